This is an optimization exercise on Yosys and OpenROAD, whose aim is small area, not a production implementation.
Function was checked by simulation only, so behaviour that the tests miss may differ from the original.
Runs are listed by start time; runs that overlapped did not see each other's results, and the first one shown may already differ from the original design.
The series may have gaps, and a smaller design here may also do less where the tests do not look.
Power and IR drop assume default switching activity.

==> run.sh <==
#!/bin/bash
# synth_recipe.tcl (not shown) runs the flow's synth.tcl, then flattens the netlist and writes it again
# the make line also repeats each setting of config.mk as NAME=value (left out here)
make -C /OpenROAD-flow-scripts/flow DESIGN_CONFIG=/design/flow/config.mk WORK_HOME=/design/flow/orfs CLKGATE_MAP_FILE= SYNTH_SCRIPT=/design/flow/synth_recipe.tcl finish
==> design.v <==
module linked_fifo(rst, clk, push, push_fifo, pop, pop_fifo, d, q, empty, full, almost_full);
    parameter WIDTH = 8;
    parameter DEPTH = 32;
    parameter FIFOS = 8;
    parameter LOG2_FIFOS = log2(FIFOS-1);
    parameter LOG2_DEPTH = log2(DEPTH-1);
    parameter FIFO_COUNT = FIFOS;
    input rst;
    input clk;
    input push;
    input [LOG2_FIFOS-1:0] push_fifo;
    input pop;
    input [LOG2_FIFOS-1:0] pop_fifo;
    input [WIDTH-1:0] d;
    output [WIDTH-1:0] q;
    output empty;
    output full;
    output reg almost_full;
    reg [WIDTH-1:0] ram [DEPTH - 1:0];
    reg [LOG2_DEPTH:0] linked_ram [DEPTH - 1:0];
    reg ram_we;
    reg [LOG2_DEPTH-1:0] ram_addr_a, ram_addr_b;
    reg [WIDTH-1:0] ram_d, ram_q;
    reg [LOG2_DEPTH:0] linked_ram_d, linked_ram_q;
    reg [WIDTH-1:0] r_q;
    reg [LOG2_DEPTH-1:0] r_beg [FIFOS-1:0];
    reg [LOG2_DEPTH-1:0] r_end [FIFOS-1:0];
    reg [LOG2_DEPTH-1:0] beg_next, beg_curr, end_next, end_curr;
    reg [LOG2_DEPTH-1:0] empty_check;
    reg c_empty;
    reg [LOG2_FIFOS-1:0] beg_ptr, end_ptr;
    reg [LOG2_DEPTH:0] free, next_free;
    reg [LOG2_DEPTH:0] free_count;
    reg beg_we, end_we;
    integer i, j, k;
    reg [LOG2_DEPTH:0] rst_counter, next_rst_counter;
    reg [1:0] state, next_state;
    always @(posedge clk) begin
        if(state != 2) begin
            free_count <= DEPTH-FIFOS;
        end else if(pop & push) begin
        end else if(pop) begin
            free_count <= free_count + 1;
        end else if(push) begin
            free_count <= free_count - 1;
        end
    end
    always @*
        if(free_count < 2)
            almost_full = 1;
        else
            almost_full = 0;
    always @(posedge clk) begin
        if(ram_we) begin
            ram[ram_addr_a] <= ram_d;
        end
        ram_q <= ram[ram_addr_b];
    end
    assign q = ram_q;
    always @*
        ram_d = d;
    always @(posedge clk) begin
        if(ram_we) begin
            linked_ram[ram_addr_a] <= linked_ram_d;
        end
    end
    always @*
        linked_ram_q = linked_ram[ram_addr_b];
    always @(posedge clk) begin
        if(beg_we)
            r_beg[beg_ptr] <= beg_next;
        if(end_we)
            r_end[end_ptr] <= end_next;
    end
    always @* begin
        beg_curr = r_beg[beg_ptr];
        end_curr = r_end[end_ptr];
        empty_check = r_end[beg_ptr];
    end
    always @* begin
        if(empty_check == beg_curr)
            c_empty = 1;
        else
            c_empty = 0;
    end
    assign empty = c_empty;
    always @* begin
        if(rst) begin
            next_rst_counter = 0;
        end else if(rst_counter[LOG2_DEPTH] != 1) begin
            next_rst_counter = rst_counter + 1;
        end else
            next_rst_counter = DEPTH;
    end
    always @(posedge clk)
        rst_counter <= next_rst_counter;
    always @* begin
        if(rst)
            next_state = 0;
        else if((state == 0) && (next_rst_counter == FIFOS))
            next_state = 1;
        else if(rst_counter[LOG2_DEPTH] == 1)
            next_state = 2;
        else
            next_state = state;
    end
    always @(posedge clk) begin
        state <= next_state;
        free <= next_free;
    end
    always @* begin
        ram_we = 0;
        beg_next = 0;
        beg_we = 0;
        end_we = 0;
        end_next = 0;
        beg_ptr = pop_fifo;
        end_ptr = push_fifo;
        next_free = free;
        ram_addr_a = end_curr;
        ram_addr_b = beg_curr;
        linked_ram_d = 0;
        if(state == 0)begin
            ram_we = 0;
            beg_we = 1;
            end_we = 1;
            beg_next = rst_counter;
            end_next = rst_counter;
            beg_ptr = rst_counter;
            end_ptr = rst_counter;
            next_free = FIFOS;
            ram_addr_a = end_curr;
            ram_addr_b = beg_curr;
        end else if(state == 1) begin
            ram_we = 1;
            linked_ram_d = next_rst_counter;
            ram_addr_a = rst_counter;
        end else if(state == 2) begin
            if(push && pop) begin
                ram_we = 1;
                beg_we = 1;
                end_we = 1;
                ram_addr_a = end_curr;
                linked_ram_d = beg_curr;
                end_ptr = push_fifo;
                beg_ptr = pop_fifo;
                end_next = beg_curr;
                beg_next = linked_ram_q;
                ram_addr_b = beg_curr;
            end else if(push) begin
                ram_we = 1;
                end_we = 1;
                ram_addr_a = end_curr;
                linked_ram_d = free; 
                end_ptr = push_fifo;
                end_next = free;
                ram_addr_b = free;
                next_free = linked_ram_q;
            end else if(pop) begin
                beg_we = 1;
                beg_next = linked_ram_q;
                ram_addr_b = beg_curr;
                ram_addr_a = beg_curr;
                next_free = beg_curr;
                ram_we = 1;
                linked_ram_d = free;
            end
        end
    end
    assign full = free[LOG2_DEPTH];
     function integer log2;
    input [31:0] value;
    for (log2=0; value>0; log2=log2+1)
        value = value>>1;
endfunction
endmodule
function integer log2;
    input [31:0] value;
    for (log2=0; value>0; log2=log2+1)
        value = value>>1;
endfunction
==> constraint.sdc <==
create_clock -name core_clock -period 6.0 [get_ports {clk}]
set_input_delay 1.2000 -clock core_clock [delete_from_list [all_inputs] [get_ports {clk}]]
set_output_delay 1.2000 -clock core_clock [all_outputs]
set_load 0.01 [all_outputs]
==> config.mk <==
export PLATFORM = sky130hd
export DESIGN_NAME = linked_fifo
export DESIGN_NICKNAME = linked_fifo
export VERILOG_FILES = /design/flow/design.v
export SDC_FILE = /design/flow/constraint.sdc
export NUM_CORES = 4
export LEC_CHECK = 0
export CAP_MARGIN = 20
export CORE_MARGIN = 2
export CORE_UTILIZATION = 40
export SLEW_MARGIN = 20
==> results.sh, run 1 <==
export IMPL_wire_per_inst_um=22.5
export IMPL_ys_flop_type="edfxtp_1"
export IMPL_core_um2=58900
export IMPL_htreeDepth=2
export IMPL_r2r_end="r_beg[1][2]"
export IMPL_rrSetupSlack_ns=1.24
export IMPL_routed_via_density=5.68
export IMPL_ir_drop_uv=288
export IMPL_cts_setup_buffers=0
export IMPL_detail_route_antenna_nets=0
export IMPL_routed_wl_um=61700
export IMPL_cts_buffers=56
export IMPL_p_leak_nw=9.38
export IMPL_slew_violations=0
export IMPL_antenna_found_initial=0
export IMPL_synth_edf_count=528
export IMPL_grt_pass1_vias=15100
export IMPL_cts_resized=0
export IMPL_yosys_cell_types_count=76
export IMPL_worst_hold_slack_ns=0.506
export IMPL_ys_seq_area_share_pct=68.9
export IMPL_max_slew_margin_pct=34.5
export IMPL_status="no timing/DRC/antenna violations"
export IMPL_min_from="free_count[2]"
export IMPL_path_cells="clkdlybuf4s50_1 > inv_1 > a31oi_1 > buf_4 > o32a_1 > and2_1 > xnor2_1 > nand3_1 > nor3_1 > clkdlybuf4s50_1"
export IMPL_worst_path_max_delay_cell="clkdlybuf4s50_1"
export IMPL_path_class="input pin to primary output"
export IMPL_first_pass_iters=5
export IMPL_min_period_ns=5.48
export IMPL_power_internal_mw=6.84
export IMPL_n_antenna_cell=0
export IMPL_synth_nets=1878
export IMPL_rr_worst_depth=11
export IMPL_most_common_layout_cells="528 x edfxtp_1, 386 x nand2_1, 165 x nor2_1"
export IMPL_cpMostUsedCell="clkdlybuf4s50_1"
export IMPL_synth_seq_cells=556
export IMPL_gp_congestion=0.903
export IMPL_r2r_start="state[1]"
export IMPL_hold_viol=0
export IMPL_drcViolationCount=0
export IMPL_ys_warn_count=9
export IMPL_grt_pass1_wl_um=93800
export IMPL_postSynthCellCount=1851
export IMPL_start_util_pct=40.4
export IMPL_clock_latency_ns=0.65
export IMPL_worstPathMaxFanout=10
export IMPL_hp_class="register to register"
export IMPL_io_buffers=28
export IMPL_worstPathArrival_ns=4.28
export IMPL_final_common_cell="edfxtp_1"
export IMPL_drv_cap=0
export IMPL_numClockSinks=556
export IMPL_p_clk_share_pct=35.3
export IMPL_num_rows=89
export IMPL_grt_total_usage_pct=20.1
export IMPL_dieArea_um2=61500
export IMPL_clock_skew_ns=0.0500
export IMPL_setup_violations=0
export IMPL_clkSlewWorstSetupHoldPaths_ns=0.05
export IMPL_hpwl_um=38000
export IMPL_cts_tree="built"
export IMPL_power_density_nw_per_um2=354
export IMPL_p_comb_share_pct=19.7
export IMPL_avgSynthCellArea_um2=12.9
export IMPL_setup_tns_ns=0
export IMPL_root_buffer="clkbuf_16"
export IMPL_grt_max_degree=84
export IMPL_p_sw_share_pct=28.9
export IMPL_first_iter_violations=1516
export IMPL_route_vias_total=15600
export IMPL_cts_hold_buffers=0
export IMPL_worstSetupStartpointType="input pin"
export IMPL_cp_slowest_stage_delay_ns=0.57
export IMPL_cp_required_ns=4.80
export IMPL_max_freq_mhz=183
export IMPL_fin_nets=1948
export IMPL_rsz0062_at_grt="false"
export IMPL_worstSetupEndpointType="primary output"
export IMPL_synth_area_um2=23800
export IMPL_finalCritPeriodShare_pct=91.3
export IMPL_whs_path_depth=2
export IMPL_ios=29
export IMPL_cp_top_family="buffers and inverters"
export IMPL_worst_pin_slew_ns=0.983
export IMPL_fill_cells=5222
export IMPL_p_switching_mw=2.78
export IMPL_globalRouteOverflowTotal=0
export IMPL_drive_gt1_share_pct=13.0
export IMPL_cp_num_buf_inv=4
export IMPL_min_to="free_count[2]"
export IMPL_synthArstFlopShare_pct=0
export IMPL_layout_area_overhead_vs_synth_pct=14.1
export IMPL_pwr_share_seq_pct=45.0
export IMPL_fp_dieW_um=248
export IMPL_die_y_um=248
export IMPL_clockBufferDepth=3
how the worst max path moves through the flow:
stage | slack (ns) | cells after the start | to | startpoint
global placement | 0.45 | 12 | r_beg[0][2] | push
floorplan | 1.68 | 13 | empty | pop_fifo[0]
CTS | 0.55 | 10 | empty | pop_fifo[2]
finish | 0.52 | 10 | empty | pop_fifo[2]
global route | 0.25 | 9 | empty | pop_fifo[2]
detailed placement | 0.42 | 13 | r_beg[0][2] | pop_fifo[2]
power by group through the flow:
stage | combinational (mW) | sequential [mW] | clock (mW)
after floorplan | 1.21 | 4.40 | 0
after global placement | 1.87 | 4.41 | 0
after detailed placement | 1.88 | 4.41 | 0
after CTS | 1.90 | 4.33 | 3.47
after global routing | 2.05 | 4.33 | 3.63
final | 1.89 | 4.33 | 3.40
layout make-up:
cell class                      count  area, um2  area share, %
Sequential cell                   556      16400           60.4
Multi-Input combinational cell   1168       6850           25.2
Clock buffer                       70       1460           5.39
Timing Repair Buffer              129       1110           4.08
Tap cell                          773        967           3.56
Clock inverter                     36        337           1.24
Inverter                           10       37.5          0.138
sequential cells by signal, indices dropped and copies added (netlist names):
register	cells
free_count	6
ram	256
r_beg	40
state	2
r_end	40
ram_q	8
free	6
linked_ram	192
rst_counter	6
worst min-delay path, cell delays in order, from the launching register on:
cell	delay, ns
dfxtp_1	0.32
nor2_1	0.09
a211oi_1	0.05
cells in the mapped netlist, drive strengths merged (6+ instances only):
cell type / count / area share [%]
edfxtp: 528 / 67
nand2: 387 / 6.1
nor2: 168 / 2.7
nand3: 91 / 1.9
buf: 80 / 2.0
mux2i: 71 / 3.0
o21ai: 51 / 1.1
clkbuf: 37 / 0.58
a311oi: 35 / 1.3
a21oi: 34 / 0.71
a31oi: 33 / 0.93
and3: 33 / 0.87
dfxtp: 28 / 2.4
a22oi: 22 / 0.75
nor3: 19 / 0.40
o22ai: 17 / 0.45
a211oi: 14 / 0.44
mux2: 13 / 0.61
a22o: 10 / 0.37
a31o: 10 / 0.37
inv: 10 / 0.16
a221oi: 9 / 0.33
a32oi: 9 / 0.33
nand2b: 9 / 0.24
a311o: 8 / 0.34
ha: 8 / 0.42
nor2b: 8 / 0.21
o31a: 8 / 0.29
xnor2: 8 / 0.29
a21boi: 6 / 0.24
o31ai: 6 / 0.33
o32ai: 6 / 0.35
xor2: 6 / 0.22
layer usage:
layer / GRT usage [%] / wire length [um] / vias up
li1: - / - / 7087
met1: 28.0 / 27200 / 7848
met2: 33.3 / 29400 / 555
met3: 2.76 / 3920 / 84
met4: 5.20 / 1200 / 0
met5: 0 / 0 / -
cell families (layout without fill, tap and decap cells):
kind of cell	Yosys count	in the layout	synth area share, %
muxes	89	89	4.07
DFF	556	556	68.9
xor gates and xnor gates	14	14	0.515
buffers and inverters	127	245	2.72
and+or+nand+nor	747	747	13.5
AOI/OAI and AO/OA	309	309	9.72
adders and majority gates	9	9	0.505
stage by stage:
step           power (mW)  instances  instance area (um2)  utilization, %  worst slack (ns)
4_1_cts              9.69       2741                27200            46.1             0.552
6_report             9.62       2742                27200            46.1             0.521
5_1_grt              10.0       2742                27200            46.1             0.248
3_3_place_gp         6.28       2634                25300            43.0             0.454
2_1_floorplan        5.61       1851                23800               -              1.68
3_5_place_dp         6.29       2635                25400            43.1             0.423
==> inputs of run 2 (changes only) <==
==> design.v (replaced) <==
module lf_therm(input [4:0] v, input force_, output [25:0] t);
    reg [7:0] gl;
    reg [3:0] gh, eh;
    reg [25:0] r;
    integer j;
    always @* begin
        for (j = 0; j < 8; j = j + 1) gl[j] = j > v[2:0];
        for (j = 0; j < 4; j = j + 1) begin
            gh[j] = force_ | (j > v[4:3]);
            eh[j] = j == v[4:3];
        end
        for (j = 0; j <= 25; j = j + 1)
            r[j] = gh[j / 8] | (eh[j / 8] & gl[j % 8]);
    end
    assign t = r;
endmodule
module lf_therm_en(input [4:0] v, input en, output [25:0] t);
    reg [7:0] gl;
    reg [3:0] gh, eh;
    reg [25:0] r;
    integer j;
    always @* begin
        for (j = 0; j < 8; j = j + 1) gl[j] = j > v[2:0];
        for (j = 0; j < 4; j = j + 1) begin
            gh[j] = en & (j > v[4:3]);
            eh[j] = en & (j == v[4:3]);
        end
        for (j = 0; j <= 25; j = j + 1)
            r[j] = gh[j / 8] | (eh[j / 8] & gl[j % 8]);
    end
    assign t = r;
endmodule
module lf_ptrs(input clk, input rst, input push, input pop, input c, input [2:0] push_fifo, input [2:0] pop_fifo,
               output [44:0] sflat);
    reg [4:0] s [0:8];
    integer k;
    reg a, b;
    always @(posedge clk) begin
        for (k = 0; k <= 8; k = k + 1) begin
            a = push & (k > push_fifo);
            b = pop & (k <= pop_fifo);
            if (rst)
                s[k] <= 5'd0;
            else if ((a & b) | (~c & (a | b)))
                s[k] <= (s[k] == 5'd24) ? 5'd0 : s[k] + 5'd1;
        end
    end
    genvar i;
    generate for (i = 0; i <= 8; i = i + 1) begin : g
        assign sflat[i*5 +: 5] = s[i];
    end endgenerate
endmodule
module lf_sel(input [44:0] sflat, input [2:0] push_fifo, input [2:0] pop_fifo,
              output [4:0] P, output [4:0] Q, output [4:0] E);
    wire [4:0] s [0:8];
    genvar i;
    generate for (i = 0; i <= 8; i = i + 1) begin : g
        assign s[i] = sflat[i*5 +: 5];
    end endgenerate
    assign P = s[push_fifo + 4'd1];
    assign Q = s[pop_fifo];
    assign E = s[pop_fifo + 4'd1];
endmodule
module lf_flags(input [4:0] s0, input [4:0] s8, input [4:0] P, input [4:0] Q, input [4:0] E,
                input push, input pop,
                output empty, output full, output almost_full, output wx, output wy);
    function [4:0] inc25;
        input [4:0] v;
        inc25 = (v == 24) ? 5'd0 : v + 5'd1;
    endfunction
    assign empty = (Q == E);
    wire [4:0] s8p1 = inc25(s8);
    assign full = (s8p1 == s0);
    assign almost_full = full | (inc25(s8p1) == s0);
    assign wx = pop & (s0 > Q);
    assign wy = push & ~(P < s0);
endmodule
module lf_ctl(input c, input wx, input wy, input [25:0] t0, input [25:0] tp, input [25:0] tq,
              output [24:0] ld, output [24:0] sh, output [24:0] hold, output [24:0] qs);
    genvar i;
    generate
        for (i = 0; i < 25; i = i + 1) begin : g_slot
            wire x = (t0[i] & ~tq[i]) | (wx & (t0[i] | ~tq[i]));
            wire y = (tp[i] & ~t0[i+1]) | (wy & (tp[i] | ~t0[i+1]));
            assign sh[i] = (x & y) | (~c & (x | y));
            assign ld[i] = tp[i+1] & ~tp[i];
            assign hold[i] = ~(sh[i] | ld[i]);
            assign qs[i] = tq[i+1] & ~tq[i];
        end
    endgenerate
endmodule
module lf_data(input clk, input [7:0] d, input [24:0] ld, input [24:0] sh, input [24:0] hold, input [24:0] qs,
               output [7:0] q);
    reg [7:0] mem [0:24];
    reg [7:0] r_q;
    wire [7:0] qsel [0:25];
    assign qsel[0] = 8'd0;
    genvar i;
    generate
        for (i = 0; i < 25; i = i + 1) begin : g_slot
            wire [7:0] prev = mem[(i + 24) % 25];
            always @(posedge clk)
                mem[i] <= ({8{ld[i]}} & d) | ({8{sh[i]}} & prev) | ({8{hold[i]}} & mem[i]);
            assign qsel[i+1] = qsel[i] | ({8{qs[i]}} & mem[i]);
        end
    endgenerate
    always @(posedge clk)
        r_q <= qsel[25];
    assign q = r_q;
endmodule
module linked_fifo(rst, clk, push, push_fifo, pop, pop_fifo, d, q, empty, full, almost_full);
    input rst;
    input clk;
    input push;
    input [2:0] push_fifo;
    input pop;
    input [2:0] pop_fifo;
    input [7:0] d;
    output [7:0] q;
    output empty;
    output full;
    output almost_full;
    wire [44:0] sflat;
    wire [4:0] P, Q, E;
    wire wx, wy;
    wire [25:0] t0, tp, tq;
    wire [24:0] ld, sh, hold, qs;
    wire c = push & pop & (push_fifo < pop_fifo);
    lf_ptrs u_ptrs(clk, rst, push, pop, c, push_fifo, pop_fifo, sflat);
    lf_sel u_sel(sflat, push_fifo, pop_fifo, P, Q, E);
    lf_flags u_flags(sflat[4:0], sflat[44:40], P, Q, E, push, pop, empty, full, almost_full, wx, wy);
    lf_therm u_t0(sflat[4:0], 1'b0, t0);
    lf_therm_en u_tp(P, push, tp);
    lf_therm u_tq(Q, ~pop, tq);
    lf_ctl u_ctl(c, wx, wy, t0, tp, tq, ld, sh, hold, qs);
    lf_data u_data(clk, d, ld, sh, hold, qs, q);
endmodule
function integer log2;
    input [31:0] value;
    for (log2=0; value>0; log2=log2+1)
        value = value>>1;
endfunction
==> results.sh, run 2 <==
export IMPL_avgSynthCellArea_um2=8.85
export IMPL_hpwl_um=47800
export IMPL_numClockSinks=253
export IMPL_largest_reg_flops=200
export IMPL_cp_top_family="buffers and inverters"
export IMPL_path_class="input pin to primary output"
export IMPL_ir_drop_uv=190
export IMPL_clock_latency_ns=0.57
export IMPL_die_y_um=201
export IMPL_cts_buffers=28
export IMPL_synth_nets=1806
export IMPL_clockBufferDepth=3
export IMPL_routed_via_density=6.66
export IMPL_worst_path_max_delay_cell="clkdlybuf4s50_1"
export IMPL_drive_gt1_share_pct=14.9
export IMPL_routed_wl_um=65300
export IMPL_p_sw_share_pct=38.6
export IMPL_worstSetupEndpointType="primary output"
export IMPL_p_clk_share_pct=25.4
export IMPL_finalCritPeriodShare_pct=95.4
export IMPL_grt_pass1_vias=14600
export IMPL_synth_edf_count=0
export IMPL_drcViolationCount=0
export IMPL_drv_cap=0
export IMPL_wire_per_inst_um=28.0
export IMPL_cts_hold_buffers=0
export IMPL_postSynthCellCount=1754
export IMPL_max_slew_margin_pct=20.9
export IMPL_cp_slowest_stage_delay_ns=0.61
export IMPL_final_util_pct=45.7
export IMPL_setup_tns_ns=0
export IMPL_p_leak_nw=7.23
export IMPL_worstPathMaxFanout=17
export IMPL_path_cells="clkdlybuf4s50_1 > and2_1 > ha_1 > buf_4 > mux2_2 > a21oi_1 > o22ai_1 > a21oi_1 > xnor2_1 > nand3_1 > nor3_1 > clkdlybuf4s50_1"
export IMPL_cts_setup_buffers=0
export IMPL_cp_required_ns=4.80
export IMPL_num_rows=72
export IMPL_p_switching_mw=2.69
export IMPL_synth_seq_cells=253
export IMPL_cts_tree="built"
export IMPL_worstPathArrival_ns=4.53
export IMPL_htreeDepth=1
export IMPL_antenna_found_initial=0
export IMPL_power_density_nw_per_um2=397
export IMPL_layout_area_overhead_vs_synth_pct=13.2
export IMPL_synthArstFlopShare_pct=0
export IMPL_first_pass_iters=6
export IMPL_dieArea_um2=40400
export IMPL_regMostFlops="u_data.mem"
export IMPL_design_area_um2=17600
export IMPL_ys_flop_type="dfxtp_1"
export IMPL_placed_area_um2=16600
export IMPL_synth_most_common_cell="dfxtp_1"
export IMPL_worst_pin_slew_ns=1.19
export IMPL_ys_warn_count=8
export IMPL_clock_skew_ns=0.0209
export IMPL_worstSetupStartpointType="input pin"
export IMPL_core_um2=38500
export IMPL_finalPower_mw=6.97
export IMPL_grt_total_usage_pct=31.7
export IMPL_rsz0062_at_grt="false"
export IMPL_synth_area_top_cells="dfxtp_1 33%, a22o_1 5.8%, a221o_1 5.4%, a21o_1 4.8%, a22oi_1 4.2%"
export IMPL_start_util_pct=40.4
export IMPL_ios=29
export IMPL_pwr_share_seq_pct=46.2
export IMPL_cts_resized=0
export IMPL_ys_seq_area_share_pct=32.6
export IMPL_yosysTopAreaCell="dfxtp_1"
export IMPL_io_buffers=28
export IMPL_fin_nets=1844
export IMPL_setup_violations=0
export IMPL_fp_dieW_um=201
export IMPL_slew_violations=0
export IMPL_yosys_cell_types_count=105
export IMPL_hp_class="register to register"
export IMPL_p_comb_share_pct=28.4
export IMPL_globalRouteOverflowTotal=0
export IMPL_power_internal_mw=4.28
export IMPL_min_period_ns=5.73
export IMPL_final_common_cell="dfxtp_1"
export IMPL_cp_num_buf_inv=3
export IMPL_hold_viol=0
export IMPL_rrSetupSlack_ns=1.77
export IMPL_yosys_top_cells_count="253 x dfxtp_1, 142 x nor2_1, 103 x a22o_1, 100 x a21o_1, 94 x nand2_1"
export IMPL_root_buffer="clkbuf_16"
export IMPL_first_iter_violations=2164
export IMPL_worst_hold_slack_ns=0.483
export IMPL_n_antenna_cell=0
export IMPL_most_common_layout_cells="253 x dfxtp_1, 142 x nor2_1, 103 x a22o_1"
export IMPL_max_freq_mhz=175
export IMPL_grt_max_degree=38
export IMPL_route_vias_total=15500
export IMPL_detail_route_antenna_nets=0
export IMPL_clkSlewWorstSetupHoldPaths_ns=0.06
export IMPL_yosysTopAreaCellShare_pct=32.6
export IMPL_gp_congestion=0.998
export IMPL_status="no timing/DRC/antenna violations"
export IMPL_synth_area_um2=15500
export IMPL_largestRegisters="u_data.mem: 200 flops, u_ptrs.s: 45 flops, u_data.r_q: 8 flops"
export IMPL_grt_pass1_wl_um=98000
-- run 2: metrics by stage --
stage / worst slack (ns) / instances
floorplan: 0.167 / 1754
global placement: 0.244 / 2278
detailed placement: 0.139 / 2280
CTS: 0.358 / 2330
global route: 0.192 / 2330
finish: 0.274 / 2330
-- run 2: kinds of logic (layout without fill, tap and decap cells) --
group,Yosys count,count (layout),share of synthesized area (%)
buffers and inverters,182,240,5.20
flip-flops,253,253,32.6
XOR/XNOR,49,49,2.76
multiplexers,33,33,2.48
AO/OA/AOI/OAI,651,651,33.6
AND/OR/NAND/NOR,510,510,17.7
adder cells (fa/ha/maj),76,76,5.63
-- run 2: path summary, 6_finish.rpt --
| check | from | end | depth (start not counted) |
|---|---|---|---|
| min reg2reg | u_data.mem[1][7] | u_data.mem[1][7] | 2 |
| max | pop_fifo[1] | empty | 12 |
| min | u_data.mem[1][7] | u_data.mem[1][7] | 2 |
| max reg2reg | u_ptrs.s[0][4] | u_data.mem[9][2] | 14 |
-- run 2: area by class of cell --
class	count	area, um2
Multi-Input combinational cell	1319	9680
Timing Repair Buffer	116	963
Fill cell	3783	20900
Inverter	74	280
Clock buffer	39	823
Sequential cell	253	5060
Tap cell	518	648
Clock inverter	11	114
-- run 2: power by group through the flow --
stage                     Combinational [mW]  Sequential [mW]  Clock (mW)
after floorplan                         1.42             2.73           0
after CTS                               1.94             3.15        1.78
after global placement                  1.89             3.18           0
after global routing                    2.13             3.23        1.86
after detailed placement                1.93             3.17           0
final                                   1.98             3.22        1.77
-- run 2: worst register-to-register path, cell delays in order (launching register included) --
cell,delay (ns)
dfxtp_1,0.30
buf_4,0.20
inv_1,0.42
and3_1,0.30
a21o_1,0.13
inv_1,0.10
ha_1,0.32
a21oi_1,0.20
o21ai_0,0.19
o21ai_2,0.67
buf_4,0.25
o22ai_1,0.07
a2bb2oi_1,0.15
maj3_2,0.44
a221o_1,0.39
-- run 2: layer usage --
| layer | wire length, um | GRT usage (%) | up-vias |
|---|---|---|---|
| li1 | - | - | 6861 |
| met1 | 28200 | 45.6 | 7568 |
| met2 | 27000 | 45.8 | 937 |
| met3 | 7310 | 6.57 | 159 |
| met4 | 2800 | 12.7 | 0 |
| met5 | 0 | 0 | - |
==> inputs of run 3 (changes only) <==
--- a/config.mk
+++ b/config.mk
@@ -10,2 +10,4 @@
 export CORE_UTILIZATION = 40
+export CTS_BUF_LIST = sky130_fd_sc_hd__clkbuf_4
+export CTS_CLUSTER_SIZE = 20
 export SLEW_MARGIN = 20
==> results.sh, run 3 <==
export IMPL_core_um2=38500
export IMPL_dpl_cell_count=2280
export IMPL_first_iter_violations=2380
export IMPL_max_freq_mhz=175
export IMPL_routed_via_density=6.58
export IMPL_yosys_cell_types_count=105
export IMPL_setup_tns_ns=0
export IMPL_antenna_found_initial=2
export IMPL_most_common_layout_cells="253 x dfxtp_1, 142 x nor2_1, 103 x a22o_1"
export IMPL_synth_area_um2=15500
export IMPL_synth_nets=1806
export IMPL_yosysTopAreaCellShare_pct=32.6
export IMPL_min_period_ns=5.71
export IMPL_die_y_um=201
export IMPL_drive_gt1_share_pct=17.8
export IMPL_clock_latency_ns=0.84
export IMPL_synth_most_common_cell="dfxtp_1"
export IMPL_worstPathArrival_ns=4.51
export IMPL_first_pass_iters=6
export IMPL_grt_pass1_wl_um=98600
export IMPL_yosys_top_cells_count="253 x dfxtp_1, 142 x nor2_1, 103 x a22o_1, 100 x a21o_1, 94 x nand2_1"
export IMPL_grt_total_usage_pct=32.3
export IMPL_cp_required_ns=4.80
export IMPL_grt_pass1_vias=14900
export IMPL_design_area_um2=17500
export IMPL_regMostFlops="u_data.mem"
export IMPL_ios=29
export IMPL_rsz0062_at_grt="false"
export IMPL_synth_area_top_cells="dfxtp_1 33%, a22o_1 5.8%, a221o_1 5.4%, a21o_1 4.8%, a22oi_1 4.2%"
export IMPL_cts_buffers=72
export IMPL_ys_seq_area_share_pct=32.6
export IMPL_p_leak_nw=7.29
export IMPL_io_buffers=28
export IMPL_synth_compound_area_share_pct=33.6
export IMPL_gp_congestion=0.998
export IMPL_ys_warn_count=8
export IMPL_worstPathMaxFanout=6
export IMPL_clkSlewWorstSetupHoldPaths_ns=0.07
export IMPL_placed_area_um2=16600
export IMPL_root_buffer="clkbuf_4"
export IMPL_routed_wl_um=66200
export IMPL_final_common_cell="dfxtp_1"
export IMPL_rrSetupSlack_ns=1.76
export IMPL_fp_dieW_um=201
export IMPL_cts_hold_buffers=0
export IMPL_drv_cap=0
export IMPL_largest_reg_flops=200
export IMPL_worstSetupStartpointType="input pin"
export IMPL_detail_route_antenna_nets=0
export IMPL_htreeDepth=3
export IMPL_numClockSinks=253
export IMPL_layout_area_overhead_vs_synth_pct=12.9
export IMPL_path_class="input pin to primary output"
export IMPL_start_util_pct=40.4
export IMPL_finalCritPeriodShare_pct=95.1
export IMPL_cts_resized=0
export IMPL_fin_nets=1888
export IMPL_max_slew_margin_pct=22.8
export IMPL_final_cells=2403
export IMPL_hpwl_um=47800
export IMPL_cts_setup_buffers=0
export IMPL_dieArea_um2=40400
export IMPL_synth_top_family_by_area="compound AO/OA/AOI/OAI gates"
export IMPL_wire_per_inst_um=27.5
export IMPL_worstSetupEndpointType="primary output"
export IMPL_ys_flop_type="dfxtp_1"
export IMPL_cts_tree="built"
export IMPL_clockBufferDepth=3
export IMPL_grt_max_degree=38
export IMPL_hp_class="register to register"
export IMPL_yosysTopAreaCell="dfxtp_1"
export IMPL_clock_skew_ns=0.107
export IMPL_ir_drop_uv=128
export IMPL_synth_mux_area_share_pct=2.48
export IMPL_synth_xor_area_share_pct=2.76
export IMPL_route_vias_total=15800
export IMPL_drcViolationCount=0
export IMPL_yosys_area_share_simple_pct=17.7
export IMPL_status="no timing/DRC/antenna violations"
export IMPL_worst_hold_slack_ns=0.468
export IMPL_synth_seq_cells=253
export IMPL_slew_violations=0
export IMPL_synthArstFlopShare_pct=0
export IMPL_synth_edf_count=0
export IMPL_yosys_area_share_adder_pct=5.63
export IMPL_postSynthCellCount=1754
export IMPL_globalRouteOverflowTotal=0
export IMPL_avgSynthCellArea_um2=8.85
export IMPL_largestRegisters="u_data.mem: 200 flops, u_ptrs.s: 45 flops, u_data.r_q: 8 flops"
export IMPL_num_rows=72
export IMPL_power_density_nw_per_um2=389
export IMPL_setup_violations=0
export IMPL_hold_viol=0
export IMPL_worst_pin_slew_ns=1.16
-- run 3: path summary, 6_finish.rpt --
| kind | startpoint | endpoint | cells after the start |
|---|---|---|---|
| worst max register to register | u_ptrs.s[0][4] | u_data.mem[9][2] | 14 |
| worst max-delay path | pop_fifo[0] | empty | 12 |
| worst min register to register | u_data.mem[21][4] | u_data.mem[22][4] | 2 |
| worst min-delay path | u_data.mem[21][4] | u_data.mem[22][4] | 2 |
-- run 3: kinds of logic (layout without fill, tap and decap cells) --
family	after synthesis	in the layout
and+or+nand+nor	510	510
DFF	253	253
buffers and inverters	182	309
xor gates and xnor gates	49	49
muxes	33	33
AOI/OAI and AO/OA	651	651
other	0	4
adders and majority gates	76	76
-- run 3: worst max-delay path, cell delays in order --
cell,delay (ns)
clkdlybuf4s50_1,0.46
and2_1,0.20
ha_1,0.35
nand2b_1,0.25
nand2_1,0.12
nor2_1,0.05
o21ai_0,0.37
o211ai_1,0.14
o21ai_0,0.25
xnor2_1,0.12
nor3_1,0.36
clkdlybuf4s50_1,0.61
-- run 3: routing by layer --
layer / track usage [%] / vias to the layer above / part of all wire (%)
met3: 8.44 / 171 / 12
li1: - / 6988 / -
met4: 14.4 / 0 / 4.7
met5: 0 / - / 0
met1: 45.5 / 7652 / 43
met2: 45.9 / 991 / 41
-- run 3: metrics by stage --
step	util [%]	power (mW)	setup WS (ns)
global route	45.6	7.10	0.190
detailed placement	43.3	5.10	0.139
finish	45.6	6.82	0.292
global placement	43.2	5.08	0.244
CTS	45.5	6.73	0.358
floorplan	-	4.15	0.167
-- run 3: layout make-up --
type                            count  area, um2
Multi-Input combinational cell   1319       9680
Timing Repair Buffer              116        963
Antenna cell                        4       10.0
Inverter                           74        280
Fill cell                        3821      20900
Sequential cell                   253       5060
Clock inverter                     17        111
Tap cell                          518        648
Clock buffer                      102        766
-- run 3: where the power goes --
part           internal (mW)  switching, mW  leakage (nW)
clock network          0.823          0.799         0.522
registers               2.33          0.888          2.09
logic                  0.907           1.07          4.68
==> inputs of run 4 (changes only) <==
--- a/config.mk
+++ b/config.mk
@@ -9,5 +9,4 @@
 export CORE_MARGIN = 2
-export CORE_UTILIZATION = 40
-export CTS_BUF_LIST = sky130_fd_sc_hd__clkbuf_4
-export CTS_CLUSTER_SIZE = 20
+export CORE_UTILIZATION = 60
+export CTS_BUF_LIST = sky130_fd_sc_hd__clkbuf_8
 export SLEW_MARGIN = 20
==> results.sh, run 4 <==
export IMPL_worst_path_max_delay_cell="clkdlybuf4s50_1"
export IMPL_clockBufferDepth=3
export IMPL_yosysTopAreaCellShare_pct=32.6
export IMPL_io_buffers=28
export IMPL_cts_hold_buffers=0
export IMPL_gp_congestion=1.07
export IMPL_rr_worst_depth=14
export IMPL_postSynthCellCount=1754
export IMPL_synth_most_common_cell="dfxtp_1"
export IMPL_setup_violations=0
export IMPL_crit_start="pop_fifo[0]"
export IMPL_hold_viol=0
export IMPL_hp_class="register to register"
export IMPL_clock_skew_ns=0.0271
export IMPL_slew_violations=0
export IMPL_ys_warn_count=8
export IMPL_setup_tns_ns=0
export IMPL_detail_route_antenna_nets=0
export IMPL_min_from="u_data.mem[19][4]"
export IMPL_synth_seq_cells=253
export IMPL_largestRegisters="u_data.mem: 200 flops, u_ptrs.s: 45 flops, u_data.r_q: 8 flops"
export IMPL_r2r_start="u_ptrs.s[0][4]"
export IMPL_worstPathArrival_ns=4.51
export IMPL_route_vias_total=16100
export IMPL_grt_pass1_vias=14600
export IMPL_htreeDepth=2
export IMPL_largest_reg_flops=200
export IMPL_numClockSinks=253
export IMPL_whs_path_depth=1
export IMPL_avgSynthCellArea_um2=8.85
export IMPL_routed_wl_um=63000
export IMPL_yosys_cell_types_count=105
export IMPL_path_cells="clkdlybuf4s50_1 > and2_1 > ha_1 > buf_4 > a21o_1 > o211ai_2 > and2_1 > buf_4 > xnor2_1 > nor3_1 > clkdlybuf4s50_1"
export IMPL_ir_drop_uv=357
export IMPL_synth_nets=1806
export IMPL_power_internal_mw=4.08
export IMPL_p_comb_share_pct=29.1
export IMPL_final_common_cell="dfxtp_1"
export IMPL_clkSlewWorstSetupHoldPaths_ns=0.06
export IMPL_max_freq_mhz=175
export IMPL_clock_latency_ns=0.57
export IMPL_globalRouteOverflowTotal=0
export IMPL_grt_max_degree=27
export IMPL_cts_setup_buffers=0
export IMPL_yosysTopAreaCell="dfxtp_1"
export IMPL_worstPathMaxFanout=26
export IMPL_start_util_pct=61.3
export IMPL_num_rows=58
export IMPL_worstSetupEndpointType="primary output"
export IMPL_synth_area_top_cells="dfxtp_1 33%, a22o_1 5.8%, a221o_1 5.4%, a21o_1 4.8%, a22oi_1 4.2%"
export IMPL_synth_area_um2=15500
export IMPL_pwr_share_seq_pct=47.9
export IMPL_ys_seq_area_share_pct=32.6
export IMPL_root_buffer="clkbuf_8"
export IMPL_fp_dieW_um=165
export IMPL_status="no timing/DRC/antenna violations"
export IMPL_rsz0062_at_grt="false"
export IMPL_synth_edf_count=0
export IMPL_worstSetupStartpointType="input pin"
export IMPL_first_pass_iters=8
export IMPL_synthArstFlopShare_pct=0
export IMPL_ys_flop_type="dfxtp_1"
export IMPL_die_y_um=165
export IMPL_layout_area_overhead_vs_synth_pct=10.6
export IMPL_fin_nets=1852
export IMPL_p_leak_nw=7.22
export IMPL_cts_buffers=43
export IMPL_max_slew_margin_pct=26.4
export IMPL_routed_via_density=7.45
export IMPL_finalWorstSetupSlack_ns=0.286
export IMPL_n_antenna_cell=0
export IMPL_ios=29
export IMPL_most_common_layout_cells="253 x dfxtp_1, 142 x nor2_1, 103 x a22o_1"
export IMPL_yosys_top_cells_count="253 x dfxtp_1, 142 x nor2_1, 103 x a22o_1, 100 x a21o_1, 94 x nand2_1"
export IMPL_p_sw_share_pct=39.6
export IMPL_drcViolationCount=0
export IMPL_cts_resized=0
export IMPL_grt_pass1_wl_um=92900
export IMPL_cp_slowest_stage_delay_ns=0.62
export IMPL_power_density_nw_per_um2=394
export IMPL_cts_tree="built"
export IMPL_pre_cts_slack_ns=0.220
export IMPL_first_iter_violations=2936
export IMPL_finalCritPeriodShare_pct=95.2
export IMPL_p_clk_share_pct=23.0
export IMPL_regMostFlops="u_data.mem"
export IMPL_drive_gt1_share_pct=15.0
export IMPL_core_um2=25300
export IMPL_drv_cap=0
export IMPL_grt_total_usage_pct=45.8
export IMPL_hpwl_um=45800
export IMPL_path_class="input pin to primary output"
export IMPL_worst_pin_slew_ns=1.10
export IMPL_p_switching_mw=2.68
export IMPL_min_period_ns=5.71
export IMPL_dieArea_um2=27200
export IMPL_antenna_found_initial=0
export IMPL_cp_required_ns=4.80
export IMPL_wire_per_inst_um=29.2
==> run 4: stage by stage <==
stage          hold slack [ns]  area (um2)  std cells  power, mW  utilization (%)
6_report                 0.494       17200       2157       6.77             67.8
5_1_grt                  0.508       17200       2157       6.93             67.8
4_1_cts                  0.487       17200       2157       6.61             67.8
3_5_place_dp             0.474       16300       2085       5.05             64.4
3_3_place_gp             0.458       16300       2085       5.00             64.4
2_1_floorplan            0.441       15500       1754       4.15                -
==> run 4: kinds of logic (layout without fill, tap and decap cells) <==
family | after synthesis | in the layout | synth area share, %
AO/OA/AOI/OAI | 651 | 651 | 33.6
AND/OR/NAND/NOR | 510 | 510 | 17.7
flip-flops | 253 | 253 | 32.6
buffers and inverters | 182 | 255 | 5.20
adder cells (fa/ha/maj) | 76 | 76 | 5.63
XOR/XNOR | 49 | 49 | 2.76
multiplexers | 33 | 33 | 2.48
==> run 4: layout make-up <==
cell class              instances  area (um2)
multi-input cells            1319        9680
clock buffers                  51         702
well taps                     330         413
repair buffers                109         883
clock inverters                21         144
inverters                      74         280
fillers                      2091        8160
flip-flops and latches        253        5060
==> run 4: final timing paths <==
check                                         end  slack [ns]
worst min-delay path            u_data.mem[19][4]        0.49
worst max-delay path                        empty        0.29
worst max register to register  u_data.mem[14][2]        1.64
worst min register to register  u_data.mem[19][4]        0.49
==> run 4: worst max-delay path: cells and delay by family <==
| family | cells | cell delay [ns] |
|---|---|---|
| AND/OR/NAND/NOR | 3 | 0.74 |
| adder cells (fa/ha/maj) | 1 | 0.28 |
| XOR/XNOR | 1 | 0.18 |
| buffers and inverters | 4 | 1.70 |
| AO/OA/AOI/OAI | 2 | 0.40 |
==> run 4: metal layers <==
layer / routed length [um] / share of wire, % / GRT usage [%] / up-vias
met2: 24800 / 39 / 64.3 / 1359
li1: - / - / - / 6894
met1: 24500 / 39 / 65.0 / 7541
met5: 0 / 0 / 0.568 / -
met4: 3550 / 5.6 / 19.9 / 0
met3: 10200 / 16 / 13.2 / 282
==> run 4: power by group through the flow <==
stage,Clock (mW),Combinational (mW),Sequential [mW]
after floorplan,0,1.42,2.73
after global placement,0,1.84,3.16
after detailed placement,0,1.89,3.16
after CTS,1.56,1.91,3.14
after global routing,1.62,2.09,3.21
final,1.56,1.97,3.24
==> inputs of run 5 (changes only) <==
--- a/design.v
+++ b/design.v
@@ -35,16 +35,18 @@
     reg [4:0] s [0:8];
-    integer k;
-    reg a, b;
-    always @(posedge clk) begin
-        for (k = 0; k <= 8; k = k + 1) begin
-            a = push & (k > push_fifo);
-            b = pop & (k <= pop_fifo);
-            if (rst)
-                s[k] <= 5'd0;
-            else if ((a & b) | (~c & (a | b)))
-                s[k] <= (s[k] == 5'd24) ? 5'd0 : s[k] + 5'd1;
-        end
-    end
+    wire [8:0] a, b, en;
     genvar i;
     generate for (i = 0; i <= 8; i = i + 1) begin : g
+        assign a[i] = push & (i > push_fifo);
+        assign b[i] = pop & (i <= pop_fifo);
+        assign en[i] = (a[i] & b[i]) | (~c & (a[i] | b[i]));
+        wire [4:0] v = s[i];
+        wire w = v[4] & v[3];
+        wire [4:0] t;
+        assign t[0] = en[i] & ~w;
+        assign t[1] = en[i] & v[0];
+        assign t[2] = t[1] & v[1];
+        assign t[3] = (t[2] & v[2]) | (en[i] & w);
+        assign t[4] = (t[2] & v[2] & v[3]) | (en[i] & w);
+        always @(posedge clk)
+            s[i] <= rst ? 5'd0 : (v ^ t);
         assign sflat[i*5 +: 5] = s[i];
@@ -54,10 +56,17 @@
               output [4:0] P, output [4:0] Q, output [4:0] E);
-    wire [4:0] s [0:8];
-    genvar i;
-    generate for (i = 0; i <= 8; i = i + 1) begin : g
-        assign s[i] = sflat[i*5 +: 5];
-    end endgenerate
-    assign P = s[push_fifo + 4'd1];
-    assign Q = s[pop_fifo];
-    assign E = s[pop_fifo + 4'd1];
+    wire [7:0] fh = 8'd1 << push_fifo;
+    wire [7:0] gh = 8'd1 << pop_fifo;
+    reg [4:0] p, q, e;
+    integer k;
+    always @* begin
+        p = 5'd0; q = 5'd0; e = 5'd0;
+        for (k = 0; k < 8; k = k + 1) begin
+            p = p | ({5{fh[k]}} & sflat[(k+1)*5 +: 5]);
+            q = q | ({5{gh[k]}} & sflat[k*5 +: 5]);
+            e = e | ({5{gh[k]}} & sflat[(k+1)*5 +: 5]);
+        end
+    end
+    assign P = p;
+    assign Q = q;
+    assign E = e;
 endmodule
@@ -66,10 +75,6 @@
                 output empty, output full, output almost_full, output wx, output wy);
-    function [4:0] inc25;
-        input [4:0] v;
-        inc25 = (v == 24) ? 5'd0 : v + 5'd1;
-    endfunction
     assign empty = (Q == E);
-    wire [4:0] s8p1 = inc25(s8);
-    assign full = (s8p1 == s0);
-    assign almost_full = full | (inc25(s8p1) == s0);
+    wire [5:0] r = {1'b0, s0} - {1'b0, s8};
+    assign full = (r == 6'd1) | (r == 6'd40);
+    assign almost_full = full | (r == 6'd2) | (r == 6'd41);
     assign wx = pop & (s0 > Q);
--- a/config.mk
+++ b/config.mk
@@ -9,4 +9,3 @@
 export CORE_MARGIN = 2
-export CORE_UTILIZATION = 60
-export CTS_BUF_LIST = sky130_fd_sc_hd__clkbuf_8
+export CORE_UTILIZATION = 40
 export SLEW_MARGIN = 20
==> results.sh, run 5 <==
export IMPL_status="no timing/DRC/antenna violations"
export IMPL_routed_wl_um=62600
export IMPL_die_y_um=194
export IMPL_fill_cells=3407
export IMPL_worstPathMaxFanout=12
export IMPL_ir_drop_uv=303
export IMPL_rrSetupSlack_ns=1.60
export IMPL_min_period_ns=5.43
export IMPL_path_class="input pin to primary output"
export IMPL_cts_hold_buffers=0
export IMPL_final_util_pct=46.6
export IMPL_clkSlewWorstSetupHoldPaths_ns=0.06
export IMPL_grt_total_usage_pct=32.4
export IMPL_drv_cap=0
export IMPL_max_freq_mhz=184
export IMPL_cts_setup_buffers=0
export IMPL_p_comb_share_pct=24.1
export IMPL_grt_max_degree=46
export IMPL_avgSynthCellArea_um2=9.03
export IMPL_fp_dieW_um=194
export IMPL_dieArea_um2=37500
export IMPL_most_common_layout_cells="253 x dfxtp_1, 144 x nor2_1, 109 x a22o_1, 109 x a221o_1, 103 x a21o_1"
export IMPL_fin_nets=1705
export IMPL_first_pass_iters=7
export IMPL_setup_tns_ns=0
export IMPL_finalCritPeriodShare_pct=90.5
export IMPL_yosysTopAreaCellShare_pct=35.2
export IMPL_finalWorstSetupSlack_ns=0.572
export IMPL_yosys_cell_types_count=85
export IMPL_ys_warn_count=7
export IMPL_first_iter_violations=2052
export IMPL_num_rows=69
export IMPL_ys_flop_type="dfxtp_1"
export IMPL_clock_skew_ns=0.0454
export IMPL_pwr_share_seq_pct=48.2
export IMPL_hold_viol=0
export IMPL_multiInputGateArea_um2=8790
export IMPL_clock_latency_ns=0.60
export IMPL_htreeDepth=1
export IMPL_p_leak_nw=7.07
export IMPL_worstPathArrival_ns=4.23
export IMPL_cp_num_buf_inv=6
export IMPL_placed_area_um2=15500
export IMPL_routed_via_density=6.84
export IMPL_synth_area_um2=14400
export IMPL_power_density_nw_per_um2=406
export IMPL_worst_hold_slack_ns=0.497
export IMPL_path_cells="clkdlybuf4s50_1 > buf_4 > inv_2 > mux2_2 > inv_1 > buf_4 > a21oi_1 > o21ai_0 > nor4_1 > clkdlybuf4s50_1"
export IMPL_grt_pass1_vias=13600
export IMPL_worst_path_max_delay_cell="clkdlybuf4s50_1"
export IMPL_grt_pass1_wl_um=92300
export IMPL_finalPower_mw=6.70
export IMPL_postSynthCellCount=1595
export IMPL_layout_area_overhead_vs_synth_pct=14.7
export IMPL_core_um2=35500
export IMPL_start_util_pct=40.6
export IMPL_rsz0062_at_grt="false"
export IMPL_dpl_cell_count=2081
export IMPL_p_clk_share_pct=27.6
export IMPL_antenna_found_initial=3
export IMPL_route_vias_total=14600
export IMPL_final_common_cell="dfxtp_1"
export IMPL_ios=29
export IMPL_regMostFlops="u_data.mem"
export IMPL_io_buffers=28
export IMPL_globalRouteOverflowTotal=0
export IMPL_max_slew_margin_pct=21.2
export IMPL_wire_per_inst_um=29.3
export IMPL_synth_seq_cells=253
export IMPL_register_area_um2=5060
export IMPL_synth_edf_count=0
export IMPL_ys_seq_area_share_pct=35.2
export IMPL_synthArstFlopShare_pct=0
export IMPL_worst_pin_slew_ns=1.17
export IMPL_root_buffer="clkbuf_16"
export IMPL_design_area_um2=16500
export IMPL_cts_buffers=28
export IMPL_cp_top_family="buffers and inverters"
export IMPL_hp_class="register to register"
export IMPL_p_sw_share_pct=37.3
export IMPL_synth_most_common_cell="dfxtp_1"
export IMPL_power_internal_mw=4.20
export IMPL_worstSetupEndpointType="primary output"
export IMPL_cp_slowest_stage_delay_ns=0.75
export IMPL_cts_tree="built"
export IMPL_cp_required_ns=4.80
export IMPL_hpwl_um=46500
export IMPL_clockBufferDepth=3
export IMPL_detail_route_antenna_nets=0
export IMPL_largestRegisters="u_data.mem: 200 flops, u_ptrs.s: 45 flops, u_data.r_q: 8 flops"
export IMPL_drcViolationCount=0
export IMPL_pre_cts_slack_ns=0.129
export IMPL_cts_resized=0
export IMPL_gp_congestion=1.04
export IMPL_worstSetupStartpointType="input pin"
export IMPL_setup_violations=0
export IMPL_yosysTopAreaCell="dfxtp_1"
export IMPL_final_cells=2136
export IMPL_synth_nets=1648
export IMPL_largest_reg_flops=200
export IMPL_drive_gt1_share_pct=12.4
export IMPL_numClockSinks=253
export IMPL_p_switching_mw=2.50
export IMPL_synth_area_top_cells="dfxtp_1 35%, a221o_1 7.6%, a22o_1 6.6%, a21o_1 5.4%, nor2_1 3.8%"
export IMPL_slew_violations=0
export IMPL_yosys_top_cells_count="253 x dfxtp_1, 144 x nor2_1, 109 x a221o_1, 109 x a22o_1, 103 x a21o_1"
run 5: cell count changes after synthesis, sizes merged, moves of 19 or more:
cell	delta
a221o	+26
inv	-22
nand2	-20
nor4	-20
xnor2	-19
a22oi	-32
run 5: final timing paths:
kind	endpoint	cells after the start	from
max	empty	10	pop_fifo[1]
min	u_data.mem[16][3]	1	u_data.mem[16][3]
max reg2reg	u_data.mem[23][1]	9	u_ptrs.s[0][2]
min reg2reg	u_data.mem[16][3]	1	u_data.mem[16][3]
run 5: logic make-up after synthesis:
| group | share of synthesized area (%) |
|---|---|
| flops | 35.2 |
| mux | 5.27 |
| fa+ha+maj | 5.73 |
| compound gates | 34.3 |
| simple gates | 14.8 |
| buf+inv | 3.90 |
| xor+xnor | 0.791 |
run 5: power by group through the flow:
| stage | logic, mW | clock network (mW) | registers (mW) |
|---|---|---|---|
| after floorplan | 1.17 | 0 | 2.69 |
| after global placement | 1.54 | 0 | 3.18 |
| after detailed placement | 1.57 | 0 | 3.17 |
| after CTS | 1.58 | 1.87 | 3.15 |
| after global routing | 1.74 | 1.93 | 3.22 |
| final | 1.62 | 1.85 | 3.23 |
run 5: final cells by class:
cell class	count	area share, %
antenna	3	0.0454
clock buffer	37	4.75
clock inverter	13	1.23
inverter	48	1.09
multi-input combinational	1210	53.2
sequential	253	30.7
tap	461	3.49
timing repair buffer	111	5.51
run 5: worst reg2reg max path, delay by kind of cell, from the launching register on:
kind                       cells  cell delay [ns]
AOI/OAI and AO/OA              6             2.19
DFF                            1             0.82
and+or+nand+nor                1             0.59
adders and majority gates      1             0.39
buffers and inverters          1             0.33
run 5: metal layers:
layer	global-route usage, %	share of wire [%]
met1	43.2	41
met2	47.6	42
met3	6.75	10
met4	20.8	7.6
met5	0	0.021
==> inputs of run 6 (changes only) <==
==> flow/run.sh (new file) <==
#!/bin/bash
# Standard ORFS layout; clock tree built without dummy loads.
set -euo pipefail
export CTS_ARGS="-sink_clustering_enable -repair_clock_nets -dont_use_dummy_load"
bash standard.sh > standard_flow.log 2>&1
==> standard.sh (new file) <==
#!/bin/bash
# synth_recipe.tcl (not shown) runs the flow's synth.tcl, then flattens the netlist and writes it again
# the make line also repeats each setting of config.mk as NAME=value (left out here)
make -C /OpenROAD-flow-scripts/flow DESIGN_CONFIG=/design/flow/config.mk WORK_HOME=/design/flow/orfs CLKGATE_MAP_FILE= SYNTH_SCRIPT=/design/flow/synth_recipe.tcl "${@:-finish}"
removed: run.sh
==> results.sh, run 6 <==
export IMPL_status="no timing/DRC/antenna violations"
export IMPL_ir_drop_uv=284
export IMPL_largest_reg_flops=200
export IMPL_fp_dieW_um=194
export IMPL_io_buffers=28
export IMPL_hold_viol=0
export IMPL_synth_area_um2=14400
export IMPL_drv_cap=0
export IMPL_cts_tree="built"
export IMPL_cp_required_ns=4.80
export IMPL_clkSlewWorstSetupHoldPaths_ns=0.05
export IMPL_slew_violations=0
export IMPL_root_buffer="clkbuf_16"
export IMPL_start_util_pct=40.6
export IMPL_hp_class="register to register"
export IMPL_synth_edf_count=0
export IMPL_p_leak_nw=6.93
export IMPL_setup_tns_ns=0
export IMPL_cts_setup_buffers=0
export IMPL_fin_nets=1705
export IMPL_first_iter_violations=2078
export IMPL_antenna_found_initial=0
export IMPL_worstSetupStartpointType="input pin"
export IMPL_cts_hold_buffers=0
export IMPL_worstSetupEndpointType="primary output"
export IMPL_power_density_nw_per_um2=390
export IMPL_n_antenna_cell=0
export IMPL_ys_seq_area_share_pct=35.2
export IMPL_first_pass_iters=7
export IMPL_max_freq_mhz=184
export IMPL_yosys_cell_types_count=85
export IMPL_routed_via_density=6.89
export IMPL_synth_most_common_cell="dfxtp_1"
export IMPL_worst_hold_slack_ns=0.491
export IMPL_finalCritPeriodShare_pct=90.6
export IMPL_numClockSinks=253
export IMPL_gp_congestion=1.04
export IMPL_grt_max_degree=46
export IMPL_dieArea_um2=37500
export IMPL_synth_nets=1648
export IMPL_setup_violations=0
export IMPL_most_common_layout_cells="253 x dfxtp_1, 144 x nor2_1, 109 x a22o_1, 109 x a221o_1, 103 x a21o_1"
export IMPL_yosys_top_cells_count="253 x dfxtp_1, 144 x nor2_1, 109 x a221o_1, 109 x a22o_1, 103 x a21o_1"
export IMPL_globalRouteOverflowTotal=0
export IMPL_grt_pass1_vias=13500
export IMPL_yosysTopAreaCell="dfxtp_1"
export IMPL_yosysTopAreaCellShare_pct=35.2
export IMPL_final_common_cell="dfxtp_1"
export IMPL_worstPathMaxFanout=12
export IMPL_num_rows=69
export IMPL_clock_skew_ns=0.0736
export IMPL_ios=29
export IMPL_drive_gt1_share_pct=11.5
export IMPL_core_um2=35500
export IMPL_grt_pass1_wl_um=91900
export IMPL_ys_flop_type="dfxtp_1"
export IMPL_worst_pin_slew_ns=1.14
export IMPL_grt_total_usage_pct=32.3
export IMPL_rsz0062_at_grt="false"
export IMPL_synthArstFlopShare_pct=0
export IMPL_die_y_um=194
export IMPL_synth_seq_cells=253
export IMPL_layout_area_overhead_vs_synth_pct=12.7
export IMPL_route_vias_total=14600
export IMPL_detail_route_antenna_nets=0
export IMPL_synth_area_top_cells="dfxtp_1 35%, a221o_1 7.6%, a22o_1 6.6%, a21o_1 5.4%, nor2_1 3.8%"
export IMPL_avgSynthCellArea_um2=9.03
export IMPL_clock_latency_ns=0.59
export IMPL_path_class="input pin to primary output"
export IMPL_cts_buffers=28
export IMPL_worstPathArrival_ns=4.24
export IMPL_clockBufferDepth=3
export IMPL_ys_warn_count=7
export IMPL_regMostFlops="u_data.mem"
export IMPL_largestRegisters="u_data.mem: 200 flops, u_ptrs.s: 45 flops, u_data.r_q: 8 flops"
export IMPL_htreeDepth=1
export IMPL_wire_per_inst_um=29.6
export IMPL_cts_resized=0
export IMPL_drcViolationCount=0
export IMPL_routed_wl_um=62500
export IMPL_postSynthCellCount=1595
export IMPL_hpwl_um=46500
export IMPL_max_slew_margin_pct=23.6
export IMPL_min_period_ns=5.44
==> run 6: cell counts after synthesis <==
No cell type changed its count.
==> run 6: worst paths after layout <==
| check | from | endpoint | slack (ns) | cells after the start |
|---|---|---|---|---|
| worst max-delay path | pop_fifo[1] | empty | 0.56 | 10 |
| worst min-delay path | u_data.mem[16][3] | u_data.mem[16][3] | 0.49 | 1 |
| worst max register to register | u_ptrs.s[0][2] | u_data.mem[23][3] | 1.59 | 9 |
| worst min register to register | u_data.mem[16][3] | u_data.mem[16][3] | 0.49 | 1 |
==> run 6: logic make-up (layout without fill, tap and decap cells) <==
logic type	after synthesis	in the layout	synth area share, %
AO/OA/AOI/OAI	627	627	34.3
XOR/XNOR	13	13	0.791
adder cells (fa/ha/maj)	71	71	5.73
buffers and inverters	132	187	3.90
flip-flops	253	253	35.2
multiplexers	55	55	5.27
AND/OR/NAND/NOR	444	444	14.8
==> run 6: per-stage QoR <==
step	setup WS, ns	util (%)	instances	area [um2]	power [mW]
global placement	0.282	43.7	2081	15500	4.72
finish	0.562	45.7	2111	16200	6.32
detailed placement	0.129	43.7	2081	15500	4.74
floorplan	0.886	-	1595	14400	3.87
global route	0.357	45.7	2111	16200	6.50
CTS	0.582	45.7	2109	16200	6.22
==> run 6: routing by layer <==
layer / vias up / track usage (%) / wire (um)
li1: 6360 / - / -
met4: 0 / 19.9 / 4840
met2: 868 / 48.0 / 26000
met1: 7100 / 43.2 / 25300
met5: - / 0 / 0
met3: 223 / 6.31 / 6320
==> run 6: layout make-up <==
| type | count | area [um2] |
|---|---|---|
| Fill cell | 3426 | 19300 |
| Multi-Input combinational cell | 1210 | 8790 |
| Sequential cell | 253 | 5060 |
| Timing Repair Buffer | 111 | 911 |
| Clock buffer | 28 | 701 |
| Tap cell | 461 | 577 |
| Inverter | 48 | 180 |
==> run 6: where the power goes <==
part | leakage [nW] | total (mW) | internal [mW] | switching, mW
clock | 0.345 | 1.48 | 0.811 | 0.665
combinational | 4.51 | 1.61 | 0.794 | 0.821
sequential | 2.07 | 3.23 | 2.31 | 0.917
total | 6.93 | 6.32 | 3.92 | 2.40
==> run 6: critical path, stage by stage <==
cell and delay, ns:
clkdlybuf4s50_1 0.75, buf_4 0.26, inv_2 0.12, mux2_2 0.48, inv_1 0.11, buf_4 0.22, a21oi_1 0.13, o21ai_0 0.09
nor4_1 0.26, clkdlybuf4s50_1 0.60
==> inputs of run 7 (changes only) <==
==> flow/run.sh (replaced) <==
#!/bin/bash
# Standard synthesis, then an area re-map of its combinational logic (registers untouched),
# then the standard layout with a leaner clock tree and small port buffers.
set -euo pipefail
export CTS_ARGS="-sink_clustering_enable -repair_clock_nets -dont_use_dummy_load"
R=$PWD/orfs/results/$FLOW_PLATFORM/linked_fifo/base
bash standard.sh synth > standard_synth.log 2>&1
cp $R/1_2_yosys.v $R/1_2_yosys_standard.v
export REMAP_LIB=$FLOW_HOME/platforms/sky130hd/lib/sky130_fd_sc_hd__tt_025C_1v80.lib
export REMAP_IN=$R/1_2_yosys_standard.v
export REMAP_OUT=$R/1_2_yosys.v
export REMAP_TOP=$FLOW_TOP
export REMAP_SCRIPT=$PWD/flow/remap.abc
export REMAP_DONT_USE="$(sed -n 's/^export DONT_USE_CELLS += //p;/^    sky130/p' $FLOW_HOME/platforms/sky130hd/config.mk | tr -d '\\' | tr -s ' \n' ' ' | sed 's/\(sky130_[a-z0-9_]*\)/-dont_use \1/g')"
YOSYS=$(command -v yosys || echo $FLOW_HOME/../tools/install/yosys/bin/yosys)
$YOSYS -c flow/remap.tcl > remap.log 2>&1
rm -f $R/1_synth.odb $R/1_synth.sdc
bash standard.sh > standard_flow.log 2>&1
==> flow/remap.abc (new file) <==
strash
&get -n
&st
&dch
&nf
&put
==> flow/remap.tcl (new file) <==
# Re-map the combinational logic of the standard synthesis for area; registers stay as they are.
yosys read_liberty -ignore_miss_func $::env(REMAP_LIB)
yosys read_verilog $::env(REMAP_IN)
yosys hierarchy -top $::env(REMAP_TOP)
yosys blackbox sky130_fd_sc_hd__df* sky130_fd_sc_hd__edf* sky130_fd_sc_hd__sdf* sky130_fd_sc_hd__sedf* sky130_fd_sc_hd__dl*
yosys flatten
yosys hierarchy -top $::env(REMAP_TOP)
yosys opt -purge
yosys stat
yosys abc -liberty $::env(REMAP_LIB) {*}$::env(REMAP_DONT_USE) -script $::env(REMAP_SCRIPT)
yosys opt_clean -purge
yosys hilomap -singleton -hicell sky130_fd_sc_hd__conb_1 HI -locell sky130_fd_sc_hd__conb_1 LO
yosys splitnets
yosys opt_clean -purge
yosys insbuf -buf sky130_fd_sc_hd__buf_4 A X
yosys check
yosys stat -liberty $::env(REMAP_LIB)
yosys write_verilog -noattr -nohex -nodec $::env(REMAP_OUT)
==> results.sh, run 7 <==
export IMPL_drv_cap=0
export IMPL_root_buffer="clkbuf_16"
export IMPL_power_density_nw_per_um2=398
export IMPL_finalWorstSetupSlack_ns=0.498
export IMPL_detail_route_antenna_nets=0
export IMPL_ios=29
export IMPL_path_cells="clkdlybuf4s50_1 > buf_4 > nor2_1 > a221oi_1 > a21oi_1 > xnor2_1 > nand3_1 > a211oi_1 > clkdlybuf4s50_1"
export IMPL_ys_warn_count=7
export IMPL_worstPathMaxFanout=13
export IMPL_cp_num_buf_inv=3
export IMPL_finalCritPeriodShare_pct=91.7
export IMPL_drive_gt1_share_pct=7.74
export IMPL_ir_drop_uv=227
export IMPL_routed_via_density=6.54
export IMPL_grt_max_degree=45
export IMPL_finalPower_mw=6.17
export IMPL_design_area_um2=15500
export IMPL_max_slew_margin_pct=24.9
export IMPL_placed_area_um2=14800
export IMPL_io_buffers=28
export IMPL_slew_violations=0
export IMPL_worst_pin_slew_ns=1.12
export IMPL_cts_hold_buffers=0
export IMPL_final_util_pct=47.7
export IMPL_avgSynthCellArea_um2=8.10
export IMPL_final_common_cell="nand2_1"
export IMPL_clock_latency_ns=0.58
export IMPL_path_class="input pin to primary output"
export IMPL_fp_dieW_um=186
export IMPL_hpwl_um=43200
export IMPL_antenna_found_initial=1
export IMPL_die_y_um=186
export IMPL_grt_pass1_vias=13400
export IMPL_most_common_layout_cells="382 x nand2_1, 253 x dfxtp_1, 179 x a22oi_1"
export IMPL_min_period_ns=5.50
export IMPL_clockBufferDepth=3
export IMPL_num_rows=66
export IMPL_cp_top_family="buffers and inverters"
export IMPL_worstSetupStartpointType="input pin"
export IMPL_setup_violations=0
export IMPL_clkSlewWorstSetupHoldPaths_ns=0.05
export IMPL_postSynthCellCount=1630
export IMPL_synth_area_um2=13200
export IMPL_layout_area_overhead_vs_synth_pct=17.5
export IMPL_htreeDepth=1
export IMPL_setup_tns_ns=0
export IMPL_globalRouteOverflowTotal=0
export IMPL_p_leak_nw=6.67
export IMPL_status="no timing/DRC/antenna violations"
export IMPL_worstPathArrival_ns=4.30
export IMPL_drcViolationCount=0
export IMPL_worst_path_max_delay_cell="clkdlybuf4s50_1"
export IMPL_cts_buffers=29
export IMPL_gp_congestion=1.05
export IMPL_routed_wl_um=58800
export IMPL_hold_viol=0
export IMPL_grt_pass1_wl_um=87100
export IMPL_worstSetupEndpointType="primary output"
export IMPL_rsz0062_at_grt="false"
export IMPL_synth_nets=1648
export IMPL_first_iter_violations=2145
export IMPL_cpMostUsedCell="clkdlybuf4s50_1"
export IMPL_first_pass_iters=6
export IMPL_cts_tree="built"
export IMPL_cts_setup_buffers=0
export IMPL_route_vias_total=14600
export IMPL_start_util_pct=40.6
export IMPL_grt_total_usage_pct=33.8
export IMPL_max_freq_mhz=182
export IMPL_cts_resized=0
export IMPL_numClockSinks=253
export IMPL_fin_nets=1804
export IMPL_clock_skew_ns=0.0626
export IMPL_wire_per_inst_um=26.4
export IMPL_core_um2=32500
export IMPL_largestRegisters="u_data.mem: 200 flops, u_ptrs.s: 45 flops, u_data.r_q: 8 flops"
export IMPL_dieArea_um2=34500
export IMPL_cp_required_ns=4.80
export IMPL_pre_cts_slack_ns=0.325
export IMPL_regMostFlops="u_data.mem"
export IMPL_hp_class="register to register"
export IMPL_largest_reg_flops=200
export IMPL_cp_slowest_stage_delay_ns=0.71
[run 7: worst paths after layout]
kind,cells past startpoint,startpoint,slack (ns),end
setup reg to reg,13,u_ptrs.s[0][0],1.82,u_data.mem[17][1]
hold / removal,2,u_data.mem[16][7],0.46,u_data.mem[16][7]
hold reg to reg,2,u_data.mem[16][7],0.46,u_data.mem[16][7]
setup / recovery,9,pop_fifo[2],0.50,empty
[run 7: routing by layer]
layer / vias to the layer above / track usage (%) / routed length [um]
met1: 6959 / 44.9 / 23600
li1: 6495 / - / -
met4: 2 / 16.7 / 3380
met3: 205 / 7.49 / 6510
met2: 912 / 51.6 / 25200
met5: - / 0 / 13
[run 7: worst reg2reg max path: cells and delay by family, from the launching register on]
family,cells,cell delay [ns]
compound gates,7,2.01
fa+ha+maj,1,0.51
buf+inv,2,0.46
flops,1,0.52
simple gates,3,0.58
[run 7: area by class of cell]
type,instances,area [um2]
fillers,3214,17000
multi-input cells,1358,8080
flip-flops and latches,253,5060
repair buffers,125,1010
clock buffers,29,726
well taps,442,553
inverters,19,71.3
diodes,1,2.50
[run 7: through the flow]
step                hold WS, ns  instances
finish                    0.461       2227
floorplan                 0.430       1630
global route              0.480       2226
CTS                       0.458       2226
global placement          0.441       2197
detailed placement        0.454       2197
[run 7: where the power goes]
| part | total, mW | leakage [nW] | switching, mW | internal (mW) |
|---|---|---|---|---|
| clock network | 1.51 | 0.357 | 0.670 | 0.839 |
| logic | 1.37 | 4.24 | 0.732 | 0.636 |
| registers | 3.29 | 2.07 | 0.953 | 2.34 |
==> inputs of run 8 (changes only) <==
--- a/flow/run.sh
+++ b/flow/run.sh
@@ -4,3 +4,4 @@
 set -euo pipefail
-export CTS_ARGS="-sink_clustering_enable -repair_clock_nets -dont_use_dummy_load"
+export CTS_ARGS="-sink_clustering_enable -repair_clock_nets -dont_use_dummy_load -buf_list sky130_fd_sc_hd__clkbuf_8 -sink_clustering_size 16 -sink_clustering_max_diameter 80"
+export BUFFER_PORTS_ARGS="-buffer_cell sky130_fd_sc_hd__buf_2"
 R=$PWD/orfs/results/$FLOW_PLATFORM/linked_fifo/base
--- a/config.mk
+++ b/config.mk
@@ -7,5 +7,6 @@
 export LEC_CHECK = 0
-export CAP_MARGIN = 20
+export CAP_MARGIN = 0
 export CORE_MARGIN = 2
 export CORE_UTILIZATION = 40
-export SLEW_MARGIN = 20
+export GPL_TIMING_DRIVEN = 0
+export SLEW_MARGIN = 0
==> results.sh, run 8 <==
export IMPL_power_internal_mw=3.21
export IMPL_worstPathArrival_ns=6.15
export IMPL_clock_latency_ns=0.59
export IMPL_worstPathMaxFanout=28
export IMPL_grt_total_usage_pct=32.6
export IMPL_fp_dieW_um=186
export IMPL_first_pass_iters=8
export IMPL_globalRouteOverflowTotal=0
export IMPL_cts_buffers=21
export IMPL_wire_per_inst_um=26.9
export IMPL_design_area_um2=14300
export IMPL_slew_violations=9
export IMPL_core_um2=32500
export IMPL_num_rows=66
export IMPL_finalPower_mw=5.42
export IMPL_finalWorstSetupSlack_ns=0.380
export IMPL_worstSetupStartpointType="input pin"
export IMPL_power_density_nw_per_um2=380
export IMPL_htreeDepth=1
export IMPL_synth_area_um2=13200
export IMPL_final_cells=2125
export IMPL_fin_nets=1703
export IMPL_detail_route_antenna_nets=0
export IMPL_largest_reg_flops=200
export IMPL_numClockSinks=253
export IMPL_placed_area_um2=14000
export IMPL_final_common_cell="nand2_1"
export IMPL_most_common_layout_cells="382 x nand2_1, 253 x dfxtp_1, 178 x a22oi_1"
export IMPL_die_y_um=186
export IMPL_gp_congestion=0.942
export IMPL_p_switching_mw=2.21
export IMPL_dpl_cell_count=2104
export IMPL_io_buffers=28
export IMPL_path_class="input pin to register"
export IMPL_violations="max-capacitance violations, max-slew violations"
export IMPL_grt_pass1_vias=12800
export IMPL_clock_skew_ns=0.0895
export IMPL_grt_max_degree=45
export IMPL_pre_cts_slack_ns=-0.236
export IMPL_p_clk_share_pct=16.7
export IMPL_max_freq_mhz=178
export IMPL_grt_pass1_wl_um=83700
export IMPL_rsz0062_at_grt="false"
export IMPL_n_antenna_cell=0
export IMPL_drv_cap=1
export IMPL_fill_cells=3328
export IMPL_status="failed layout checks"
export IMPL_worst_pin_slew_ns=1.50
export IMPL_ys_warn_count=7
export IMPL_dieArea_um2=34500
export IMPL_clockBufferDepth=3
export IMPL_final_util_pct=43.9
export IMPL_multiInputGateArea_um2=8120
export IMPL_route_vias_total=14100
export IMPL_regMostFlops="u_data.mem"
export IMPL_cts_hold_buffers=0
export IMPL_register_area_um2=5060
export IMPL_p_leak_nw=6.02
export IMPL_avgSynthCellArea_um2=8.10
export IMPL_worstSetupEndpointType="register"
export IMPL_root_buffer="clkbuf_8"
export IMPL_finalCritPeriodShare_pct=93.7
export IMPL_min_period_ns=5.62
export IMPL_hp_class="register to register"
export IMPL_hold_viol=0
export IMPL_drive_gt1_share_pct=3.92
export IMPL_ir_drop_uv=198
export IMPL_postSynthCellCount=1630
export IMPL_cp_required_ns=6.53
export IMPL_routed_wl_um=57100
export IMPL_routed_via_density=6.63
export IMPL_synth_nets=1648
export IMPL_max_slew_margin_pct=-0.832
export IMPL_first_iter_violations=2156
export IMPL_pwr_share_seq_pct=59.3
export IMPL_hpwl_um=40900
export IMPL_antenna_found_initial=1
export IMPL_cts_tree="built"
export IMPL_largestRegisters="u_data.mem: 200 flops, u_ptrs.s: 45 flops, u_data.r_q: 8 flops"
export IMPL_start_util_pct=40.6
export IMPL_clkSlewWorstSetupHoldPaths_ns=0.11
export IMPL_p_comb_share_pct=24.0
export IMPL_setup_violations=0
export IMPL_layout_area_overhead_vs_synth_pct=8.11
export IMPL_drcViolationCount=0
export IMPL_p_sw_share_pct=40.8
export IMPL_ios=29
run 8: area by class of cell:
| cell class | instances | share of cell area [%] |
|---|---|---|
| sequential | 253 | 35.5 |
| inverter | 19 | 0.500 |
| timing repair buffer | 32 | 1.27 |
| multi-input combinational | 1358 | 56.8 |
| clock buffer | 21 | 2.02 |
| tap | 442 | 3.87 |
run 8: repair_timing:
action                                  in CTS  in global routing
endpoints found under the setup margin       0                 29
gates resized for setup                      0                  2
setup buffers                                0                  0
run 8: critical path, stage by stage:
cell       delay (ns)
buf_2            0.41
nor2_1           0.23
a2111oi_0        0.50
mux2_1           0.59
o221ai_1         0.22
o211a_1          0.34
o21ai_0          1.00
o22ai_1          0.24
maj3_1           0.64
a21oi_1          0.57
nand2_1          0.12
nand2_1          0.07
run 8: final timing paths:
check	slack, ns	cells after the start	end	start
max	0.38	12	u_data.mem[11][1]	push_fifo[1]
min	0.47	2	u_data.mem[11][4]	u_data.mem[11][4]
max reg2reg	1.16	11	u_data.mem[11][1]	u_ptrs.s[2][3]
min reg2reg	0.47	2	u_data.mem[11][4]	u_data.mem[11][4]
run 8: routing by layer:
layer / vias to the layer above / routed length, um / global-route usage [%]
li1: 6278 / - / -
met1: 6712 / 23200 / 44.0
met2: 921 / 24500 / 49.7
met3: 177 / 6260 / 6.63
met4: 2 / 3100 / 15.4
met5: - / 12 / 0
run 8: power groups by stage:
stage / logic, mW / registers [mW] / clock network [mW]
finish: 1.30 / 3.22 / 0.904
global route: 1.45 / 3.23 / 0.966
CTS: 1.28 / 3.15 / 0.905
detailed placement: 1.27 / 3.19 / 0
global placement: 1.24 / 3.19 / 0
floorplan: 0.933 / 2.74 / 0
run 8: stage by stage:
step / TNS (ns) / hold WS, ns
floorplan: 0 / 0.430
global placement: -406.52 / 0.444
detailed placement: -7.48 / 0.449
CTS: 0 / 0.460
global route: 0 / 0.490
finish: 0 / 0.468
==> inputs of run 9 (changes only) <==
--- a/config.mk
+++ b/config.mk
@@ -7,3 +7,3 @@
 export LEC_CHECK = 0
-export CAP_MARGIN = 0
+export CAP_MARGIN = 10
 export CORE_MARGIN = 2
@@ -11,2 +11,2 @@
 export GPL_TIMING_DRIVEN = 0
-export SLEW_MARGIN = 0
+export SLEW_MARGIN = 10
==> results.sh, run 9 <==
export IMPL_io_buffers=28
export IMPL_cp_required_ns=6.45
export IMPL_antenna_found_initial=1
export IMPL_pwr_share_seq_pct=59.5
export IMPL_drive_gt1_share_pct=4.21
export IMPL_clock_skew_ns=0.0520
export IMPL_multiInputGateArea_um2=8120
export IMPL_worst_pin_slew_ns=1.37
export IMPL_clockBufferDepth=3
export IMPL_most_common_layout_cells="381 x nand2_1, 253 x dfxtp_1, 178 x a22oi_1"
export IMPL_start_util_pct=40.6
export IMPL_path_class="input pin to register"
export IMPL_max_freq_mhz=179
export IMPL_hp_class="register to register"
export IMPL_regMostFlops="u_data.mem"
export IMPL_detail_route_antenna_nets=0
export IMPL_avgSynthCellArea_um2=8.10
export IMPL_wire_per_inst_um=26.7
export IMPL_p_switching_mw=2.21
export IMPL_status="no timing/DRC/antenna violations"
export IMPL_p_comb_share_pct=24.0
export IMPL_layout_area_overhead_vs_synth_pct=8.25
export IMPL_finalWorstSetupSlack_ns=0.401
export IMPL_max_slew_margin_pct=8.79
export IMPL_die_y_um=186
export IMPL_gp_congestion=0.942
export IMPL_fill_cells=3329
export IMPL_ios=29
export IMPL_hold_viol=0
export IMPL_num_rows=66
export IMPL_p_leak_nw=6.04
export IMPL_fin_nets=1707
export IMPL_final_common_cell="nand2_1"
export IMPL_min_period_ns=5.60
export IMPL_routed_wl_um=56900
export IMPL_worstSetupStartpointType="input pin"
export IMPL_power_density_nw_per_um2=379
export IMPL_pre_cts_slack_ns=-0.263
export IMPL_largestRegisters="u_data.mem: 200 flops, u_ptrs.s: 45 flops, u_data.r_q: 8 flops"
export IMPL_clkSlewWorstSetupHoldPaths_ns=0.10
export IMPL_grt_pass1_vias=12900
export IMPL_grt_pass1_wl_um=83900
export IMPL_route_vias_total=14100
export IMPL_register_area_um2=5060
export IMPL_grt_max_degree=45
export IMPL_cts_hold_buffers=0
export IMPL_worstPathMaxFanout=31
export IMPL_core_um2=32500
export IMPL_drv_cap=0
export IMPL_globalRouteOverflowTotal=0
export IMPL_cts_buffers=21
export IMPL_p_clk_share_pct=16.5
export IMPL_finalCritPeriodShare_pct=93.3
export IMPL_synth_nets=1648
export IMPL_power_internal_mw=3.21
export IMPL_numClockSinks=253
export IMPL_setup_tns_ns=0
export IMPL_largest_reg_flops=200
export IMPL_worstPathArrival_ns=6.05
export IMPL_drcViolationCount=0
export IMPL_first_pass_iters=10
export IMPL_routed_via_density=6.64
export IMPL_hpwl_um=41200
export IMPL_ir_drop_uv=172
export IMPL_setup_violations=0
export IMPL_dieArea_um2=34500
export IMPL_rsz0062_at_grt="false"
export IMPL_min_from="u_data.mem[11][0]"
export IMPL_cts_setup_buffers=0
export IMPL_ys_warn_count=7
export IMPL_cts_tree="built"
export IMPL_htreeDepth=1
export IMPL_first_iter_violations=2260
export IMPL_cts_resized=0
export IMPL_r2r_start="u_ptrs.s[0][0]"
export IMPL_root_buffer="clkbuf_8"
export IMPL_crit_start="pop_fifo[0]"
export IMPL_worstSetupEndpointType="register"
export IMPL_grt_total_usage_pct=32.7
export IMPL_slew_violations=0
export IMPL_p_sw_share_pct=40.8
export IMPL_fp_dieW_um=186
export IMPL_clock_latency_ns=0.59
export IMPL_synth_area_um2=13200
export IMPL_n_antenna_cell=0
export IMPL_postSynthCellCount=1630
run 9: per-layer routing:
layer / track usage [%] / wire [um] / up-vias
li1: - / - / 6301
met1: 44.6 / 22900 / 6751
met2: 48.6 / 24200 / 915
met3: 6.34 / 6400 / 175
met4: 17.0 / 3380 / 4
met5: 1.19 / 67 / -
run 9: final timing paths:
kind | endpoint | slack, ns | cells after the start
hold reg to reg | u_data.mem[11][0] | 0.46 | 2
hold / removal | u_data.mem[11][0] | 0.46 | 2
setup reg to reg | u_data.mem[0][6] | 1.12 | 12
setup / recovery | u_data.mem[0][6] | 0.40 | 13
run 9: power groups by stage:
stage | registers [mW] | clock network, mW | logic, mW
after global routing | 3.23 | 0.959 | 1.45
after detailed placement | 3.18 | 0 | 1.27
after global placement | 3.19 | 0 | 1.24
after CTS | 3.15 | 0.905 | 1.28
after floorplan | 2.74 | 0 | 0.933
final | 3.22 | 0.895 | 1.30
run 9: area by class of cell:
type | instances | share of cell area [%]
multi-input combinational | 1358 | 56.8
sequential | 253 | 35.4
clock buffer | 21 | 2.02
tap | 442 | 3.87
inverter | 19 | 0.499
timing repair buffer | 36 | 1.38
run 9: worst max-delay path, cell delays in order:
cell      delay [ns]
buf_2           0.48
nor2b_1         0.25
a221o_1         0.45
o31ai_2         0.53
buf_4           0.27
a22oi_1         0.07
a2111o_1        0.36
a31oi_4         0.73
o21ai_0         0.16
o21ai_0         0.85
nor2_1          0.34
a22oi_1         0.24
nand2_1         0.08
run 9: through the flow:
| step | cells | util (%) | hold WS, ns | area [um2] | power, mW |
|---|---|---|---|---|---|
| detailed placement | 2107 | 43.0 | 0.449 | 14000 | 4.46 |
| global placement | 2100 | 42.7 | 0.444 | 13900 | 4.43 |
| floorplan | 1630 | - | 0.430 | 13200 | 3.67 |
| CTS | 2128 | 43.9 | 0.461 | 14300 | 5.34 |
| finish | 2129 | 43.9 | 0.463 | 14300 | 5.42 |
| global route | 2129 | 43.9 | 0.485 | 14300 | 5.64 |
==> inputs of run 10 (changes only) <==
--- a/config.mk
+++ b/config.mk
@@ -7,6 +7,5 @@
 export LEC_CHECK = 0
-export CAP_MARGIN = 10
+export CAP_MARGIN = 0
 export CORE_MARGIN = 2
 export CORE_UTILIZATION = 40
-export GPL_TIMING_DRIVEN = 0
-export SLEW_MARGIN = 10
+export SLEW_MARGIN = 0
==> results.sh, run 10 <==
export IMPL_root_buffer="clkbuf_8"
export IMPL_hp_class="register to register"
export IMPL_largest_reg_flops=200
export IMPL_layout_area_overhead_vs_synth_pct=9.56
export IMPL_drive_gt1_share_pct=5.31
export IMPL_worstPathMaxFanout=25
export IMPL_clock_latency_ns=0.60
export IMPL_numClockSinks=253
export IMPL_rrSetupSlack_ns=1.67
export IMPL_setup_tns_ns=0
export IMPL_crit_start="pop_fifo[2]"
export IMPL_first_iter_violations=1965
export IMPL_status="no timing/DRC/antenna violations"
export IMPL_globalRouteOverflowTotal=0
export IMPL_avgSynthCellArea_um2=8.10
export IMPL_power_density_nw_per_um2=379
export IMPL_final_cells=2155
export IMPL_r2r_end="u_data.mem[5][2]"
export IMPL_cts_resized=0
export IMPL_cp_required_ns=4.80
export IMPL_slew_violations=0
export IMPL_worstSetupStartpointType="input pin"
export IMPL_cp_slowest_stage_delay_ns=0.44
export IMPL_final_util_pct=44.5
export IMPL_placed_area_um2=14200
export IMPL_dpl_cell_count=2134
export IMPL_fp_dieW_um=186
export IMPL_synth_nets=1648
export IMPL_pwr_share_seq_pct=60.3
export IMPL_drcViolationCount=0
export IMPL_first_pass_iters=9
export IMPL_num_rows=66
export IMPL_cts_tree="built"
export IMPL_p_clk_share_pct=16.1
export IMPL_synth_area_um2=13200
export IMPL_cts_setup_buffers=0
export IMPL_grt_max_degree=45
export IMPL_n_antenna_cell=0
export IMPL_hpwl_um=42700
export IMPL_max_freq_mhz=198
export IMPL_grt_pass1_wl_um=85300
export IMPL_routed_wl_um=57800
export IMPL_cts_hold_buffers=0
export IMPL_hold_viol=0
export IMPL_drv_cap=0
export IMPL_clockBufferDepth=3
export IMPL_wire_per_inst_um=26.8
export IMPL_most_common_layout_cells="382 x nand2_1, 253 x dfxtp_1, 179 x a22oi_1"
export IMPL_postSynthCellCount=1630
export IMPL_htreeDepth=1
export IMPL_crit_cells=9
export IMPL_routed_via_density=6.55
export IMPL_worst_pin_slew_ns=1.12
export IMPL_clkSlewWorstSetupHoldPaths_ns=0.10
export IMPL_ys_warn_count=7
export IMPL_finalCritPeriodShare_pct=84.1
export IMPL_fin_nets=1733
export IMPL_antenna_found_initial=2
export IMPL_grt_total_usage_pct=33.3
export IMPL_dieArea_um2=34500
export IMPL_p_leak_nw=6.17
export IMPL_cpMostUsedCell="buf_2"
export IMPL_gp_congestion=1.01
export IMPL_grt_pass1_vias=13000
export IMPL_min_period_ns=5.04
export IMPL_power_internal_mw=3.22
export IMPL_die_y_um=186
export IMPL_clock_skew_ns=0.101
export IMPL_regMostFlops="u_data.mem"
export IMPL_ir_drop_uv=182
export IMPL_worstPathArrival_ns=3.84
export IMPL_path_cells="buf_2 > nor2_1 > a221o_1 > a22oi_1 > buf_4 > xnor2_1 > o21ai_0 > a211oi_1 > buf_2"
export IMPL_rr_worst_depth=11
export IMPL_p_comb_share_pct=23.7
export IMPL_setup_violations=0
export IMPL_design_area_um2=14500
export IMPL_largestRegisters="u_data.mem: 200 flops, u_ptrs.s: 45 flops, u_data.r_q: 8 flops"
export IMPL_worstSetupEndpointType="primary output"
export IMPL_p_switching_mw=2.26
export IMPL_io_buffers=28
export IMPL_worst_path_max_delay_cell="a221o_1"
export IMPL_p_sw_share_pct=41.3
export IMPL_cp_num_buf_inv=3
export IMPL_core_um2=32500
export IMPL_max_slew_margin_pct=24.5
export IMPL_final_common_cell="nand2_1"
export IMPL_r2r_start="u_ptrs.s[7][3]"
export IMPL_start_util_pct=40.6
export IMPL_route_vias_total=14100
export IMPL_rsz0062_at_grt="false"
export IMPL_ios=29
export IMPL_cts_buffers=21
export IMPL_path_class="input pin to primary output"
export IMPL_detail_route_antenna_nets=0
export IMPL_cp_top_family="compound AO/OA/AOI/OAI gates"
export IMPL_crit_end="empty"
[run 10: worst min path at each step]
| stage | start | end | slack, ns | cells after the start |
|---|---|---|---|---|
| after floorplan | u_data.mem[9][3] | u_data.mem[9][3] | 0.43 | 2 |
| after global routing | u_data.mem[14][1] | u_data.mem[14][1] | 0.49 | 2 |
| after global placement | u_data.mem[14][1] | u_data.mem[14][1] | 0.45 | 2 |
| after CTS | u_data.mem[16][7] | u_data.mem[16][7] | 0.47 | 2 |
| final | u_data.mem[16][7] | u_data.mem[16][7] | 0.47 | 2 |
| after detailed placement | u_data.mem[16][7] | u_data.mem[16][7] | 0.46 | 2 |
[run 10: cell type report]
class	instances	area [um2]
multi-input cells	1358	8080
flip-flops and latches	253	5060
well taps	442	553
inverters	19	71.3
fillers	3402	18100
clock buffers	21	289
repair buffers	62	408
[run 10: metal layers]
layer / up-vias / GRT usage [%] / share of wire (%)
met5: - / 0 / 0.059
met4: 6 / 20.6 / 7.6
met3: 221 / 6.36 / 9.6
met2: 867 / 52.1 / 43
met1: 6676 / 42.4 / 39
li1: 6349 / - / -
[run 10: power groups by stage]
stage / combinational, mW / clock (mW) / sequential [mW]
2_1_floorplan: 0.933 / 0 / 2.74
3_3_place_gp: 1.24 / 0 / 3.29
3_5_place_dp: 1.27 / 0 / 3.27
4_1_cts: 1.28 / 0.897 / 3.24
5_1_grt: 1.44 / 0.953 / 3.31
6_report: 1.30 / 0.882 / 3.31
[run 10: metrics by stage]
step / hold WS [ns] / power (mW) / worst slack [ns]
finish: 0.468 / 5.49 / 0.957
global route: 0.492 / 5.70 / 0.666
CTS: 0.469 / 5.41 / 0.995
detailed placement: 0.456 / 4.54 / 0.535
global placement: 0.447 / 4.53 / 0.738
floorplan: 0.430 / 3.67 / 0.0614
[run 10: worst reg2reg max path, delay by kind of cell, from the launching register on]
family	cells	cell delay [ns]
mux	1	0.47
fa+ha+maj	2	1.07
simple gates	3	0.81
compound gates	5	1.55
flops	1	0.41
==> inputs of run 11 (changes only) <==
==> design.v (replaced) <==
module linked_fifo(rst, clk, push, push_fifo, pop, pop_fifo, d, q, empty, full, almost_full);
    parameter WIDTH = 8;
    parameter FIFOS = 8;
    parameter SLOTS = 24;
    input rst;
    input clk;
    input push;
    input [2:0] push_fifo;
    input pop;
    input [2:0] pop_fifo;
    input [WIDTH-1:0] d;
    output [WIDTH-1:0] q;
    output empty;
    output full;
    output almost_full;
    reg [WIDTH-1:0] mem [0:SLOTS-1];
    reg [4:0] s [1:FIFOS];
    reg [WIDTH-1:0] r_q;
    function [SLOTS+1:0] therm;
        input [4:0] v;
        input en;
        reg [7:0] gl;
        reg [3:0] gh, eh;
        integer j, m;
        begin
            for (j = 0; j < 8; j = j + 1) gl[j] = j >= v[2:0];
            for (j = 0; j < 4; j = j + 1) begin
                gh[j] = en & (j > v[4:3]);
                eh[j] = en & (j == v[4:3]);
            end
            therm[0] = 1'b0;
            for (j = 1; j <= SLOTS + 1; j = j + 1) begin
                m = j - 1;
                therm[j] = gh[m / 8] | (eh[m / 8] & gl[m % 8]);
            end
        end
    endfunction
    wire [4:0] sv [0:FIFOS];
    assign sv[0] = 5'd0;
    genvar k;
    generate for (k = 1; k <= FIFOS; k = k + 1) begin : g_sv
        assign sv[k] = s[k];
    end endgenerate
    wire [4:0] P = sv[push_fifo + 4'd1];
    wire [4:0] Q = sv[pop_fifo];
    wire [4:0] E = sv[pop_fifo + 4'd1];
    assign empty = (Q == E);
    wire [4:0] s8 = s[FIFOS];
    assign full = s8[4] & s8[3];
    assign almost_full = s8[4] & (s8[3] | (s8[2] & s8[1] & s8[0]));
    wire c = push_fifo < pop_fifo;
    wire up_mode = push & (~pop | c);
    wire dn_mode = pop & (~push | ~c);
    wire ld_here = ~pop | c;
    wire [SLOTS+1:0] gp = therm(P, push);
    wire [SLOTS+1:0] gq = therm(Q, pop);
    generate for (k = 1; k <= FIFOS; k = k + 1) begin : g_ptr
        wire inc = up_mode & (k > push_fifo) & ~(pop & (k > pop_fifo));
        wire dec = dn_mode & (k > pop_fifo) & ~(push & (k > push_fifo));
        wire [4:0] v = s[k];
        wire [4:0] tg;
        wire [4:0] ca, cb;
        assign ca[0] = inc;
        assign cb[0] = dec;
        genvar b;
        for (b = 1; b < 5; b = b + 1) begin : g_c
            assign ca[b] = ca[b-1] & v[b-1];
            assign cb[b] = cb[b-1] & ~v[b-1];
        end
        assign tg = ca | cb;
        always @(posedge clk)
            s[k] <= rst ? 5'd0 : s[k] ^ tg;
    end endgenerate
    wire [WIDTH-1:0] qsel [0:SLOTS];
    assign qsel[0] = {WIDTH{1'b0}};
    genvar i;
    generate
        for (i = 0; i < SLOTS; i = i + 1) begin : g_slot
            wire up = gp[i] & ~gq[i];
            wire dn = gq[i+1] & ~gp[i+2];
            wire ld = ld_here ? (gp[i+1] & ~gp[i]) : (gp[i+2] & ~gp[i+1]);
            wire hold = ~(up | dn | ld);
            wire [WIDTH-1:0] below = (i > 0) ? mem[i - 1] : {WIDTH{1'b0}};
            wire [WIDTH-1:0] above = (i < SLOTS - 1) ? mem[i + 1] : {WIDTH{1'b0}};
            always @(posedge clk)
                mem[i] <= ({WIDTH{ld}} & d) | ({WIDTH{up}} & below) | ({WIDTH{dn}} & above)
                        | ({WIDTH{hold}} & mem[i]);
            wire qs = gq[i+1] & ~gq[i];
            assign qsel[i+1] = qsel[i] | ({WIDTH{qs}} & mem[i]);
        end
    endgenerate
    always @(posedge clk)
        r_q <= qsel[SLOTS];
    assign q = r_q;
endmodule
function integer log2;
    input [31:0] value;
    for (log2=0; value>0; log2=log2+1)
        value = value>>1;
endfunction
--- a/flow/run.sh
+++ b/flow/run.sh
@@ -1,4 +1,5 @@
 #!/bin/bash
-# Standard synthesis, then an area re-map of its combinational logic (registers untouched),
-# then the standard layout with a leaner clock tree and small port buffers.
+# Standard synthesis; then the combinational logic is re-mapped for area with a few ABC scripts
+# (registers untouched) and the smallest netlist is kept; then the standard layout with a
+# clock tree without dummy loads and small port buffers.
 set -euo pipefail
@@ -11,9 +12,22 @@
 export REMAP_IN=$R/1_2_yosys_standard.v
-export REMAP_OUT=$R/1_2_yosys.v
 export REMAP_TOP=$FLOW_TOP
-export REMAP_SCRIPT=$PWD/flow/remap.abc
 export REMAP_DONT_USE="$(sed -n 's/^export DONT_USE_CELLS += //p;/^    sky130/p' $FLOW_HOME/platforms/sky130hd/config.mk | tr -d '\\' | tr -s ' \n' ' ' | sed 's/\(sky130_[a-z0-9_]*\)/-dont_use \1/g')"
 YOSYS=$(command -v yosys || echo $FLOW_HOME/../tools/install/yosys/bin/yosys)
-$YOSYS -c flow/remap.tcl > remap.log 2>&1
-rm -f $R/1_synth.odb $R/1_synth.sdc
+best=""; best_area=""
+for s in flow/remap[0-9].abc; do
+  n=$(basename $s .abc)
+  export REMAP_SCRIPT=$PWD/$s REMAP_OUT=$PWD/$n.v
+  if $YOSYS -c flow/remap.tcl > $n.log 2>&1; then
+    a=$(sed -n 's/.*Chip area for module [^:]*: //p' $n.log | tail -1)
+    echo "$n $a" >> remap_choice.log
+    if [[ -n "$a" ]] && { [[ -z "$best_area" ]] || awk -v a=$a -v b=$best_area 'BEGIN{exit !(a<b)}'; }; then
+      best=$n; best_area=$a
+    fi
+  fi
+done
+echo "chosen $best $best_area" >> remap_choice.log
+if [[ -n "$best" ]]; then
+  cp $best.v $R/1_2_yosys.v
+  rm -f $R/1_synth.odb $R/1_synth.sdc
+fi
 bash standard.sh > standard_flow.log 2>&1
--- a/flow/remap.tcl
+++ b/flow/remap.tcl
@@ -8,2 +8,3 @@
 yosys opt -purge
+yosys rename -hide w:_*_.*
 yosys stat
==> flow/remap1.abc (new file) <==
strash
&get -n
&st
&dch
&nf -R 1000 -F 20 -A 20 -C 32
&put
==> flow/remap2.abc (new file) <==
strash
&get -n
&st
&dch
&nf -R 1000 -C 32 -F 4 -A 4
&put
==> flow/remap3.abc (new file) <==
strash
&get -n
&st
&dch -x
&nf -R 1000 -F 10 -A 10
&put
==> flow/remap4.abc (new file) <==
strash
&get -n
&st
&dch
&nf -R 1000 -F 10 -A 10
&put
==> flow/remap5.abc (new file) <==
strash
&get -n
&st
&dch -f
&nf -R 1000 -F 10 -A 10
&put
==> flow/remap6.abc (new file) <==
strash
&get -n
&st
&dch
&nf -R 1000 -C 32
&put
==> flow/remap7.abc (new file) <==
strash
&get -n
&st
&dch -x
&nf -R 1000
&put
--- a/config.mk
+++ b/config.mk
@@ -7,5 +7,6 @@
 export LEC_CHECK = 0
-export CAP_MARGIN = 0
+export CAP_MARGIN = 10
 export CORE_MARGIN = 2
 export CORE_UTILIZATION = 40
-export SLEW_MARGIN = 0
+export GPL_TIMING_DRIVEN = 0
+export SLEW_MARGIN = 10
removed: flow/remap.abc
==> results.sh, run 11 <==
export IMPL_status="no timing/DRC/antenna violations"
export IMPL_dr_wl_met3_um=6820
export IMPL_max_slew_margin_pct=12.7
export IMPL_finalWorstSetupSlack_ns=0.215
export IMPL_regMostFlops="mem"
export IMPL_clockBufferDepth=3
export IMPL_cts_hold_buffers=0
export IMPL_ir_drop_uv=236
export IMPL_rsz0062_at_grt="false"
export IMPL_io_buffers=28
export IMPL_met2_length_um=22300
export IMPL_grt_max_degree=41
export IMPL_fp_dieW_um=179
export IMPL_power_density_nw_per_um2=428
export IMPL_routed_wl_um=54300
export IMPL_layout_area_overhead_vs_synth_pct=8.65
export IMPL_placed_area_um2=13000
export IMPL_worst_path_max_delay_cell="a21oi_4"
export IMPL_most_common_layout_cells="414 x nand2_1, 240 x dfxtp_1, 182 x a222oi_1"
export IMPL_synth_area_um2=12200
export IMPL_design_area_um2=13300
export IMPL_path_class="input pin to primary output"
export IMPL_worst_hold_slack_ns=0.442
export IMPL_worstSetupEndpointType="primary output"
export IMPL_worstPathMaxFanout=22
export IMPL_multiInputGateArea_um2=7400
export IMPL_start_util_pct=40.3
export IMPL_pre_cts_slack_ns=-1.04
export IMPL_numClockSinks=240
export IMPL_max_freq_mhz=173
export IMPL_cts_tree="built"
export IMPL_final_common_cell="nand2_1"
export IMPL_finalCritPeriodShare_pct=96.4
export IMPL_wire_per_inst_um=27.8
export IMPL_dieArea_um2=32000
export IMPL_drv_cap=0
export IMPL_p_leak_nw=5.25
export IMPL_fill_cells=3101
export IMPL_die_y_um=179
export IMPL_finalPower_mw=5.70
export IMPL_cp_slowest_stage_delay_ns=0.72
export IMPL_core_um2=30300
export IMPL_fin_nets=1578
export IMPL_drive_gt1_share_pct=4.75
export IMPL_worstPathArrival_ns=4.58
export IMPL_final_cells=1955
export IMPL_grt_pass1_vias=12400
export IMPL_top_layer="met5"
export IMPL_slew_violations=0
export IMPL_cts_buffers=20
export IMPL_dpl_cell_count=1934
export IMPL_gp_congestion=1.06
export IMPL_worstSetupStartpointType="input pin"
export IMPL_met1Wirelength_um=22900
export IMPL_first_iter_violations=2710
export IMPL_synth_nets=1521
export IMPL_postSynthCellCount=1503
export IMPL_final_util_pct=43.8
export IMPL_cp_num_buf_inv=4
export IMPL_setup_tns_ns=0
export IMPL_hp_class="register to register"
export IMPL_route_vias_total=13500
export IMPL_grt_pass1_wl_um=80600
export IMPL_worst_pin_slew_ns=1.30
export IMPL_largestRegisters="mem: 192 flops, s: 40 flops, r_q: 8 flops"
export IMPL_hold_viol=0
export IMPL_clkSlewWorstSetupHoldPaths_ns=0.09
export IMPL_detail_route_antenna_nets=0
export IMPL_antenna_found_initial=2
export IMPL_register_area_um2=4800
export IMPL_num_rows=64
export IMPL_cp_top_family="buffers and inverters"
export IMPL_setup_violations=0
export IMPL_hpwl_um=39900
export IMPL_largest_reg_flops=192
export IMPL_path_cells="buf_2 > clkinv_1 > a221oi_1 > a31oi_1 > a21oi_4 > clkinvlp_4 > xnor2_1 > nand3_1 > nor3_1 > buf_2"
export IMPL_ios=29
export IMPL_avgSynthCellArea_um2=8.14
export IMPL_cts_setup_buffers=0
export IMPL_clock_skew_ns=0.0737
export IMPL_min_period_ns=5.78
export IMPL_clock_latency_ns=0.59
export IMPL_cp_required_ns=4.80
export IMPL_first_pass_iters=11
export IMPL_cpMostUsedCell="buf_2"
export IMPL_drcViolationCount=0
export IMPL_grt_total_usage_pct=33.4
export IMPL_htreeDepth=1
export IMPL_ys_warn_count=3
export IMPL_root_buffer="clkbuf_8"
export IMPL_globalRouteOverflowTotal=0
export IMPL_routed_via_density=6.92
[run 11: cell type report]
type,count,share of cell area (%)
Multi-Input combinational cell,1229,55.7
Clock buffer,20,2.07
Tap cell,396,3.73
Sequential cell,240,36.1
Antenna cell,1,0.0188
Timing Repair Buffer,35,1.39
Inverter,34,0.988
[run 11: where the power goes]
| group | switching [mW] | internal, mW |
|---|---|---|
| logic | 0.934 | 0.655 |
| registers | 1.05 | 2.21 |
| clock network | 0.550 | 0.299 |
[run 11: final timing paths]
path	depth (start not counted)	from	end	slack, ns
setup / recovery	10	pop_fifo[2]	empty	0.22
hold / removal	2	mem[0][6]	mem[1][6]	0.44
setup reg to reg	13	s[3][0]	mem[20][4]	1.40
hold reg to reg	2	mem[0][6]	mem[1][6]	0.44
[run 11: worst register-to-register path, cell delays in order (launching register included)]
cell and delay (ns):
dfxtp_1 0.41, mux2_1 0.33, a221oi_1 0.24, a31oi_1 0.10, a21oi_4 0.72, clkinvlp_4 0.61
nor2_1 0.35, nor2_1 0.15, nor2_1 0.18, nor2_1 0.07, nor2_1 0.57, nor3_1 0.32
a222oi_1 0.32, nand2_1 0.10
[run 11: what timing repair did]
item	in CTS	in global routing
setup endpoints to repair	51	31
gates cloned	0	0
resized for setup	4	4
[run 11: routing by layer]
metal / GRT usage [%] / up-vias
li1: - / 6021
met1: 47.4 / 6517
met2: 48.4 / 867
met3: 8.84 / 129
met4: 12.2 / 2
met5: 0 / -
==> inputs of run 12 (changes only) <==
--- a/flow/run.sh
+++ b/flow/run.sh
@@ -5,3 +5,3 @@
 set -euo pipefail
-export CTS_ARGS="-sink_clustering_enable -repair_clock_nets -dont_use_dummy_load -buf_list sky130_fd_sc_hd__clkbuf_8 -sink_clustering_size 16 -sink_clustering_max_diameter 80"
+export CTS_ARGS="-sink_clustering_enable -repair_clock_nets -dont_use_dummy_load -buf_list sky130_fd_sc_hd__clkbuf_16 -sink_clustering_size 30 -sink_clustering_max_diameter 120"
 export BUFFER_PORTS_ARGS="-buffer_cell sky130_fd_sc_hd__buf_2"
--- a/config.mk
+++ b/config.mk
@@ -9,4 +9,5 @@
 export CORE_MARGIN = 2
-export CORE_UTILIZATION = 40
+export CORE_UTILIZATION = 50
 export GPL_TIMING_DRIVEN = 0
+export SETUP_SLACK_MARGIN = 0.3
 export SLEW_MARGIN = 10
==> results.sh, run 12 <==
export IMPL_worstSetupStartpointType="input pin"
export IMPL_most_common_layout_cells="414 x nand2_1, 240 x dfxtp_1, 182 x a222oi_1"
export IMPL_wire_per_inst_um=28.3
export IMPL_p_leak_nw=5.28
export IMPL_finalPower_mw=5.73
export IMPL_grt_max_degree=41
export IMPL_design_area_um2=13300
export IMPL_placed_area_um2=12900
export IMPL_met1Wirelength_um=21600
export IMPL_globalRouteOverflowTotal=0
export IMPL_numClockSinks=240
export IMPL_largest_reg_flops=192
export IMPL_cts_hold_buffers=0
export IMPL_setup_violations=0
export IMPL_cts_tree="built"
export IMPL_status="no timing/DRC/antenna violations"
export IMPL_power_density_nw_per_um2=431
export IMPL_fp_dieW_um=160
export IMPL_path_class="input pin to primary output"
export IMPL_ios=29
export IMPL_drcViolationCount=0
export IMPL_grt_pass1_vias=12200
export IMPL_hpwl_um=39400
export IMPL_path_cells="buf_2 > clkinv_1 > and3_1 > a21oi_1 > o21ai_0 > a221oi_2 > clkinv_1 > xnor2_1 > nor3_1 > buf_2"
export IMPL_worst_pin_slew_ns=1.27
export IMPL_cts_resized=5
export IMPL_hold_viol=0
export IMPL_drive_gt1_share_pct=5.10
export IMPL_root_buffer="clkbuf_16"
export IMPL_ir_drop_uv=268
export IMPL_slew_violations=0
export IMPL_drv_cap=0
export IMPL_avgSynthCellArea_um2=8.14
export IMPL_regMostFlops="mem"
export IMPL_postSynthCellCount=1503
export IMPL_detail_route_antenna_nets=0
export IMPL_clkSlewWorstSetupHoldPaths_ns=0.11
export IMPL_die_y_um=160
export IMPL_io_buffers=28
export IMPL_fin_nets=1569
export IMPL_top_layer="met5"
export IMPL_grt_pass1_wl_um=79000
export IMPL_clock_skew_ns=0.0592
export IMPL_synth_nets=1521
export IMPL_n_antenna_cell=0
export IMPL_cp_required_ns=4.80
export IMPL_cp_slowest_stage_delay_ns=0.65
export IMPL_grt_total_usage_pct=39.8
export IMPL_start_util_pct=50.6
export IMPL_core_um2=24200
export IMPL_route_vias_total=13900
export IMPL_first_iter_violations=3083
export IMPL_num_rows=57
export IMPL_met2_length_um=21000
export IMPL_cts_setup_buffers=0
export IMPL_hp_class="register to register"
export IMPL_finalCritPeriodShare_pct=93.6
export IMPL_dr_wl_met3_um=8040
export IMPL_cts_buffers=12
export IMPL_synth_area_um2=12200
export IMPL_worstSetupEndpointType="primary output"
export IMPL_rsz0062_at_grt="true"
export IMPL_clock_latency_ns=0.50
export IMPL_clockBufferDepth=3
export IMPL_worstPathArrival_ns=4.42
export IMPL_ys_warn_count=3
export IMPL_max_freq_mhz=178
export IMPL_dieArea_um2=25700
export IMPL_worst_path_max_delay_cell="a221oi_2"
export IMPL_gp_congestion=1.08
export IMPL_first_pass_iters=13
export IMPL_min_period_ns=5.62
export IMPL_largestRegisters="mem: 192 flops, s: 40 flops, r_q: 8 flops"
export IMPL_final_common_cell="nand2_1"
export IMPL_max_slew_margin_pct=14.9
export IMPL_routed_wl_um=53000
export IMPL_worstPathMaxFanout=25
export IMPL_htreeDepth=1
export IMPL_routed_via_density=7.43
export IMPL_antenna_found_initial=1
export IMPL_layout_area_overhead_vs_synth_pct=8.66
[run 12: metal layers]
layer,track usage [%],up-vias
met5,0,-
met4,12.2,2
met3,9.09,154
met2,55.7,1164
met1,60.3,6606
li1,-,5996
[run 12: worst paths after layout]
path              slack (ns)    endpoint  cells past startpoint        start
setup reg to reg        1.68  mem[17][7]                     13      s[6][2]
hold reg to reg         0.47   mem[0][0]                      2    mem[0][0]
hold / removal          0.47   mem[0][0]                      2    mem[0][0]
setup / recovery        0.38       empty                     10  pop_fifo[0]
[run 12: stage by stage]
stage          utilization (%)  hold slack (ns)  cells  TNS (ns)  setup slack, ns
6_report                  55.0            0.467   1873         0            0.385
5_1_grt                   55.0            0.469   1873         0            0.161
4_1_cts                   54.7            0.469   1873         0            0.344
3_5_place_dp              53.4            0.453   1861    -43.98           -0.878
3_3_place_gp              52.9            0.448   1855   -281.54            -2.85
2_1_floorplan                -            0.430   1503         0            0.593
[run 12: power by group]
group          switching, mW  total (mW)  leakage, nW  internal (mW)
clock network          0.517       0.881        0.148          0.363
logic                  0.942        1.60         3.14          0.661
registers               1.04        3.25         1.99           2.21
[run 12: final cells by class]
type | count | area (um2)
clock buffer | 12 | 300
fill | 2312 | 10900
timing repair buffer | 34 | 198
sequential | 240 | 4800
multi-input combinational | 1229 | 7460
tap | 324 | 405
inverter | 34 | 129
[run 12: critical path: cells and delay by family]
kind | cells | cell delay, ns
buffers and inverters | 4 | 1.52
AO/OA/AOI/OAI | 3 | 0.86
AND/OR/NAND/NOR | 2 | 0.57
XOR/XNOR | 1 | 0.26
==> inputs of run 13 (changes only) <==
--- a/flow/run.sh
+++ b/flow/run.sh
@@ -5,4 +5,4 @@
 set -euo pipefail
-export CTS_ARGS="-sink_clustering_enable -repair_clock_nets -dont_use_dummy_load -buf_list sky130_fd_sc_hd__clkbuf_16 -sink_clustering_size 30 -sink_clustering_max_diameter 120"
-export BUFFER_PORTS_ARGS="-buffer_cell sky130_fd_sc_hd__buf_2"
+export CTS_ARGS="-sink_clustering_enable -repair_clock_nets -dont_use_dummy_load -buf_list sky130_fd_sc_hd__clkbuf_8 -sink_clustering_size 16 -sink_clustering_max_diameter 80"
+export BUFFER_PORTS_ARGS="-buffer_cell sky130_fd_sc_hd__buf_1"
 R=$PWD/orfs/results/$FLOW_PLATFORM/linked_fifo/base
--- a/config.mk
+++ b/config.mk
@@ -7,7 +7,7 @@
 export LEC_CHECK = 0
-export CAP_MARGIN = 10
+export CAP_MARGIN = 5
 export CORE_MARGIN = 2
-export CORE_UTILIZATION = 50
+export CORE_UTILIZATION = 40
 export GPL_TIMING_DRIVEN = 0
-export SETUP_SLACK_MARGIN = 0.3
-export SLEW_MARGIN = 10
+export SETUP_SLACK_MARGIN = 0.2
+export SLEW_MARGIN = 5
==> results.sh, run 13 <==
export IMPL_avgSynthCellArea_um2=8.14
export IMPL_cts_setup_buffers=0
export IMPL_rrSetupSlack_ns=1.56
export IMPL_layout_area_overhead_vs_synth_pct=9.81
export IMPL_hold_viol=0
export IMPL_grt_max_degree=41
export IMPL_pwr_share_seq_pct=57.2
export IMPL_register_area_um2=4800
export IMPL_r2r_start="s[2][0]"
export IMPL_first_iter_violations=3188
export IMPL_htreeDepth=1
export IMPL_num_rows=64
export IMPL_status="no timing/DRC/antenna violations"
export IMPL_worst_path_max_delay_cell="a21oi_4"
export IMPL_crit_start="pop_fifo[2]"
export IMPL_cp_num_buf_inv=4
export IMPL_path_cells="clkdlybuf4s15_2 > clkinv_1 > a221oi_1 > a31oi_2 > a21oi_4 > clkinv_2 > xnor2_1 > nand3_1 > nor3_1 > buf_1"
export IMPL_crit_cells=10
export IMPL_p_leak_nw=5.24
export IMPL_drv_cap=0
export IMPL_routed_via_density=7.02
export IMPL_postSynthCellCount=1503
export IMPL_synth_nets=1521
export IMPL_finalCritPeriodShare_pct=95.8
export IMPL_n_antenna_cell=0
export IMPL_multiInputGateArea_um2=7530
export IMPL_clock_skew_ns=0.0543
export IMPL_finalWorstSetupSlack_ns=0.251
export IMPL_first_pass_iters=9
export IMPL_cp_slowest_stage_delay_ns=0.58
export IMPL_min_period_ns=5.75
export IMPL_p_switching_mw=2.54
export IMPL_regMostFlops="mem"
export IMPL_numClockSinks=240
export IMPL_rsz0062_at_grt="true"
export IMPL_detail_route_antenna_nets=0
export IMPL_grt_pass1_wl_um=81800
export IMPL_clock_latency_ns=0.58
export IMPL_worstPathArrival_ns=4.55
export IMPL_root_buffer="clkbuf_8"
export IMPL_die_y_um=179
export IMPL_wire_per_inst_um=28.4
export IMPL_p_comb_share_pct=28.1
export IMPL_max_freq_mhz=174
export IMPL_drcViolationCount=0
export IMPL_grt_pass1_vias=12200
export IMPL_setup_violations=0
export IMPL_cts_buffers=20
export IMPL_final_common_cell="nand2_1"
export IMPL_p_clk_share_pct=14.7
export IMPL_pre_cts_slack_ns=-1.53
export IMPL_worstSetupEndpointType="primary output"
export IMPL_worstPathMaxFanout=21
export IMPL_dieArea_um2=32000
export IMPL_globalRouteOverflowTotal=0
export IMPL_fp_dieW_um=179
export IMPL_ir_drop_uv=251
export IMPL_power_internal_mw=3.17
export IMPL_largestRegisters="mem: 192 flops, s: 40 flops, r_q: 8 flops"
export IMPL_fin_nets=1580
export IMPL_core_um2=30300
export IMPL_r2r_end="mem[20][7]"
export IMPL_start_util_pct=40.3
export IMPL_routed_wl_um=55500
export IMPL_cts_hold_buffers=0
export IMPL_slew_violations=0
export IMPL_path_class="input pin to primary output"
export IMPL_cts_tree="built"
export IMPL_ys_warn_count=3
export IMPL_grt_total_usage_pct=34.4
export IMPL_p_sw_share_pct=44.5
export IMPL_finalPower_mw=5.71
export IMPL_clkSlewWorstSetupHoldPaths_ns=0.10
export IMPL_fill_cells=3202
export IMPL_route_vias_total=13700
export IMPL_synth_area_um2=12200
export IMPL_io_buffers=28
export IMPL_max_slew_margin_pct=14.7
export IMPL_rr_worst_depth=13
export IMPL_cp_top_family="buffers and inverters"
export IMPL_antenna_found_initial=0
export IMPL_gp_congestion=1.03
export IMPL_hp_class="register to register"
export IMPL_drive_gt1_share_pct=5.32
export IMPL_worstSetupStartpointType="input pin"
export IMPL_power_density_nw_per_um2=425
export IMPL_largest_reg_flops=192
export IMPL_ios=29
export IMPL_worst_pin_slew_ns=1.27
export IMPL_most_common_layout_cells="414 x nand2_1, 240 x dfxtp_1, 182 x a222oi_1"
export IMPL_hpwl_um=40800
export IMPL_cp_required_ns=4.80
export IMPL_setup_tns_ns=0
export IMPL_clockBufferDepth=3
export IMPL_crit_end="empty"
[run 13: repair_timing]
item	in CTS	in global routing
resized for setup	21	23
setup endpoints to repair	172	127
cloned	1	0
[run 13: per-layer routing]
metal	global-route usage (%)	up-vias	part of all wire [%]
li1	-	6022	-
met1	49.3	6685	42
met2	49.9	897	42
met3	8.35	129	12
met4	11.7	0	3.9
met5	0	-	0
[run 13: per-stage QoR]
step                hold WS (ns)  std cells  util [%]  cell area (um2)
floorplan                  0.430       1503         -            12200
CTS                        0.472       1955      43.9            13300
finish                     0.471       1956      44.3            13400
global route               0.484       1956      44.3            13400
detailed placement         0.453       1934      42.7            13000
global placement           0.448       1927      42.3            12800
[run 13: final cells by class]
cell class                      count  area share (%)
Clock buffer                       20            2.05
Inverter                           34           0.987
Multi-Input combinational cell   1230            56.0
Sequential cell                   240            35.7
Tap cell                          396            3.69
Timing Repair Buffer               36            1.52
[run 13: worst reg2reg max path, stage by stage (launching register included)]
cell and delay (ns):
dfxtp_1 0.41, mux2_1 0.32, a221oi_1 0.30, a31oi_2 0.16, a21oi_4 0.58, clkinv_2 0.42, nor2_1 0.35, nor2_1 0.16
nor2_1 0.21, nor2_1 0.06, nor2_1 0.59, nor3_1 0.34, a222oi_1 0.36, nand2_1 0.08
[run 13: power groups by stage]
stage	clock, mW	sequential (mW)	combinational [mW]
floorplan	0	2.70	1.13
global placement	0	3.23	1.50
detailed placement	0	3.23	1.54
CTS	0.855	3.20	1.56
global route	0.903	3.29	1.78
finish	0.838	3.27	1.60
[run 13: how the worst min path moves through the flow]
stage,slack [ns],end,depth (start not counted),startpoint
after floorplan,0.43,mem[22][6],2,mem[23][6]
after global placement,0.45,mem[22][6],2,mem[23][6]
after detailed placement,0.45,mem[22][6],2,mem[23][6]
after CTS,0.47,mem[1][2],2,mem[0][2]
after global routing,0.48,mem[0][2],2,mem[0][2]
final,0.47,mem[1][2],2,mem[0][2]
==> inputs of run 14 (changes only) <==
--- a/flow/run.sh
+++ b/flow/run.sh
@@ -6,3 +6,3 @@
 export CTS_ARGS="-sink_clustering_enable -repair_clock_nets -dont_use_dummy_load -buf_list sky130_fd_sc_hd__clkbuf_8 -sink_clustering_size 16 -sink_clustering_max_diameter 80"
-export BUFFER_PORTS_ARGS="-buffer_cell sky130_fd_sc_hd__buf_1"
+export BUFFER_PORTS_ARGS="-buffer_cell sky130_fd_sc_hd__buf_2"
 R=$PWD/orfs/results/$FLOW_PLATFORM/linked_fifo/base
--- a/config.mk
+++ b/config.mk
@@ -7,3 +7,3 @@
 export LEC_CHECK = 0
-export CAP_MARGIN = 5
+export CAP_MARGIN = 10
 export CORE_MARGIN = 2
@@ -11,3 +11,3 @@
 export GPL_TIMING_DRIVEN = 0
-export SETUP_SLACK_MARGIN = 0.2
-export SLEW_MARGIN = 5
+export SETUP_SLACK_MARGIN = 0.4
+export SLEW_MARGIN = 10
==> results.sh, run 14 <==
export IMPL_layout_area_overhead_vs_synth_pct=9.18
export IMPL_ir_drop_uv=236
export IMPL_largest_reg_flops=192
export IMPL_globalRouteOverflowTotal=0
export IMPL_rrSetupSlack_ns=1.52
export IMPL_worstPathArrival_ns=4.39
export IMPL_p_comb_share_pct=28.0
export IMPL_path_class="input pin to primary output"
export IMPL_worst_hold_slack_ns=0.435
export IMPL_regMostFlops="mem"
export IMPL_p_leak_nw=5.27
export IMPL_max_freq_mhz=179
export IMPL_drcViolationCount=0
export IMPL_gp_congestion=1.06
export IMPL_max_slew_margin_pct=11.2
export IMPL_grt_pass1_vias=12400
export IMPL_route_vias_total=13700
export IMPL_worst_pin_slew_ns=1.32
export IMPL_routed_via_density=7.01
export IMPL_slew_violations=0
export IMPL_cts_tree="built"
export IMPL_grt_pass1_wl_um=80600
export IMPL_final_util_pct=44.0
export IMPL_cp_required_ns=4.80
export IMPL_fp_dieW_um=179
export IMPL_p_sw_share_pct=44.6
export IMPL_clkSlewWorstSetupHoldPaths_ns=0.10
export IMPL_clock_skew_ns=0.0743
export IMPL_synth_area_um2=12200
export IMPL_clock_latency_ns=0.60
export IMPL_numClockSinks=240
export IMPL_largestRegisters="mem: 192 flops, s: 40 flops, r_q: 8 flops"
export IMPL_power_density_nw_per_um2=428
export IMPL_htreeDepth=1
export IMPL_dieArea_um2=32000
export IMPL_setup_violations=0
export IMPL_root_buffer="clkbuf_8"
export IMPL_worstSetupEndpointType="primary output"
export IMPL_p_switching_mw=2.55
export IMPL_first_pass_iters=13
export IMPL_postSynthCellCount=1503
export IMPL_start_util_pct=40.3
export IMPL_hold_viol=0
export IMPL_worstPathMaxFanout=25
export IMPL_wire_per_inst_um=27.9
export IMPL_die_y_um=179
export IMPL_hpwl_um=39900
export IMPL_pwr_share_seq_pct=57.0
export IMPL_cts_buffers=20
export IMPL_core_um2=30300
export IMPL_routed_wl_um=54600
export IMPL_p_clk_share_pct=14.9
export IMPL_n_antenna_cell=0
export IMPL_num_rows=64
export IMPL_worstSetupStartpointType="input pin"
export IMPL_avgSynthCellArea_um2=8.14
export IMPL_min_period_ns=5.59
export IMPL_power_internal_mw=3.17
export IMPL_fill_cells=3092
export IMPL_synth_nets=1521
export IMPL_ys_warn_count=3
export IMPL_drv_cap=0
export IMPL_grt_max_degree=41
export IMPL_hp_class="register to register"
export IMPL_cts_hold_buffers=0
export IMPL_final_common_cell="nand2_1"
export IMPL_first_iter_violations=2892
export IMPL_antenna_found_initial=2
export IMPL_rsz0062_at_grt="true"
export IMPL_io_buffers=28
export IMPL_ios=29
export IMPL_status="no timing/DRC/antenna violations"
export IMPL_finalCritPeriodShare_pct=93.2
export IMPL_detail_route_antenna_nets=0
export IMPL_drive_gt1_share_pct=5.71
export IMPL_fin_nets=1579
export IMPL_grt_total_usage_pct=33.4
export IMPL_most_common_layout_cells="414 x nand2_1, 240 x dfxtp_1, 182 x a222oi_1"
export IMPL_clockBufferDepth=3
==> run 14: per-layer routing <==
| metal | GRT usage [%] | vias to the layer above | routed length [um] |
|---|---|---|---|
| met4 | 12.2 | 4 | 2250 |
| met3 | 8.84 | 135 | 6800 |
| met2 | 48.4 | 937 | 22500 |
| met1 | 47.4 | 6603 | 23000 |
| li1 | - | 6017 | - |
| met5 | 0 | - | 27 |
==> run 14: power groups by stage <==
| stage | clock network (mW) | registers [mW] | logic, mW |
|---|---|---|---|
| after global routing | 0.915 | 3.29 | 1.78 |
| after detailed placement | 0 | 3.22 | 1.54 |
| after global placement | 0 | 3.22 | 1.50 |
| after CTS | 0.855 | 3.19 | 1.55 |
| final | 0.854 | 3.26 | 1.60 |
| after floorplan | 0 | 2.70 | 1.13 |
==> run 14: area by class of cell <==
| type | instances | area (um2) | area share [%] |
|---|---|---|---|
| well taps | 396 | 495 | 3.71 |
| repair buffers | 35 | 185 | 1.39 |
| inverters | 34 | 129 | 0.964 |
| flip-flops and latches | 240 | 4800 | 36.0 |
| clock buffers | 20 | 275 | 2.06 |
| multi-input cells | 1230 | 7470 | 55.9 |
==> run 14: through the flow <==
step / cell area, um2 / TNS [ns] / worst slack, ns / instances / total power [mW]
global placement: 12900 / -268.03 / -2.95 / 1927 / 4.73
floorplan: 12200 / 0 / 0.593 / 1503 / 3.83
CTS: 13300 / 0 / 0.423 / 1954 / 5.60
finish: 13400 / 0 / 0.409 / 1955 / 5.71
detailed placement: 13000 / -61.37 / -1.04 / 1934 / 4.77
global route: 13400 / 0 / 0.285 / 1955 / 5.99
==> run 14: final timing paths <==
path,start,to,cells past startpoint
worst min register to register,mem[1][2],mem[2][2],2
worst min-delay path,mem[1][2],mem[2][2],2
worst max register to register,s[3][0],mem[22][5],11
worst max-delay path,pop_fifo[0],empty,10
==> run 14: timing repair <==
item,CTS,global route
cloned,0,1
endpoints found under the setup margin,104,75
gates resized for setup,6,17
buffers inserted,0,0
==> run 14: critical path: stages <==
cell	delay, ns
buf_2	0.40
clkinv_1	0.43
and3_1	0.29
a21oi_1	0.10
o21ai_0	0.12
a221oi_2	0.63
clkinv_1	0.53
xnor2_1	0.26
nor3_1	0.23
buf_2	0.18
==> inputs of run 15 (changes only) <==
--- a/flow/run.sh
+++ b/flow/run.sh
@@ -5,3 +5,3 @@
 set -euo pipefail
-export CTS_ARGS="-sink_clustering_enable -repair_clock_nets -dont_use_dummy_load -buf_list sky130_fd_sc_hd__clkbuf_8 -sink_clustering_size 16 -sink_clustering_max_diameter 80"
+export CTS_ARGS="-sink_clustering_enable -repair_clock_nets -dont_use_dummy_load -buf_list sky130_fd_sc_hd__clkbuf_16 -sink_clustering_size 30 -sink_clustering_max_diameter 120"
 export BUFFER_PORTS_ARGS="-buffer_cell sky130_fd_sc_hd__buf_2"
--- a/config.mk
+++ b/config.mk
@@ -11,3 +11,2 @@
 export GPL_TIMING_DRIVEN = 0
-export SETUP_SLACK_MARGIN = 0.4
 export SLEW_MARGIN = 10
==> results.sh, run 15 <==
export IMPL_min_from="mem[23][6]"
export IMPL_ios=29
export IMPL_drcViolationCount=0
export IMPL_r2r_end="mem[20][7]"
export IMPL_start_util_pct=40.3
export IMPL_grt_pass1_wl_um=80200
export IMPL_setup_tns_ns=0
export IMPL_power_internal_mw=3.20
export IMPL_synth_area_um2=12200
export IMPL_r2r_start="s[2][0]"
export IMPL_cts_setup_buffers=0
export IMPL_pwr_share_seq_pct=57.1
export IMPL_min_to="mem[22][6]"
export IMPL_hpwl_um=39900
export IMPL_rsz0062_at_grt="false"
export IMPL_core_um2=30300
export IMPL_power_density_nw_per_um2=428
export IMPL_worstSetupEndpointType="primary output"
export IMPL_globalRouteOverflowTotal=0
export IMPL_setup_violations=0
export IMPL_max_slew_margin_pct=16.9
export IMPL_first_pass_iters=12
export IMPL_worstSetupStartpointType="input pin"
export IMPL_root_buffer="clkbuf_16"
export IMPL_path_class="input pin to primary output"
export IMPL_layout_area_overhead_vs_synth_pct=8.63
export IMPL_fill_cells=3086
export IMPL_io_buffers=28
export IMPL_antenna_found_initial=2
export IMPL_htreeDepth=1
export IMPL_grt_max_degree=41
export IMPL_grt_total_usage_pct=33.2
export IMPL_numClockSinks=240
export IMPL_detail_route_antenna_nets=0
export IMPL_drv_cap=0
export IMPL_slew_violations=0
export IMPL_design_area_um2=13300
export IMPL_clockBufferDepth=3
export IMPL_avgSynthCellArea_um2=8.14
export IMPL_route_vias_total=13500
export IMPL_final_common_cell="nand2_1"
export IMPL_postSynthCellCount=1503
export IMPL_rr_worst_depth=13
export IMPL_dieArea_um2=32000
export IMPL_rrSetupSlack_ns=1.45
export IMPL_hp_class="register to register"
export IMPL_p_comb_share_pct=27.9
export IMPL_wire_per_inst_um=27.6
export IMPL_worstPathMaxFanout=22
export IMPL_min_period_ns=5.79
export IMPL_routed_wl_um=53700
export IMPL_largest_reg_flops=192
export IMPL_gp_congestion=1.06
export IMPL_hold_viol=0
export IMPL_finalCritPeriodShare_pct=96.5
export IMPL_largestRegisters="mem: 192 flops, s: 40 flops, r_q: 8 flops"
export IMPL_grt_pass1_vias=12300
export IMPL_ys_warn_count=3
export IMPL_drive_gt1_share_pct=4.20
export IMPL_clkSlewWorstSetupHoldPaths_ns=0.12
export IMPL_fp_dieW_um=179
export IMPL_worstPathArrival_ns=4.59
export IMPL_num_rows=64
export IMPL_whs_path_depth=2
export IMPL_most_common_layout_cells="414 x nand2_1, 240 x dfxtp_1, 182 x a222oi_1"
export IMPL_p_leak_nw=5.24
export IMPL_p_clk_share_pct=15.0
export IMPL_status="no timing/DRC/antenna violations"
export IMPL_cp_required_ns=4.80
export IMPL_synth_nets=1521
export IMPL_clock_skew_ns=0.0137
export IMPL_placed_area_um2=13000
export IMPL_p_sw_share_pct=43.8
export IMPL_ir_drop_uv=197
export IMPL_cts_tree="built"
export IMPL_first_iter_violations=2664
export IMPL_n_antenna_cell=0
export IMPL_fin_nets=1569
export IMPL_routed_via_density=6.95
export IMPL_regMostFlops="mem"
export IMPL_die_y_um=179
export IMPL_worst_pin_slew_ns=1.24
export IMPL_max_freq_mhz=173
export IMPL_p_switching_mw=2.49
export IMPL_clock_latency_ns=0.49
export IMPL_cts_buffers=11
[run 15: cell type report]
class                      instances  area (um2)  share of cell area [%]
multi-input combinational       1229        7400                    55.7
sequential                       240        4800                    36.1
tap                              396         495                    3.73
clock buffer                      11         275                    2.07
timing repair buffer              35         185                    1.39
inverter                          34         131                   0.988
[run 15: worst max path at each step]
stage | from | endpoint | slack [ns] | cells past startpoint
global route | pop_fifo[2] | mem[5][0] | 0.02 | 12
floorplan | pop_fifo[0] | mem[23][0] | 0.59 | 11
finish | pop_fifo[2] | empty | 0.21 | 10
detailed placement | push_fifo[2] | mem[9][4] | -1.04 | 14
CTS | pop_fifo[2] | empty | 0.17 | 10
global placement | pop_fifo[2] | mem[23][5] | -2.95 | 12
[run 15: stage by stage]
stage | setup slack, ns | power, mW | instances | hold slack, ns | utilization [%]
after floorplan | 0.593 | 3.83 | 1503 | 0.430 | -
after global placement | -2.95 | 4.73 | 1927 | 0.447 | 42.4
after detailed placement | -1.04 | 4.77 | 1934 | 0.451 | 42.8
after CTS | 0.166 | 5.61 | 1945 | 0.468 | 43.8
after global routing | 0.0232 | 5.97 | 1945 | 0.506 | 43.8
final | 0.212 | 5.69 | 1945 | 0.472 | 43.8
[run 15: worst max-delay path: stages]
cell and delay (ns):
buf_2 0.37, clkinv_1 0.46, a221oi_1 0.39, a31oi_1 0.10, a21oi_4 0.73, clkinvlp_4 0.60
xnor2_1 0.30, nand3_1 0.09, nor3_1 0.17, buf_2 0.17
[run 15: metal layers]
layer	GRT usage (%)	routed length [um]	part of all wire (%)
met5	0	92	0.17
met4	11.0	2170	4.0
met3	8.46	6400	12
met2	48.2	22100	41
met1	47.5	22900	43
[run 15: what timing repair did]
item                                   4_1_cts  5_1_grt
hold buffers                                 0        0
endpoints found under the hold margin        0        0
setup endpoints to repair                   70       62
pin swaps                                    0        0
resized for setup                            4        4
[run 15: power groups by stage]
| stage | registers [mW] | logic [mW] | clock network [mW] |
|---|---|---|---|
| floorplan | 2.70 | 1.13 | 0 |
| global placement | 3.22 | 1.50 | 0 |
| detailed placement | 3.22 | 1.54 | 0 |
| CTS | 3.19 | 1.55 | 0.868 |
| global route | 3.28 | 1.77 | 0.912 |
| finish | 3.25 | 1.59 | 0.852 |

## static timing again, ports no longer ideal
How much do the figures lean on ideal ports? The routed layouts below were timed once more, with nothing changed but the port constraints.
Step 1 sets driving cells, clkbuf_16 on the clock port and buf_2 on the other inputs (assumed; they add their load-dependent delay and slew).
Step 2 times the ports against the registers' clock, not the clock port: input delays grow and output delays shrink by t, the midpoint of the rising clock arrivals with the driver on.
a / b / c = ideal ports / drivers / drivers and shift; a / b = the first two.
run	t, ns	setup WS [ns]	hold slack, ns	worst data-port slew with drivers (ns)
run 1	0.675	0.521 / 0.495 / 0.273	0.506 / 0.506 / 0.506	0.07
run 2	0.623	0.274 / 0.251 / 0.023	0.483 / 0.483 / 0.483	0.04
run 3	0.840	0.292 / 0.264 / 0.031	0.468 / 0.468 / 0.468	0.03
run 4	0.603	0.286 / 0.259 / 0.000	0.494 / 0.494 / 0.494	0.04
run 5	0.627	0.572 / 0.539 / 0.001	0.497 / 0.497 / 0.497	0.04
run 6	0.607	0.562 / 0.530 / 0.001	0.491 / 0.491 / 0.491	0.04
run 7	0.605	0.498 / 0.478 / 0.187	0.461 / 0.461 / 0.461	0.04
run 8	0.596	0.380 / 0.409 / -0.187	0.468 / 0.468 / 0.468	0.03
run 9	0.616	0.401 / 0.428 / -0.188	0.463 / 0.463 / 0.463	0.03
run 10	0.598	0.957 / 0.934 / 0.425	0.468 / 0.468 / 0.468	0.03
run 11	0.605	0.215 / 0.194 / -0.207	0.442 / 0.442 / 0.442	0.03
run 12	0.525	0.385 / 0.363 / 0.002	0.467 / 0.467 / 0.467	0.03
run 13	0.601	0.251 / 0.231 / -0.275	0.471 / 0.471 / 0.471	0.03
run 14	0.609	0.409 / 0.382 / -0.081	0.435 / 0.435 / 0.435	0.03
run 15	0.538	0.212 / 0.191 / -0.232	0.472 / 0.472 / 0.472	0.03
For run 9, which loses most, drivers alone change the setup slack by +0.027 ns; drivers and shift together by -0.589 ns.
